This design comes from an exercise in tuning for small area on the open sky130 flow, not from production work.
RTL that was checked went through simulation tests only; none was proved equivalent to the original.
Order is by start time. A run may have started before the one above it ended, and the first run may already hold edits.
Some runs may be left out. An edit can pass the tests and still lose a function that they never use.
Function not checked in run 1: the RTL went through the layout flow alone.

`design/flow/design.v`:
```
`timescale 1ns / 1ps
module pe( CLK, Row_ID, Data_I_In, Data_I_Out, Data_W_In, Data_W_Out, EN_W_In, EN_W_Out, EN_ID_In, EN_ID_Out, Psum_In, Psum_Out,
Addr_P_In,
Valid_P_In,
Addr_P_Out,
Valid_P_Out );
input CLK;
input [6-1:0] Row_ID;
input signed [8-1:0] Data_I_In, Data_W_In;
output reg signed [8-1:0] Data_I_Out, Data_W_Out;
input EN_W_In;
output reg EN_W_Out;
input [6-1:0] EN_ID_In;
output reg [6-1:0] EN_ID_Out;
input signed [24-1:0] Psum_In;
output reg signed [24-1:0] Psum_Out;
input [14-1:0]   Addr_P_In;
input [1-1:0]  Valid_P_In;
output reg [14-1:0] Addr_P_Out;
output reg [1-1:0] Valid_P_Out;
reg signed [8-1:0] Data_W_Buf;
always @(posedge CLK) begin
    Data_I_Out <= Data_I_In;
    Data_W_Out <= Data_W_In;
    EN_W_Out <= EN_W_In;
    EN_ID_Out <= EN_ID_In;
    Addr_P_Out <= Addr_P_In;
    Valid_P_Out <= Valid_P_In;
    if (EN_W_In & (EN_ID_In == Row_ID)) begin
        Data_W_Buf <= Data_W_In;
    end
    else if (!EN_W_In & (EN_ID_In == Row_ID)) begin
        Data_W_Buf <= 0;
    end
    Psum_Out <= Data_I_In * Data_W_Buf + Psum_In;
end
endmodule
`timescale 1ns / 1ps
module systolic ( CLK, i_Data_I_In, i_Data_W_In, i_EN_W_In, i_EN_ID_In, i_Psum_In, o_Psum_Out,
i_Addr_P_In, i_Valid_P_In, o_Addr_P_Out, o_Valid_P_Out
 );
input CLK;
input [8*8-1:0] i_Data_I_In;
input [8*8-1:0] i_Data_W_In;
input [8-1:0] i_EN_W_In;
input [6-1:0] i_EN_ID_In;
input [8*24-1:0] i_Psum_In;
output [8*24-1:0] o_Psum_Out;
input  [8*14-1:0] i_Addr_P_In;
input  [8*1-1:0] i_Valid_P_In;
output [8*14-1:0] o_Addr_P_Out;
output [8*1-1:0] o_Valid_P_Out;
wire [8*8*8-1:0] Data_I_In;
wire [8*8*8-1:0] Data_I_Out;
wire [8*8*8-1:0] Data_W_In;
wire [8*8*8-1:0] Data_W_Out;
wire [8*8-1:0] EN_W_In;
wire [8*8-1:0] EN_W_Out;
wire [8*8*6-1:0] EN_ID_In;
wire [8*8*6-1:0] EN_ID_Out;
wire [8*8*24-1:0] Psum_In;
wire [8*8*24-1:0] Psum_Out;
wire [8*8*14-1:0] Addr_P_In;
wire [8*8*1-1:0] Valid_P_In;
wire [8*8*14-1:0] Addr_P_Out;
wire [8*8*1-1:0] Valid_P_Out;
genvar i, j;
generate
    for(i=0;i<8;i=i+1) begin:loop_pe_col
        assign o_Addr_P_Out[14*i+:14] = Addr_P_Out[14*i+14*8*(8-1)+:14];
        assign o_Valid_P_Out[1*i+:1] = Valid_P_Out[1*i+1*8*(8-1)+:1];
        assign o_Psum_Out[24*i+:24] = Psum_Out[24*i+24*8*(8-1)+:24];
        for(j=0;j<8;j=j+1) begin:loop_pe_row
            pe pe ( .CLK(CLK),
                    .Row_ID(j),
                    .Data_I_In(Data_I_In[8*i+8*8*j+:8]),
                    .Data_I_Out(Data_I_Out[8*i+8*8*j+:8]),
                    .Data_W_In(Data_W_In[8*i+8*8*j+:8]),
                    .Data_W_Out(Data_W_Out[8*i+8*8*j+:8]),
                    .EN_W_In(EN_W_In[i+8*j]),
                    .EN_W_Out(EN_W_Out[i+8*j]),
                    .EN_ID_In(EN_ID_In[6*i+6*8*j+:6]),
                    .EN_ID_Out(EN_ID_Out[6*i+6*8*j+:6]),
                    .Psum_In(Psum_In[24*i+24*8*j+:24]),
                    .Psum_Out(Psum_Out[24*i+24*8*j+:24]),
                    .Addr_P_In(Addr_P_In[14*i+14*8*j+:14]),
                    .Valid_P_In(Valid_P_In[1*i+1*8*j+:1]),
                    .Addr_P_Out(Addr_P_Out[14*i+14*8*j+:14]),
                    .Valid_P_Out(Valid_P_Out[1*i+1*8*j+:1])
            );
       if (j>0) begin
                assign Data_W_In[8*i+8*8*j+:8] = Data_W_Out[8*i+8*8*(j-1)+:8];
                assign EN_W_In[i+8*j] = EN_W_Out[i+8*(j-1)];
                assign EN_ID_In[6*i+6*8*j+:6] = EN_ID_Out[6*i+6*8*(j-1)+:6];
                assign Psum_In[24*i+24*8*j+:24] = Psum_Out[24*i+24*8*(j-1)+:24];
                assign Addr_P_In[14*i+14*8*j+:14] = Addr_P_Out[14*i+14*8*(j-1)+:14];
                assign Valid_P_In[1*i+1*8*j+:1] = Valid_P_Out[1*i+1*8*(j-1)+:1];
            end
            else begin
                assign Data_W_In[8*i+8*8*j+:8] = i_Data_W_In[8*i+:8];
                assign EN_W_In[i+8*j] = i_EN_W_In[i];
                assign EN_ID_In[6*i+6*8*j+:6] = i_EN_ID_In[6*0+:6];
                assign Psum_In[24*i+24*8*j+:24] = i_Psum_In[24*i+:24];
                assign Addr_P_In[14*i+14*8*j+:14] = i_Addr_P_In[14*i+:14];
                assign Valid_P_In[1*i+1*8*j+:1] = i_Valid_P_In[1*i+:1];
            end
            if (i>0) begin
                assign Data_I_In[8*i+8*8*j+:8] = Data_I_Out[8*(i-1)+8*8*j+:8];                
            end
            else begin
                assign Data_I_In[8*i+8*8*j+:8] = i_Data_I_In[8*j+:8];
            end
        end
    end
endgenerate
endmodule
```
`design/flow/run.sh`:
```
#!/bin/bash
# synth_recipe.tcl (not shown) runs the flow's synth.tcl, then flattens the netlist and writes it again
# the make line also repeats each setting of config.mk as NAME=value (left out here)
make -C /OpenROAD-flow-scripts/flow DESIGN_CONFIG=/design/flow/config.mk WORK_HOME=/design/flow/orfs CLKGATE_MAP_FILE= SYNTH_SCRIPT=/design/flow/synth_recipe.tcl finish
```
`design/flow/config.mk`:
```
export PLATFORM = sky130hd
export DESIGN_NAME = systolic
export DESIGN_NICKNAME = systolic
export VERILOG_FILES = /design/flow/design.v
export SDC_FILE = /design/flow/constraint.sdc
export NUM_CORES = 4
export LEC_CHECK = 0
export CAP_MARGIN = 20
export CORE_MARGIN = 2
export CORE_UTILIZATION = 45
export PLACE_DENSITY = 0.6
export SLEW_MARGIN = 20
```
`design/flow/constraint.sdc`:
```
create_clock -name core_clock -period 8.0 [get_ports {CLK}]
set_input_delay 1.6000 -clock core_clock [delete_from_list [all_inputs] [get_ports {CLK}]]
set_output_delay 1.6000 -clock core_clock [all_outputs]
set_load 0.01 [all_outputs]
```
==> results.toml, run 1 <==
[outcome]
status = "timing/DRC/antenna clean"

[timing]
rsz0062_at_grt = "false"
finalHoldViolCount = 0
skew_ps = 88.6
setup_viol = 0
fin_crit_ps = 7410
timing.hold.ws_ps = 285
tightest_slew_ps = 1070
min_period_over_period_pct = 92.6
fmaxAchievable_mhz = 135
relSlewSlack_pct = 28.4
slew_violations = 0

[floorplan]
die_h_microns = 837
rows = 305
die_x_microns = 837
core_area_sq_um = 690000
die_area_sq_um = 700000
start_util_pct = 45.2
num_io_pins = 767

[placement]
dp_cells = 41200
io_buffers = 766
dp_hpwl_microns = 604000
gp_routability_congestion = 0.871

[clocking]
cts.clk_slew.worst_paths_ps = 70
cts_buffers = 455
cts_tree = "done"
h-tree-depth = 5
clockBufferDepth = 4
cts_resized = 0
root_buffer = "clkbuf_16"
cts_setup_buffers = 0
hold_buffers = 0
clk_latency_ps = 1120
cts_sinks = 4002

[cells_and_area]
fillers = 62900
nets = 39900
final_common_cell = "inv_1"
seq_area_sq_um = 85200
fin_util_pct = 50.5
synthToLayoutAreaGrowth_pct = 11.8
instances_no_fill = 42100
layout_common_cells = "inv_1 (5,681), fa_1 (3,584), dfxtp_1 (3,490), ha_1 (3,443), and2_1 (2,825)"
multi_input_area_sq_um = 205000
drive_gt1_share_pct = 3.76

[critical_path]
startpoint_type = "flip-flop"
crit_buf_inv = 5
required_ps = 8910
critPathSlowestCell = "o41ai_1"
path_max_fanout = 9
max_stage_delay_ps = 580
crit_arrival_ps = 8320
critPathKind = "flip-flop to flip-flop"
crit_path_end_kind = "flip-flop"
cpLargestDelayFamily = "adder cells"

[grt]
grt_max_degree = 73
antenna_found_initial = 63
grt_pass1_wl_microns = 1150000
grt_pass1_vias = 210000
grt_overflow_total = 0
grt_usage_pct = 20.3

[synth]
synthFlopType = "dfxtp_1"
avgSynthCellArea_sq_um = 10.0
synth_cell_types = 100
syn_area_sq_um = 312000
syn_inst = 31100
yosysTopAreaCell = "fa_1"
ys_seq_area_share_pct = 27.3
yosysTopAreaCellShare_pct = 23.0
synth.area.top_cells = "fa_1 (23%), dfxtp_1 (22%), ha_1 (14%), inv_1 (6.8%), and2_1 (5.7%)"
synthArstFlopShare_pct = 0
synth_warnings = 65
ys_ff_latch = 4002
synth_edf_count = 512

[job]
cap_viol_max_count = 0

[detailed_routing]
drc_errors = 0
via_per_inst = 4.93
vias = 207000
dr.pass1.iters = 8
wl_microns = 719000
drtIter0Drc = 10600
wire_per_inst_microns = 17.1
ant_nets = 0

[hold_path]
min_path_type = "flip-flop to flip-flop"
[through the flow]
stage	area (sq um)	setup TNS (ps)	worst slack, ps
2_1_floorplan	312000	0	184
3_3_place_gp	332000	-920	-276
3_5_place_dp	332000	-1160	-236
4_1_cts	349000	0	598
5_1_grt	349000	0	56.5
6_report	349000	0	590
[cells in the mapped netlist, types with 21 or more instances]
cell type  number
a211o_1        36
a211oi_1      112
a21boi_0       34
a21o_1        683
a21oi_1      1409
a31oi_1        66
a41oi_1        26
and2_1       2825
and3_1        665
and4_1         28
clkbuf_1       77
dfxtp_1      3490
edfxtp_1      512
fa_1         3584
ha_1         3443
inv_1        5681
mux2_2         64
nand2_1      1305
nand2b_1      318
nand3_1       264
nand4_1        70
nor2_1       1086
nor2b_1       613
nor3_1        337
nor4_1         42
o2111ai_1      21
o211ai_1       52
o21a_1        259
o21ai_0       652
o21ai_1        30
o21ba_2        29
o21bai_1      289
o22ai_1        24
o31a_1         40
o31ai_1        51
o41ai_1        57
or2_2          57
or3_1          60
xnor2_1      1849
xor2_1        516
[final timing paths]
check | to | depth (start not counted) | start | slack [ps]
worst max-delay path | loop_pe_col[7].loop_pe_row[1].pe.Psum_Out[22]$_DFF_P_ | 27 | loop_pe_col[7].loop_pe_row[1].pe.Data_W_Buf[1]$_SDFFCE_PN0P_ | 590
worst min-delay path | loop_pe_col[5].loop_pe_row[2].pe.Addr_P_Out[11]$_DFF_P_ | 0 | loop_pe_col[5].loop_pe_row[1].pe.Addr_P_Out[11]$_DFF_P_ | 280
worst max register to register | loop_pe_col[7].loop_pe_row[1].pe.Psum_Out[22]$_DFF_P_ | 27 | loop_pe_col[7].loop_pe_row[1].pe.Data_W_Buf[1]$_SDFFCE_PN0P_ | 590
worst min register to register | loop_pe_col[5].loop_pe_row[2].pe.Addr_P_Out[11]$_DFF_P_ | 0 | loop_pe_col[5].loop_pe_row[1].pe.Addr_P_Out[11]$_DFF_P_ | 280
[logic make-up after synthesis]
logic type                 share of synthesized area [%]
xor gates and xnor gates                            6.80
adders and majority gates                           36.8
buffers and inverters                               6.96
muxes                                              0.234
DFF                                                 27.3
AOI/OAI and AO/OA                                   8.42
and+or+nand+nor                                     13.5
[metal layers]
layer | up-vias | share of wire (%) | track usage, % | routed length (microns)
met2 | 3459 | 42 | 30.7 | 302000
met1 | 101000 | 52 | 31.5 | 373000
met5 | - | 0.013 | 0 | 92
met4 | 16 | 1.8 | 3.51 | 12800
li1 | 102000 | - | - | -
met3 | 666 | 4.3 | 2.43 | 30700
[layout make-up]
| type | count | area share [%] |
|---|---|---|
| inverter | 5681 | 6.11 |
| clock buffer | 583 | 3.63 |
| tap | 9210 | 3.30 |
| antenna | 57 | 0.0409 |
| sequential | 4002 | 24.4 |
| multi-input combinational | 21300 | 58.8 |
| clock inverter | 275 | 1.05 |
| timing repair buffer | 947 | 2.59 |
[sequential cells by signal (all words and copies together) (netlist names)]
name,flops
loop_pe_col.loop_pe_row.pe.Data_I_Out,448
loop_pe_col.loop_pe_row.pe.Data_W_Out,448
loop_pe_col.loop_pe_row.pe.Psum_Out,1536
loop_pe_col.loop_pe_row.pe.Data_W_Buf,512
loop_pe_col.loop_pe_row.pe.EN_W_Out,56
loop_pe_col.loop_pe_row.pe.Addr_P_Out,896
loop_pe_col.loop_pe_row.pe.EN_ID_Out,42
loop_pe_col.loop_pe_row.pe.Valid_P_Out,64
Power of run 1 is not shown: default switching activity piles up to over one toggle a cycle in this logic, so the estimate is an artifact.
==> run 2: changes to the inputs <==
==> design/flow/design.v (replaced) <==
`timescale 1ns / 1ps
module mac_first_c0 (a, w, sn, dci, q, dco);
  input [7:0] a, w;
  input [23:0] sn;
  input [1:0] dci;
  output [23:0] q;
  output [1:0] dco;
  wire n1, n2, n3, n4, n5, n6, n7, n8, n9, n10, n11, n12, n13, n14, n15, n16, n17, n18, n19, n20, n21, n22, n23, n24, n25, n26, n27, n28, n29, n30, n31, n32, n33, n34, n35, n36, n37, n38, n39, n40, n41, n42, n43, n44, n45, n46, n47, n48, n49, n50, n51, n52, n53, n54, n55, n56, n57, n58, n59, n60, n61, n62, n63, n64, n65, n66, n67, n68, n69, n70, n71, n72, n73, n74, n75, n76, n77, n78, n79, n80, n81, n82, n83, n84, n85, n86, n87, n88, n89, n90, n91, n92, n93, n94, n95, n96, n97, n98, n99, n100, n101, n102, n103, n104, n105, n106, n107, n108, n109, n110, n111, n112, n113, n114, n115, n116, n117, n118, n119, n120, n121, n122, n123, n124;
  wire [3:0] one, two, neg;
  assign one[0] = w[0] ^ 1'b0;
  assign two[0] = (w[1] & ~w[0] & ~1'b0) | (~w[1] & w[0] & 1'b0);
  assign neg[0] = w[1] & ~(w[0] & 1'b0);
  wire [7:0] x0 = a ^ {8{neg[0]}};
  assign n1 = ~((one[0] & x0[0]) | (two[0] & neg[0]));
  assign n2 = ~((one[0] & x0[1]) | (two[0] & x0[0]));
  assign n3 = ~((one[0] & x0[2]) | (two[0] & x0[1]));
  assign n4 = ~((one[0] & x0[3]) | (two[0] & x0[2]));
  assign n5 = ~((one[0] & x0[4]) | (two[0] & x0[3]));
  assign n6 = ~((one[0] & x0[5]) | (two[0] & x0[4]));
  assign n7 = ~((one[0] & x0[6]) | (two[0] & x0[5]));
  assign n8 = ~((one[0] & x0[7]) | (two[0] & x0[6]));
  assign n9 = (one[0] | two[0]) & x0[7];
  assign n10 = ~neg[0];
  assign one[1] = w[2] ^ w[1];
  assign two[1] = (w[3] & ~w[2] & ~w[1]) | (~w[3] & w[2] & w[1]);
  assign neg[1] = w[3] & ~(w[2] & w[1]);
  wire [7:0] x1 = a ^ {8{neg[1]}};
  assign n11 = ~((one[1] & x1[0]) | (two[1] & neg[1]));
  assign n12 = ~((one[1] & x1[1]) | (two[1] & x1[0]));
  assign n13 = ~((one[1] & x1[2]) | (two[1] & x1[1]));
  assign n14 = ~((one[1] & x1[3]) | (two[1] & x1[2]));
  assign n15 = ~((one[1] & x1[4]) | (two[1] & x1[3]));
  assign n16 = ~((one[1] & x1[5]) | (two[1] & x1[4]));
  assign n17 = ~((one[1] & x1[6]) | (two[1] & x1[5]));
  assign n18 = ~((one[1] & x1[7]) | (two[1] & x1[6]));
  assign n19 = (one[1] | two[1]) & x1[7];
  assign n20 = ~neg[1];
  assign one[2] = w[4] ^ w[3];
  assign two[2] = (w[5] & ~w[4] & ~w[3]) | (~w[5] & w[4] & w[3]);
  assign neg[2] = w[5] & ~(w[4] & w[3]);
  wire [7:0] x2 = a ^ {8{neg[2]}};
  assign n21 = ~((one[2] & x2[0]) | (two[2] & neg[2]));
  assign n22 = ~((one[2] & x2[1]) | (two[2] & x2[0]));
  assign n23 = ~((one[2] & x2[2]) | (two[2] & x2[1]));
  assign n24 = ~((one[2] & x2[3]) | (two[2] & x2[2]));
  assign n25 = ~((one[2] & x2[4]) | (two[2] & x2[3]));
  assign n26 = ~((one[2] & x2[5]) | (two[2] & x2[4]));
  assign n27 = ~((one[2] & x2[6]) | (two[2] & x2[5]));
  assign n28 = ~((one[2] & x2[7]) | (two[2] & x2[6]));
  assign n29 = (one[2] | two[2]) & x2[7];
  assign n30 = ~neg[2];
  assign one[3] = w[6] ^ w[5];
  assign two[3] = (w[7] & ~w[6] & ~w[5]) | (~w[7] & w[6] & w[5]);
  assign neg[3] = w[7] & ~(w[6] & w[5]);
  wire [7:0] x3 = a ^ {8{neg[3]}};
  assign n31 = ~((one[3] & x3[0]) | (two[3] & neg[3]));
  assign n32 = ~((one[3] & x3[1]) | (two[3] & x3[0]));
  assign n33 = ~((one[3] & x3[2]) | (two[3] & x3[1]));
  assign n34 = ~((one[3] & x3[3]) | (two[3] & x3[2]));
  assign n35 = ~((one[3] & x3[4]) | (two[3] & x3[3]));
  assign n36 = ~((one[3] & x3[5]) | (two[3] & x3[4]));
  assign n37 = ~((one[3] & x3[6]) | (two[3] & x3[5]));
  assign n38 = ~((one[3] & x3[7]) | (two[3] & x3[6]));
  assign n39 = (one[3] | two[3]) & x3[7];
  assign n40 = ~neg[3];
  add_fa un41 (.a(n10), .b(sn[0]), .c(n1), .s(q[0]), .co(n42));
  add_fa un43 (.a(sn[1]), .b(n2), .c(n42), .s(q[1]), .co(n44));
  add_fa un45 (.a(n20), .b(sn[2]), .c(n3), .s(n45), .co(n46));
  add_fa un47 (.a(n11), .b(n45), .c(n44), .s(q[2]), .co(n48));
  add_fa un49 (.a(sn[3]), .b(n4), .c(n12), .s(n49), .co(n50));
  add_fa un51 (.a(n46), .b(n49), .c(n48), .s(q[3]), .co(n52));
  add_fa un53 (.a(n30), .b(sn[4]), .c(n5), .s(n53), .co(n54));
  add_fa un55 (.a(n13), .b(n21), .c(n50), .s(n55), .co(n56));
  add_fa un57 (.a(n53), .b(n55), .c(n52), .s(q[4]), .co(dco[0]));
  add_fa un59 (.a(sn[5]), .b(n6), .c(n14), .s(n59), .co(n60));
  add_fa un61 (.a(n22), .b(n54), .c(n59), .s(n61), .co(n62));
  add_ha un63 (.a(n56), .b(n61), .s(q[5]), .co(n64));
  add_fa un65 (.a(n40), .b(sn[6]), .c(n7), .s(n65), .co(n66));
  add_fa un67 (.a(n15), .b(n23), .c(n31), .s(n67), .co(n68));
  add_fa un69 (.a(n60), .b(n65), .c(n67), .s(n69), .co(n70));
  add_fa un71 (.a(n62), .b(n69), .c(n64), .s(q[6]), .co(n72));
  add_fa un73 (.a(sn[7]), .b(n8), .c(n16), .s(n73), .co(n74));
  add_fa un75 (.a(n24), .b(n32), .c(n66), .s(n75), .co(n76));
  add_fa un77 (.a(n68), .b(n73), .c(n70), .s(n77), .co(n78));
  add_fa un79 (.a(n75), .b(n77), .c(n72), .s(q[7]), .co(n80));
  add_fa un81 (.a(sn[8]), .b(n9), .c(n17), .s(n81), .co(n82));
  add_fa un83 (.a(n25), .b(n33), .c(n74), .s(n83), .co(n84));
  add_fa un85 (.a(n81), .b(n76), .c(n83), .s(n85), .co(n86));
  add_fa un87 (.a(n78), .b(n85), .c(n80), .s(q[8]), .co(n88));
  add_fa un89 (.a(sn[9]), .b(n18), .c(n26), .s(n89), .co(n90));
  add_fa un91 (.a(n34), .b(n82), .c(n89), .s(n91), .co(n92));
  add_fa un93 (.a(n84), .b(n91), .c(n86), .s(n93), .co(n94));
  add_ha un95 (.a(n93), .b(n88), .s(q[9]), .co(dco[1]));
  add_fa un97 (.a(sn[10]), .b(n19), .c(n27), .s(n97), .co(n98));
  add_fa un99 (.a(n35), .b(n90), .c(n97), .s(n99), .co(n100));
  add_fa un101 (.a(n92), .b(n99), .c(n94), .s(q[10]), .co(n102));
  add_fa un103 (.a(sn[11]), .b(n28), .c(n36), .s(n103), .co(n104));
  add_fa un105 (.a(n98), .b(n103), .c(n100), .s(n105), .co(n106));
  add_ha un107 (.a(n105), .b(n102), .s(q[11]), .co(n108));
  add_fa un109 (.a(sn[12]), .b(n29), .c(n37), .s(n109), .co(n110));
  add_fa un111 (.a(n104), .b(n109), .c(n106), .s(n111), .co(n112));
  add_ha un113 (.a(n111), .b(n108), .s(q[12]), .co(n114));
  add_fa un115 (.a(sn[13]), .b(n38), .c(n110), .s(n115), .co(n116));
  add_fa un117 (.a(n115), .b(n112), .c(n114), .s(q[13]), .co(n118));
  add_fa un119 (.a(sn[14]), .b(n39), .c(n116), .s(n119), .co(n120));
  add_ha un121 (.a(n119), .b(n118), .s(q[14]), .co(n122));
  add_fa un123 (.a(sn[15]), .b(n120), .c(n122), .s(q[15]), .co(n124));
  wire [7:0] h = ~sn[23:16];
  assign q[23:16] = ~(h + {7'd0, ~n124});
endmodule
module mac_mid_c0 (a, w, sn, dci, q, dco);
  input [7:0] a, w;
  input [23:0] sn;
  input [1:0] dci;
  output [23:0] q;
  output [1:0] dco;
  wire n1, n2, n3, n4, n5, n6, n7, n8, n9, n10, n11, n12, n13, n14, n15, n16, n17, n18, n19, n20, n21, n22, n23, n24, n25, n26, n27, n28, n29, n30, n31, n32, n33, n34, n35, n36, n37, n38, n39, n40, n41, n42, n43, n44, n45, n46, n47, n48, n49, n50, n51, n52, n53, n54, n55, n56, n57, n58, n59, n60, n61, n62, n63, n64, n65, n66, n67, n68, n69, n70, n71, n72, n73, n74, n75, n76, n77, n78, n79, n80, n81, n82, n83, n84, n85, n86, n87, n88, n89, n90, n91, n92, n93, n94, n95, n96, n97, n98, n99, n100, n101, n102, n103, n104, n105, n106, n107, n108, n109, n110, n111, n112, n113, n114, n115, n116, n117, n118, n119, n120, n121, n122, n123, n124, n125, n126;
  wire [3:0] one, two, neg;
  assign one[0] = w[0] ^ 1'b0;
  assign two[0] = (w[1] & ~w[0] & ~1'b0) | (~w[1] & w[0] & 1'b0);
  assign neg[0] = w[1] & ~(w[0] & 1'b0);
  wire [7:0] x0 = a ^ {8{neg[0]}};
  assign n1 = ~((one[0] & x0[0]) | (two[0] & neg[0]));
  assign n2 = ~((one[0] & x0[1]) | (two[0] & x0[0]));
  assign n3 = ~((one[0] & x0[2]) | (two[0] & x0[1]));
  assign n4 = ~((one[0] & x0[3]) | (two[0] & x0[2]));
  assign n5 = ~((one[0] & x0[4]) | (two[0] & x0[3]));
  assign n6 = ~((one[0] & x0[5]) | (two[0] & x0[4]));
  assign n7 = ~((one[0] & x0[6]) | (two[0] & x0[5]));
  assign n8 = ~((one[0] & x0[7]) | (two[0] & x0[6]));
  assign n9 = (one[0] | two[0]) & x0[7];
  assign n10 = ~neg[0];
  assign one[1] = w[2] ^ w[1];
  assign two[1] = (w[3] & ~w[2] & ~w[1]) | (~w[3] & w[2] & w[1]);
  assign neg[1] = w[3] & ~(w[2] & w[1]);
  wire [7:0] x1 = a ^ {8{neg[1]}};
  assign n11 = ~((one[1] & x1[0]) | (two[1] & neg[1]));
  assign n12 = ~((one[1] & x1[1]) | (two[1] & x1[0]));
  assign n13 = ~((one[1] & x1[2]) | (two[1] & x1[1]));
  assign n14 = ~((one[1] & x1[3]) | (two[1] & x1[2]));
  assign n15 = ~((one[1] & x1[4]) | (two[1] & x1[3]));
  assign n16 = ~((one[1] & x1[5]) | (two[1] & x1[4]));
  assign n17 = ~((one[1] & x1[6]) | (two[1] & x1[5]));
  assign n18 = ~((one[1] & x1[7]) | (two[1] & x1[6]));
  assign n19 = (one[1] | two[1]) & x1[7];
  assign n20 = ~neg[1];
  assign one[2] = w[4] ^ w[3];
  assign two[2] = (w[5] & ~w[4] & ~w[3]) | (~w[5] & w[4] & w[3]);
  assign neg[2] = w[5] & ~(w[4] & w[3]);
  wire [7:0] x2 = a ^ {8{neg[2]}};
  assign n21 = ~((one[2] & x2[0]) | (two[2] & neg[2]));
  assign n22 = ~((one[2] & x2[1]) | (two[2] & x2[0]));
  assign n23 = ~((one[2] & x2[2]) | (two[2] & x2[1]));
  assign n24 = ~((one[2] & x2[3]) | (two[2] & x2[2]));
  assign n25 = ~((one[2] & x2[4]) | (two[2] & x2[3]));
  assign n26 = ~((one[2] & x2[5]) | (two[2] & x2[4]));
  assign n27 = ~((one[2] & x2[6]) | (two[2] & x2[5]));
  assign n28 = ~((one[2] & x2[7]) | (two[2] & x2[6]));
  assign n29 = (one[2] | two[2]) & x2[7];
  assign n30 = ~neg[2];
  assign one[3] = w[6] ^ w[5];
  assign two[3] = (w[7] & ~w[6] & ~w[5]) | (~w[7] & w[6] & w[5]);
  assign neg[3] = w[7] & ~(w[6] & w[5]);
  wire [7:0] x3 = a ^ {8{neg[3]}};
  assign n31 = ~((one[3] & x3[0]) | (two[3] & neg[3]));
  assign n32 = ~((one[3] & x3[1]) | (two[3] & x3[0]));
  assign n33 = ~((one[3] & x3[2]) | (two[3] & x3[1]));
  assign n34 = ~((one[3] & x3[3]) | (two[3] & x3[2]));
  assign n35 = ~((one[3] & x3[4]) | (two[3] & x3[3]));
  assign n36 = ~((one[3] & x3[5]) | (two[3] & x3[4]));
  assign n37 = ~((one[3] & x3[6]) | (two[3] & x3[5]));
  assign n38 = ~((one[3] & x3[7]) | (two[3] & x3[6]));
  assign n39 = (one[3] | two[3]) & x3[7];
  assign n40 = ~neg[3];
  add_fa un41 (.a(sn[0]), .b(n10), .c(n1), .s(q[0]), .co(n42));
  add_fa un43 (.a(sn[1]), .b(n2), .c(n42), .s(q[1]), .co(n44));
  add_fa un45 (.a(sn[2]), .b(n20), .c(n3), .s(n45), .co(n46));
  add_fa un47 (.a(n11), .b(n45), .c(n44), .s(q[2]), .co(n48));
  add_fa un49 (.a(sn[3]), .b(n4), .c(n12), .s(n49), .co(n50));
  add_fa un51 (.a(n46), .b(n49), .c(n48), .s(q[3]), .co(n52));
  add_fa un53 (.a(sn[4]), .b(n30), .c(n5), .s(n53), .co(n54));
  add_fa un55 (.a(n13), .b(n21), .c(n50), .s(n55), .co(n56));
  add_fa un57 (.a(n53), .b(n55), .c(n52), .s(q[4]), .co(dco[0]));
  add_fa un59 (.a(sn[5]), .b(dci[0]), .c(n6), .s(n59), .co(n60));
  add_fa un61 (.a(n14), .b(n22), .c(n54), .s(n61), .co(n62));
  add_fa un63 (.a(n59), .b(n56), .c(n61), .s(q[5]), .co(n64));
  add_fa un65 (.a(sn[6]), .b(n40), .c(n7), .s(n65), .co(n66));
  add_fa un67 (.a(n15), .b(n23), .c(n31), .s(n67), .co(n68));
  add_fa un69 (.a(n60), .b(n65), .c(n67), .s(n69), .co(n70));
  add_fa un71 (.a(n62), .b(n69), .c(n64), .s(q[6]), .co(n72));
  add_fa un73 (.a(sn[7]), .b(n8), .c(n16), .s(n73), .co(n74));
  add_fa un75 (.a(n24), .b(n32), .c(n66), .s(n75), .co(n76));
  add_fa un77 (.a(n68), .b(n73), .c(n70), .s(n77), .co(n78));
  add_fa un79 (.a(n75), .b(n77), .c(n72), .s(q[7]), .co(n80));
  add_fa un81 (.a(sn[8]), .b(n9), .c(n17), .s(n81), .co(n82));
  add_fa un83 (.a(n25), .b(n33), .c(n74), .s(n83), .co(n84));
  add_fa un85 (.a(n81), .b(n76), .c(n83), .s(n85), .co(n86));
  add_fa un87 (.a(n78), .b(n85), .c(n80), .s(q[8]), .co(n88));
  add_fa un89 (.a(sn[9]), .b(n18), .c(n26), .s(n89), .co(n90));
  add_fa un91 (.a(n34), .b(n82), .c(n89), .s(n91), .co(n92));
  add_fa un93 (.a(n84), .b(n91), .c(n86), .s(n93), .co(n94));
  add_ha un95 (.a(n93), .b(n88), .s(q[9]), .co(dco[1]));
  add_fa un97 (.a(sn[10]), .b(dci[1]), .c(n19), .s(n97), .co(n98));
  add_fa un99 (.a(n27), .b(n35), .c(n90), .s(n99), .co(n100));
  add_fa un101 (.a(n97), .b(n92), .c(n99), .s(n101), .co(n102));
  add_ha un103 (.a(n101), .b(n94), .s(q[10]), .co(n104));
  add_fa un105 (.a(sn[11]), .b(n28), .c(n36), .s(n105), .co(n106));
  add_fa un107 (.a(n98), .b(n105), .c(n100), .s(n107), .co(n108));
  add_fa un109 (.a(n102), .b(n107), .c(n104), .s(q[11]), .co(n110));
  add_fa un111 (.a(sn[12]), .b(n29), .c(n37), .s(n111), .co(n112));
  add_fa un113 (.a(n106), .b(n111), .c(n108), .s(n113), .co(n114));
  add_ha un115 (.a(n113), .b(n110), .s(q[12]), .co(n116));
  add_fa un117 (.a(sn[13]), .b(n38), .c(n112), .s(n117), .co(n118));
  add_fa un119 (.a(n117), .b(n114), .c(n116), .s(q[13]), .co(n120));
  add_fa un121 (.a(sn[14]), .b(n39), .c(n118), .s(n121), .co(n122));
  add_ha un123 (.a(n121), .b(n120), .s(q[14]), .co(n124));
  add_fa un125 (.a(sn[15]), .b(n122), .c(n124), .s(q[15]), .co(n126));
  wire [7:0] h = ~sn[23:16];
  assign q[23:16] = ~(h + {7'd0, ~n126});
endmodule
module mac_last_c0 (a, w, sn, dci, q, dco);
  input [7:0] a, w;
  input [23:0] sn;
  input [1:0] dci;
  output [23:0] q;
  output [1:0] dco;
  wire n1, n2, n3, n4, n5, n6, n7, n8, n9, n10, n11, n12, n13, n14, n15, n16, n17, n18, n19, n20, n21, n22, n23, n24, n25, n26, n27, n28, n29, n30, n31, n32, n33, n34, n35, n36, n37, n38, n39, n40, n41, n42, n43, n44, n45, n46, n47, n48, n49, n50, n51, n52, n53, n54, n55, n56, n57, n58, n59, n60, n61, n62, n63, n64, n65, n66, n67, n68, n69, n70, n71, n72, n73, n74, n75, n76, n77, n78, n79, n80, n81, n82, n83, n84, n85, n86, n87, n88, n89, n90, n91, n92, n93, n94, n95, n96, n97, n98, n99, n100, n101, n102, n103, n104, n105, n106, n107, n108, n109, n110, n111, n112, n113, n114, n115, n116, n117, n118, n119, n120, n121, n122, n123, n124, n125, n126, n127, n128, n129, n130, n131, n132, n133, n134, n135, n136, n137, n138, n139, n140, n141, n142;
  wire [3:0] one, two, neg;
  assign one[0] = w[0] ^ 1'b0;
  assign two[0] = (w[1] & ~w[0] & ~1'b0) | (~w[1] & w[0] & 1'b0);
  assign neg[0] = w[1] & ~(w[0] & 1'b0);
  wire [7:0] x0 = a ^ {8{neg[0]}};
  assign n1 = ~((one[0] & x0[0]) | (two[0] & neg[0]));
  assign n2 = ~((one[0] & x0[1]) | (two[0] & x0[0]));
  assign n3 = ~((one[0] & x0[2]) | (two[0] & x0[1]));
  assign n4 = ~((one[0] & x0[3]) | (two[0] & x0[2]));
  assign n5 = ~((one[0] & x0[4]) | (two[0] & x0[3]));
  assign n6 = ~((one[0] & x0[5]) | (two[0] & x0[4]));
  assign n7 = ~((one[0] & x0[6]) | (two[0] & x0[5]));
  assign n8 = ~((one[0] & x0[7]) | (two[0] & x0[6]));
  assign n9 = (one[0] | two[0]) & x0[7];
  assign n10 = ~neg[0];
  assign one[1] = w[2] ^ w[1];
  assign two[1] = (w[3] & ~w[2] & ~w[1]) | (~w[3] & w[2] & w[1]);
  assign neg[1] = w[3] & ~(w[2] & w[1]);
  wire [7:0] x1 = a ^ {8{neg[1]}};
  assign n11 = ~((one[1] & x1[0]) | (two[1] & neg[1]));
  assign n12 = ~((one[1] & x1[1]) | (two[1] & x1[0]));
  assign n13 = ~((one[1] & x1[2]) | (two[1] & x1[1]));
  assign n14 = ~((one[1] & x1[3]) | (two[1] & x1[2]));
  assign n15 = ~((one[1] & x1[4]) | (two[1] & x1[3]));
  assign n16 = ~((one[1] & x1[5]) | (two[1] & x1[4]));
  assign n17 = ~((one[1] & x1[6]) | (two[1] & x1[5]));
  assign n18 = ~((one[1] & x1[7]) | (two[1] & x1[6]));
  assign n19 = (one[1] | two[1]) & x1[7];
  assign n20 = ~neg[1];
  assign one[2] = w[4] ^ w[3];
  assign two[2] = (w[5] & ~w[4] & ~w[3]) | (~w[5] & w[4] & w[3]);
  assign neg[2] = w[5] & ~(w[4] & w[3]);
  wire [7:0] x2 = a ^ {8{neg[2]}};
  assign n21 = ~((one[2] & x2[0]) | (two[2] & neg[2]));
  assign n22 = ~((one[2] & x2[1]) | (two[2] & x2[0]));
  assign n23 = ~((one[2] & x2[2]) | (two[2] & x2[1]));
  assign n24 = ~((one[2] & x2[3]) | (two[2] & x2[2]));
  assign n25 = ~((one[2] & x2[4]) | (two[2] & x2[3]));
  assign n26 = ~((one[2] & x2[5]) | (two[2] & x2[4]));
  assign n27 = ~((one[2] & x2[6]) | (two[2] & x2[5]));
  assign n28 = ~((one[2] & x2[7]) | (two[2] & x2[6]));
  assign n29 = (one[2] | two[2]) & x2[7];
  assign n30 = ~neg[2];
  assign one[3] = w[6] ^ w[5];
  assign two[3] = (w[7] & ~w[6] & ~w[5]) | (~w[7] & w[6] & w[5]);
  assign neg[3] = w[7] & ~(w[6] & w[5]);
  wire [7:0] x3 = a ^ {8{neg[3]}};
  assign n31 = ~((one[3] & x3[0]) | (two[3] & neg[3]));
  assign n32 = ~((one[3] & x3[1]) | (two[3] & x3[0]));
  assign n33 = ~((one[3] & x3[2]) | (two[3] & x3[1]));
  assign n34 = ~((one[3] & x3[3]) | (two[3] & x3[2]));
  assign n35 = ~((one[3] & x3[4]) | (two[3] & x3[3]));
  assign n36 = ~((one[3] & x3[5]) | (two[3] & x3[4]));
  assign n37 = ~((one[3] & x3[6]) | (two[3] & x3[5]));
  assign n38 = ~((one[3] & x3[7]) | (two[3] & x3[6]));
  assign n39 = (one[3] | two[3]) & x3[7];
  assign n40 = ~neg[3];
  add_fa un41 (.a(sn[0]), .b(n10), .c(n1), .s(n41), .co(n42));
  add_fa un43 (.a(sn[1]), .b(n2), .c(n42), .s(n43), .co(n44));
  add_fa un45 (.a(sn[2]), .b(n20), .c(n3), .s(n45), .co(n46));
  add_fa un47 (.a(n11), .b(n45), .c(n44), .s(n47), .co(n48));
  add_fa un49 (.a(sn[3]), .b(n4), .c(n12), .s(n49), .co(n50));
  add_fa un51 (.a(n46), .b(n49), .c(n48), .s(n51), .co(n52));
  assign n53 = ~(n30 ^ sn[4]);
  assign n54 = n30 | sn[4];
  add_fa un55 (.a(n53), .b(n5), .c(n13), .s(n55), .co(n56));
  add_fa un57 (.a(n21), .b(n50), .c(n55), .s(n57), .co(n58));
  add_ha un59 (.a(dci[0]), .b(sn[5]), .s(n59), .co(n60));
  add_fa un61 (.a(n59), .b(n54), .c(n6), .s(n61), .co(n62));
  add_fa un63 (.a(n14), .b(n22), .c(n56), .s(n63), .co(n64));
  add_fa un65 (.a(n61), .b(n58), .c(n63), .s(n65), .co(n66));
  add_ha un67 (.a(n40), .b(sn[6]), .s(n67), .co(n68));
  add_fa un69 (.a(n60), .b(n67), .c(n7), .s(n69), .co(n70));
  add_fa un71 (.a(n15), .b(n23), .c(n31), .s(n71), .co(n72));
  add_fa un73 (.a(n62), .b(n69), .c(n71), .s(n73), .co(n74));
  add_fa un75 (.a(n64), .b(n73), .c(n66), .s(n75), .co(n76));
  add_ha un77 (.a(n68), .b(sn[7]), .s(n77), .co(n78));
  add_fa un79 (.a(n77), .b(n8), .c(n16), .s(n79), .co(n80));
  add_fa un81 (.a(n24), .b(n32), .c(n70), .s(n81), .co(n82));
  add_fa un83 (.a(n72), .b(n79), .c(n74), .s(n83), .co(n84));
  add_fa un85 (.a(n81), .b(n83), .c(n76), .s(n85), .co(n86));
  add_ha un87 (.a(sn[8]), .b(1'b1), .s(n87), .co(n88));
  add_fa un89 (.a(n87), .b(n78), .c(n9), .s(n89), .co(n90));
  add_fa un91 (.a(n17), .b(n25), .c(n33), .s(n91), .co(n92));
  add_fa un93 (.a(n80), .b(n89), .c(n91), .s(n93), .co(n94));
  add_fa un95 (.a(n82), .b(n93), .c(n84), .s(n95), .co(n96));
  add_fa un97 (.a(sn[9]), .b(n88), .c(n18), .s(n97), .co(n98));
  add_fa un99 (.a(n26), .b(n34), .c(n90), .s(n99), .co(n100));
  add_fa un101 (.a(n92), .b(n97), .c(n94), .s(n101), .co(n102));
  add_fa un103 (.a(n99), .b(n101), .c(n96), .s(n103), .co(n104));
  add_fa un105 (.a(sn[10]), .b(dci[1]), .c(n19), .s(n105), .co(n106));
  add_fa un107 (.a(n27), .b(n35), .c(n98), .s(n107), .co(n108));
  add_fa un109 (.a(n105), .b(n100), .c(n107), .s(n109), .co(n110));
  add_fa un111 (.a(n102), .b(n109), .c(n104), .s(n111), .co(n112));
  add_ha un113 (.a(sn[11]), .b(1'b1), .s(n113), .co(n114));
  add_fa un115 (.a(n113), .b(n28), .c(n36), .s(n115), .co(n116));
  add_fa un117 (.a(n106), .b(n115), .c(n108), .s(n117), .co(n118));
  add_fa un119 (.a(n110), .b(n117), .c(n112), .s(n119), .co(n120));
  add_ha un121 (.a(n114), .b(sn[12]), .s(n121), .co(n122));
  add_fa un123 (.a(n121), .b(n29), .c(n37), .s(n123), .co(n124));
  add_fa un125 (.a(n116), .b(n123), .c(n118), .s(n125), .co(n126));
  add_ha un127 (.a(sn[13]), .b(1'b1), .s(n127), .co(n128));
  add_fa un129 (.a(n127), .b(n122), .c(n38), .s(n129), .co(n130));
  add_fa un131 (.a(n124), .b(n129), .c(n126), .s(n131), .co(n132));
  add_ha un133 (.a(sn[14]), .b(1'b1), .s(n133), .co(n134));
  add_fa un135 (.a(n128), .b(n133), .c(n39), .s(n135), .co(n136));
  add_fa un137 (.a(n130), .b(n135), .c(n132), .s(n137), .co(n138));
  add_ha un139 (.a(n134), .b(sn[15]), .s(n139), .co(n140));
  add_fa un141 (.a(n139), .b(n136), .c(n138), .s(n141), .co(n142));
  wire [7:0] h = ~sn[23:16];
  wire [23:0] base = {h + {7'd0, ~n140} + {7'd0, ~n142} + 8'd250, ~{n141, n137, n131, n125, n119, n111, n103, n95, n85, n75, n65, n57, n51, n47, n43, n41}};
  assign q = base + ({23'd0, ~n52} << 4) + ({23'd0, ~n86} << 8) + ({23'd0, ~n120} << 12);
  assign dco = 2'd0;
endmodule
module mac_first_cx (a, w, sn, dci, q, dco);
  input [7:0] a, w;
  input [23:0] sn;
  input [0:0] dci;
  output [23:0] q;
  output [0:0] dco;
  wire n1, n2, n3, n4, n5, n6, n7, n8, n9, n10, n11, n12, n13, n14, n15, n16, n17, n18, n19, n20, n21, n22, n23, n24, n25, n26, n27, n28, n29, n30, n31, n32, n33, n34, n35, n36, n37, n38, n39, n40, n41, n42, n43, n44, n45, n46, n47, n48, n49, n50, n51, n52, n53, n54, n55, n56, n57, n58, n59, n60, n61, n62, n63, n64, n65, n66, n67, n68, n69, n70, n71, n72, n73, n74, n75, n76, n77, n78, n79, n80, n81, n82, n83, n84, n85, n86, n87, n88, n89, n90, n91, n92, n93, n94, n95, n96, n97, n98, n99, n100, n101, n102, n103, n104, n105, n106, n107, n108, n109, n110, n111, n112, n113, n114, n115, n116, n117, n118, n119, n120, n121, n122, n123, n124, n125, n126;
  wire [3:0] one, two, neg;
  assign one[0] = w[0] ^ 1'b0;
  assign two[0] = (w[1] & ~w[0] & ~1'b0) | (~w[1] & w[0] & 1'b0);
  assign neg[0] = w[1] & ~(w[0] & 1'b0);
  wire [7:0] x0 = a ^ {8{neg[0]}};
  assign n1 = ~((one[0] & x0[0]) | (two[0] & neg[0]));
  assign n2 = ~((one[0] & x0[1]) | (two[0] & x0[0]));
  assign n3 = ~((one[0] & x0[2]) | (two[0] & x0[1]));
  assign n4 = ~((one[0] & x0[3]) | (two[0] & x0[2]));
  assign n5 = ~((one[0] & x0[4]) | (two[0] & x0[3]));
  assign n6 = ~((one[0] & x0[5]) | (two[0] & x0[4]));
  assign n7 = ~((one[0] & x0[6]) | (two[0] & x0[5]));
  assign n8 = ~((one[0] & x0[7]) | (two[0] & x0[6]));
  assign n9 = (one[0] | two[0]) & x0[7];
  assign n10 = ~neg[0];
  assign one[1] = w[2] ^ w[1];
  assign two[1] = (w[3] & ~w[2] & ~w[1]) | (~w[3] & w[2] & w[1]);
  assign neg[1] = w[3] & ~(w[2] & w[1]);
  wire [7:0] x1 = a ^ {8{neg[1]}};
  assign n11 = ~((one[1] & x1[0]) | (two[1] & neg[1]));
  assign n12 = ~((one[1] & x1[1]) | (two[1] & x1[0]));
  assign n13 = ~((one[1] & x1[2]) | (two[1] & x1[1]));
  assign n14 = ~((one[1] & x1[3]) | (two[1] & x1[2]));
  assign n15 = ~((one[1] & x1[4]) | (two[1] & x1[3]));
  assign n16 = ~((one[1] & x1[5]) | (two[1] & x1[4]));
  assign n17 = ~((one[1] & x1[6]) | (two[1] & x1[5]));
  assign n18 = ~((one[1] & x1[7]) | (two[1] & x1[6]));
  assign n19 = (one[1] | two[1]) & x1[7];
  assign n20 = ~neg[1];
  assign one[2] = w[4] ^ w[3];
  assign two[2] = (w[5] & ~w[4] & ~w[3]) | (~w[5] & w[4] & w[3]);
  assign neg[2] = w[5] & ~(w[4] & w[3]);
  wire [7:0] x2 = a ^ {8{neg[2]}};
  assign n21 = ~((one[2] & x2[0]) | (two[2] & neg[2]));
  assign n22 = ~((one[2] & x2[1]) | (two[2] & x2[0]));
  assign n23 = ~((one[2] & x2[2]) | (two[2] & x2[1]));
  assign n24 = ~((one[2] & x2[3]) | (two[2] & x2[2]));
  assign n25 = ~((one[2] & x2[4]) | (two[2] & x2[3]));
  assign n26 = ~((one[2] & x2[5]) | (two[2] & x2[4]));
  assign n27 = ~((one[2] & x2[6]) | (two[2] & x2[5]));
  assign n28 = ~((one[2] & x2[7]) | (two[2] & x2[6]));
  assign n29 = (one[2] | two[2]) & x2[7];
  assign n30 = ~neg[2];
  assign one[3] = w[6] ^ w[5];
  assign two[3] = (w[7] & ~w[6] & ~w[5]) | (~w[7] & w[6] & w[5]);
  assign neg[3] = w[7] & ~(w[6] & w[5]);
  wire [7:0] x3 = a ^ {8{neg[3]}};
  assign n31 = ~((one[3] & x3[0]) | (two[3] & neg[3]));
  assign n32 = ~((one[3] & x3[1]) | (two[3] & x3[0]));
  assign n33 = ~((one[3] & x3[2]) | (two[3] & x3[1]));
  assign n34 = ~((one[3] & x3[3]) | (two[3] & x3[2]));
  assign n35 = ~((one[3] & x3[4]) | (two[3] & x3[3]));
  assign n36 = ~((one[3] & x3[5]) | (two[3] & x3[4]));
  assign n37 = ~((one[3] & x3[6]) | (two[3] & x3[5]));
  assign n38 = ~((one[3] & x3[7]) | (two[3] & x3[6]));
  assign n39 = (one[3] | two[3]) & x3[7];
  assign n40 = ~neg[3];
  add_fa un41 (.a(n10), .b(n1), .c(sn[0]), .s(q[0]), .co(n42));
  add_fa un43 (.a(n2), .b(sn[1]), .c(n42), .s(q[1]), .co(n44));
  add_fa un45 (.a(n20), .b(n3), .c(n11), .s(n45), .co(n46));
  add_fa un47 (.a(sn[2]), .b(n45), .c(n44), .s(q[2]), .co(n48));
  add_fa un49 (.a(n4), .b(n12), .c(sn[3]), .s(n49), .co(n50));
  add_fa un51 (.a(n46), .b(n49), .c(n48), .s(q[3]), .co(n52));
  add_fa un53 (.a(n30), .b(n5), .c(n13), .s(n53), .co(n54));
  add_fa un55 (.a(n21), .b(sn[4]), .c(n53), .s(n55), .co(n56));
  add_fa un57 (.a(n50), .b(n55), .c(n52), .s(q[4]), .co(n58));
  add_fa un59 (.a(n6), .b(n14), .c(n22), .s(n59), .co(n60));
  add_fa un61 (.a(sn[5]), .b(n54), .c(n59), .s(n61), .co(n62));
  add_fa un63 (.a(n56), .b(n61), .c(n58), .s(q[5]), .co(n64));
  add_fa un65 (.a(n40), .b(n7), .c(n15), .s(n65), .co(n66));
  add_fa un67 (.a(n23), .b(n31), .c(sn[6]), .s(n67), .co(n68));
  add_fa un69 (.a(n60), .b(n65), .c(n67), .s(n69), .co(n70));
  add_fa un71 (.a(n62), .b(n69), .c(n64), .s(q[6]), .co(n72));
  add_fa un73 (.a(n8), .b(n16), .c(n24), .s(n73), .co(n74));
  add_fa un75 (.a(n32), .b(sn[7]), .c(n66), .s(n75), .co(n76));
  add_fa un77 (.a(n73), .b(n68), .c(n75), .s(n77), .co(n78));
  add_fa un79 (.a(n70), .b(n77), .c(n72), .s(q[7]), .co(dco[0]));
  add_fa un81 (.a(n9), .b(n17), .c(n25), .s(n81), .co(n82));
  add_fa un83 (.a(n33), .b(sn[8]), .c(n74), .s(n83), .co(n84));
  add_fa un85 (.a(n81), .b(n76), .c(n83), .s(n85), .co(n86));
  add_ha un87 (.a(n78), .b(n85), .s(q[8]), .co(n88));
  add_fa un89 (.a(n18), .b(n26), .c(n34), .s(n89), .co(n90));
  add_fa un91 (.a(sn[9]), .b(n82), .c(n89), .s(n91), .co(n92));
  add_fa un93 (.a(n84), .b(n91), .c(n86), .s(n93), .co(n94));
  add_ha un95 (.a(n88), .b(n93), .s(q[9]), .co(n96));
  add_fa un97 (.a(n19), .b(n27), .c(n35), .s(n97), .co(n98));
  add_fa un99 (.a(sn[10]), .b(n90), .c(n97), .s(n99), .co(n100));
  add_fa un101 (.a(n92), .b(n99), .c(n94), .s(n101), .co(n102));
  add_ha un103 (.a(n96), .b(n101), .s(q[10]), .co(n104));
  add_fa un105 (.a(n28), .b(n36), .c(sn[11]), .s(n105), .co(n106));
  add_fa un107 (.a(n98), .b(n105), .c(n100), .s(n107), .co(n108));
  add_fa un109 (.a(n107), .b(n102), .c(n104), .s(q[11]), .co(n110));
  add_fa un111 (.a(n29), .b(n37), .c(sn[12]), .s(n111), .co(n112));
  add_fa un113 (.a(n106), .b(n111), .c(n108), .s(n113), .co(n114));
  add_ha un115 (.a(n113), .b(n110), .s(q[12]), .co(n116));
  add_fa un117 (.a(n38), .b(sn[13]), .c(n112), .s(n117), .co(n118));
  add_fa un119 (.a(n117), .b(n114), .c(n116), .s(q[13]), .co(n120));
  add_fa un121 (.a(n39), .b(sn[14]), .c(n118), .s(n121), .co(n122));
  add_ha un123 (.a(n121), .b(n120), .s(q[14]), .co(n124));
  add_fa un125 (.a(sn[15]), .b(n122), .c(n124), .s(q[15]), .co(n126));
  wire [7:0] h = ~sn[23:16];
  assign q[23:16] = ~(h + {7'd0, ~n126});
endmodule
module mac_mid_cx (a, w, sn, dci, q, dco);
  input [7:0] a, w;
  input [23:0] sn;
  input [0:0] dci;
  output [23:0] q;
  output [0:0] dco;
  wire n1, n2, n3, n4, n5, n6, n7, n8, n9, n10, n11, n12, n13, n14, n15, n16, n17, n18, n19, n20, n21, n22, n23, n24, n25, n26, n27, n28, n29, n30, n31, n32, n33, n34, n35, n36, n37, n38, n39, n40, n41, n42, n43, n44, n45, n46, n47, n48, n49, n50, n51, n52, n53, n54, n55, n56, n57, n58, n59, n60, n61, n62, n63, n64, n65, n66, n67, n68, n69, n70, n71, n72, n73, n74, n75, n76, n77, n78, n79, n80, n81, n82, n83, n84, n85, n86, n87, n88, n89, n90, n91, n92, n93, n94, n95, n96, n97, n98, n99, n100, n101, n102, n103, n104, n105, n106, n107, n108, n109, n110, n111, n112, n113, n114, n115, n116, n117, n118, n119, n120, n121, n122, n123, n124, n125, n126;
  wire [3:0] one, two, neg;
  assign one[0] = w[0] ^ 1'b0;
  assign two[0] = (w[1] & ~w[0] & ~1'b0) | (~w[1] & w[0] & 1'b0);
  assign neg[0] = w[1] & ~(w[0] & 1'b0);
  wire [7:0] x0 = a ^ {8{neg[0]}};
  assign n1 = ~((one[0] & x0[0]) | (two[0] & neg[0]));
  assign n2 = ~((one[0] & x0[1]) | (two[0] & x0[0]));
  assign n3 = ~((one[0] & x0[2]) | (two[0] & x0[1]));
  assign n4 = ~((one[0] & x0[3]) | (two[0] & x0[2]));
  assign n5 = ~((one[0] & x0[4]) | (two[0] & x0[3]));
  assign n6 = ~((one[0] & x0[5]) | (two[0] & x0[4]));
  assign n7 = ~((one[0] & x0[6]) | (two[0] & x0[5]));
  assign n8 = ~((one[0] & x0[7]) | (two[0] & x0[6]));
  assign n9 = (one[0] | two[0]) & x0[7];
  assign n10 = ~neg[0];
  assign one[1] = w[2] ^ w[1];
  assign two[1] = (w[3] & ~w[2] & ~w[1]) | (~w[3] & w[2] & w[1]);
  assign neg[1] = w[3] & ~(w[2] & w[1]);
  wire [7:0] x1 = a ^ {8{neg[1]}};
  assign n11 = ~((one[1] & x1[0]) | (two[1] & neg[1]));
  assign n12 = ~((one[1] & x1[1]) | (two[1] & x1[0]));
  assign n13 = ~((one[1] & x1[2]) | (two[1] & x1[1]));
  assign n14 = ~((one[1] & x1[3]) | (two[1] & x1[2]));
  assign n15 = ~((one[1] & x1[4]) | (two[1] & x1[3]));
  assign n16 = ~((one[1] & x1[5]) | (two[1] & x1[4]));
  assign n17 = ~((one[1] & x1[6]) | (two[1] & x1[5]));
  assign n18 = ~((one[1] & x1[7]) | (two[1] & x1[6]));
  assign n19 = (one[1] | two[1]) & x1[7];
  assign n20 = ~neg[1];
  assign one[2] = w[4] ^ w[3];
  assign two[2] = (w[5] & ~w[4] & ~w[3]) | (~w[5] & w[4] & w[3]);
  assign neg[2] = w[5] & ~(w[4] & w[3]);
  wire [7:0] x2 = a ^ {8{neg[2]}};
  assign n21 = ~((one[2] & x2[0]) | (two[2] & neg[2]));
  assign n22 = ~((one[2] & x2[1]) | (two[2] & x2[0]));
  assign n23 = ~((one[2] & x2[2]) | (two[2] & x2[1]));
  assign n24 = ~((one[2] & x2[3]) | (two[2] & x2[2]));
  assign n25 = ~((one[2] & x2[4]) | (two[2] & x2[3]));
  assign n26 = ~((one[2] & x2[5]) | (two[2] & x2[4]));
  assign n27 = ~((one[2] & x2[6]) | (two[2] & x2[5]));
  assign n28 = ~((one[2] & x2[7]) | (two[2] & x2[6]));
  assign n29 = (one[2] | two[2]) & x2[7];
  assign n30 = ~neg[2];
  assign one[3] = w[6] ^ w[5];
  assign two[3] = (w[7] & ~w[6] & ~w[5]) | (~w[7] & w[6] & w[5]);
  assign neg[3] = w[7] & ~(w[6] & w[5]);
  wire [7:0] x3 = a ^ {8{neg[3]}};
  assign n31 = ~((one[3] & x3[0]) | (two[3] & neg[3]));
  assign n32 = ~((one[3] & x3[1]) | (two[3] & x3[0]));
  assign n33 = ~((one[3] & x3[2]) | (two[3] & x3[1]));
  assign n34 = ~((one[3] & x3[3]) | (two[3] & x3[2]));
  assign n35 = ~((one[3] & x3[4]) | (two[3] & x3[3]));
  assign n36 = ~((one[3] & x3[5]) | (two[3] & x3[4]));
  assign n37 = ~((one[3] & x3[6]) | (two[3] & x3[5]));
  assign n38 = ~((one[3] & x3[7]) | (two[3] & x3[6]));
  assign n39 = (one[3] | two[3]) & x3[7];
  assign n40 = ~neg[3];
  add_fa un41 (.a(sn[0]), .b(n10), .c(n1), .s(q[0]), .co(n42));
  add_fa un43 (.a(sn[1]), .b(n2), .c(n42), .s(q[1]), .co(n44));
  add_fa un45 (.a(sn[2]), .b(n20), .c(n3), .s(n45), .co(n46));
  add_fa un47 (.a(n11), .b(n45), .c(n44), .s(q[2]), .co(n48));
  add_fa un49 (.a(sn[3]), .b(n4), .c(n12), .s(n49), .co(n50));
  add_fa un51 (.a(n46), .b(n49), .c(n48), .s(q[3]), .co(n52));
  add_fa un53 (.a(sn[4]), .b(n30), .c(n5), .s(n53), .co(n54));
  add_fa un55 (.a(n13), .b(n21), .c(n50), .s(n55), .co(n56));
  add_fa un57 (.a(n53), .b(n55), .c(n52), .s(q[4]), .co(n58));
  add_fa un59 (.a(sn[5]), .b(n6), .c(n14), .s(n59), .co(n60));
  add_fa un61 (.a(n22), .b(n54), .c(n59), .s(n61), .co(n62));
  add_fa un63 (.a(n56), .b(n61), .c(n58), .s(q[5]), .co(n64));
  add_fa un65 (.a(sn[6]), .b(n40), .c(n7), .s(n65), .co(n66));
  add_fa un67 (.a(n15), .b(n23), .c(n31), .s(n67), .co(n68));
  add_fa un69 (.a(n60), .b(n65), .c(n67), .s(n69), .co(n70));
  add_fa un71 (.a(n62), .b(n69), .c(n64), .s(q[6]), .co(n72));
  add_fa un73 (.a(sn[7]), .b(n8), .c(n16), .s(n73), .co(n74));
  add_fa un75 (.a(n24), .b(n32), .c(n66), .s(n75), .co(n76));
  add_fa un77 (.a(n68), .b(n73), .c(n70), .s(n77), .co(n78));
  add_fa un79 (.a(n75), .b(n77), .c(n72), .s(q[7]), .co(dco[0]));
  add_fa un81 (.a(sn[8]), .b(dci[0]), .c(n9), .s(n81), .co(n82));
  add_fa un83 (.a(n17), .b(n25), .c(n33), .s(n83), .co(n84));
  add_fa un85 (.a(n74), .b(n81), .c(n83), .s(n85), .co(n86));
  add_fa un87 (.a(n76), .b(n85), .c(n78), .s(q[8]), .co(n88));
  add_fa un89 (.a(sn[9]), .b(n18), .c(n26), .s(n89), .co(n90));
  add_fa un91 (.a(n34), .b(n82), .c(n84), .s(n91), .co(n92));
  add_fa un93 (.a(n89), .b(n86), .c(n91), .s(n93), .co(n94));
  add_ha un95 (.a(n93), .b(n88), .s(q[9]), .co(n96));
  add_fa un97 (.a(sn[10]), .b(n19), .c(n27), .s(n97), .co(n98));
  add_fa un99 (.a(n35), .b(n90), .c(n97), .s(n99), .co(n100));
  add_fa un101 (.a(n92), .b(n99), .c(n94), .s(n101), .co(n102));
  add_ha un103 (.a(n101), .b(n96), .s(q[10]), .co(n104));
  add_fa un105 (.a(sn[11]), .b(n28), .c(n36), .s(n105), .co(n106));
  add_fa un107 (.a(n98), .b(n105), .c(n100), .s(n107), .co(n108));
  add_fa un109 (.a(n107), .b(n102), .c(n104), .s(q[11]), .co(n110));
  add_fa un111 (.a(sn[12]), .b(n29), .c(n37), .s(n111), .co(n112));
  add_fa un113 (.a(n106), .b(n111), .c(n108), .s(n113), .co(n114));
  add_ha un115 (.a(n113), .b(n110), .s(q[12]), .co(n116));
  add_fa un117 (.a(sn[13]), .b(n38), .c(n112), .s(n117), .co(n118));
  add_fa un119 (.a(n117), .b(n114), .c(n116), .s(q[13]), .co(n120));
  add_fa un121 (.a(sn[14]), .b(n39), .c(n118), .s(n121), .co(n122));
  add_ha un123 (.a(n121), .b(n120), .s(q[14]), .co(n124));
  add_fa un125 (.a(sn[15]), .b(n122), .c(n124), .s(q[15]), .co(n126));
  wire [7:0] h = ~sn[23:16];
  assign q[23:16] = ~(h + {7'd0, ~n126});
endmodule
module mac_last_cx (a, w, sn, dci, q, dco);
  input [7:0] a, w;
  input [23:0] sn;
  input [0:0] dci;
  output [23:0] q;
  output [0:0] dco;
  wire n1, n2, n3, n4, n5, n6, n7, n8, n9, n10, n11, n12, n13, n14, n15, n16, n17, n18, n19, n20, n21, n22, n23, n24, n25, n26, n27, n28, n29, n30, n31, n32, n33, n34, n35, n36, n37, n38, n39, n40, n41, n42, n43, n44, n45, n46, n47, n48, n49, n50, n51, n52, n53, n54, n55, n56, n57, n58, n59, n60, n61, n62, n63, n64, n65, n66, n67, n68, n69, n70, n71, n72, n73, n74, n75, n76, n77, n78, n79, n80, n81, n82, n83, n84, n85, n86, n87, n88, n89, n90, n91, n92, n93, n94, n95, n96, n97, n98, n99, n100, n101, n102, n103, n104, n105, n106, n107, n108, n109, n110, n111, n112, n113, n114, n115, n116, n117, n118, n119, n120, n121, n122, n123, n124, n125, n126, n127, n128, n129, n130, n131, n132, n133, n134, n135, n136, n137, n138;
  wire [3:0] one, two, neg;
  assign one[0] = w[0] ^ 1'b0;
  assign two[0] = (w[1] & ~w[0] & ~1'b0) | (~w[1] & w[0] & 1'b0);
  assign neg[0] = w[1] & ~(w[0] & 1'b0);
  wire [7:0] x0 = a ^ {8{neg[0]}};
  assign n1 = ~((one[0] & x0[0]) | (two[0] & neg[0]));
  assign n2 = ~((one[0] & x0[1]) | (two[0] & x0[0]));
  assign n3 = ~((one[0] & x0[2]) | (two[0] & x0[1]));
  assign n4 = ~((one[0] & x0[3]) | (two[0] & x0[2]));
  assign n5 = ~((one[0] & x0[4]) | (two[0] & x0[3]));
  assign n6 = ~((one[0] & x0[5]) | (two[0] & x0[4]));
  assign n7 = ~((one[0] & x0[6]) | (two[0] & x0[5]));
  assign n8 = ~((one[0] & x0[7]) | (two[0] & x0[6]));
  assign n9 = (one[0] | two[0]) & x0[7];
  assign n10 = ~neg[0];
  assign one[1] = w[2] ^ w[1];
  assign two[1] = (w[3] & ~w[2] & ~w[1]) | (~w[3] & w[2] & w[1]);
  assign neg[1] = w[3] & ~(w[2] & w[1]);
  wire [7:0] x1 = a ^ {8{neg[1]}};
  assign n11 = ~((one[1] & x1[0]) | (two[1] & neg[1]));
  assign n12 = ~((one[1] & x1[1]) | (two[1] & x1[0]));
  assign n13 = ~((one[1] & x1[2]) | (two[1] & x1[1]));
  assign n14 = ~((one[1] & x1[3]) | (two[1] & x1[2]));
  assign n15 = ~((one[1] & x1[4]) | (two[1] & x1[3]));
  assign n16 = ~((one[1] & x1[5]) | (two[1] & x1[4]));
  assign n17 = ~((one[1] & x1[6]) | (two[1] & x1[5]));
  assign n18 = ~((one[1] & x1[7]) | (two[1] & x1[6]));
  assign n19 = (one[1] | two[1]) & x1[7];
  assign n20 = ~neg[1];
  assign one[2] = w[4] ^ w[3];
  assign two[2] = (w[5] & ~w[4] & ~w[3]) | (~w[5] & w[4] & w[3]);
  assign neg[2] = w[5] & ~(w[4] & w[3]);
  wire [7:0] x2 = a ^ {8{neg[2]}};
  assign n21 = ~((one[2] & x2[0]) | (two[2] & neg[2]));
  assign n22 = ~((one[2] & x2[1]) | (two[2] & x2[0]));
  assign n23 = ~((one[2] & x2[2]) | (two[2] & x2[1]));
  assign n24 = ~((one[2] & x2[3]) | (two[2] & x2[2]));
  assign n25 = ~((one[2] & x2[4]) | (two[2] & x2[3]));
  assign n26 = ~((one[2] & x2[5]) | (two[2] & x2[4]));
  assign n27 = ~((one[2] & x2[6]) | (two[2] & x2[5]));
  assign n28 = ~((one[2] & x2[7]) | (two[2] & x2[6]));
  assign n29 = (one[2] | two[2]) & x2[7];
  assign n30 = ~neg[2];
  assign one[3] = w[6] ^ w[5];
  assign two[3] = (w[7] & ~w[6] & ~w[5]) | (~w[7] & w[6] & w[5]);
  assign neg[3] = w[7] & ~(w[6] & w[5]);
  wire [7:0] x3 = a ^ {8{neg[3]}};
  assign n31 = ~((one[3] & x3[0]) | (two[3] & neg[3]));
  assign n32 = ~((one[3] & x3[1]) | (two[3] & x3[0]));
  assign n33 = ~((one[3] & x3[2]) | (two[3] & x3[1]));
  assign n34 = ~((one[3] & x3[3]) | (two[3] & x3[2]));
  assign n35 = ~((one[3] & x3[4]) | (two[3] & x3[3]));
  assign n36 = ~((one[3] & x3[5]) | (two[3] & x3[4]));
  assign n37 = ~((one[3] & x3[6]) | (two[3] & x3[5]));
  assign n38 = ~((one[3] & x3[7]) | (two[3] & x3[6]));
  assign n39 = (one[3] | two[3]) & x3[7];
  assign n40 = ~neg[3];
  add_fa un41 (.a(sn[0]), .b(n10), .c(n1), .s(n41), .co(n42));
  add_fa un43 (.a(sn[1]), .b(n2), .c(n42), .s(n43), .co(n44));
  add_fa un45 (.a(sn[2]), .b(n20), .c(n3), .s(n45), .co(n46));
  add_fa un47 (.a(n11), .b(n45), .c(n44), .s(n47), .co(n48));
  add_fa un49 (.a(sn[3]), .b(n4), .c(n12), .s(n49), .co(n50));
  add_fa un51 (.a(n46), .b(n49), .c(n48), .s(n51), .co(n52));
  add_fa un53 (.a(sn[4]), .b(n30), .c(n5), .s(n53), .co(n54));
  add_fa un55 (.a(n13), .b(n21), .c(n50), .s(n55), .co(n56));
  add_fa un57 (.a(n53), .b(n55), .c(n52), .s(n57), .co(n58));
  assign n59 = ~(n6 ^ sn[5]);
  assign n60 = n6 | sn[5];
  add_fa un61 (.a(n14), .b(n22), .c(n54), .s(n61), .co(n62));
  add_fa un63 (.a(n59), .b(n56), .c(n61), .s(n63), .co(n64));
  add_fa un65 (.a(sn[6]), .b(n40), .c(n7), .s(n65), .co(n66));
  add_fa un67 (.a(n15), .b(n23), .c(n31), .s(n67), .co(n68));
  add_fa un69 (.a(n60), .b(n65), .c(n67), .s(n69), .co(n70));
  add_fa un71 (.a(n62), .b(n69), .c(n64), .s(n71), .co(n72));
  add_fa un73 (.a(sn[7]), .b(n8), .c(n16), .s(n73), .co(n74));
  add_fa un75 (.a(n24), .b(n32), .c(n66), .s(n75), .co(n76));
  add_fa un77 (.a(n68), .b(n73), .c(n70), .s(n77), .co(n78));
  add_fa un79 (.a(n75), .b(n77), .c(n72), .s(n79), .co(n80));
  add_ha un81 (.a(dci[0]), .b(sn[8]), .s(n81), .co(n82));
  add_fa un83 (.a(n81), .b(n9), .c(n17), .s(n83), .co(n84));
  add_fa un85 (.a(n25), .b(n33), .c(n74), .s(n85), .co(n86));
  add_fa un87 (.a(n83), .b(n76), .c(n85), .s(n87), .co(n88));
  add_fa un89 (.a(n78), .b(n87), .c(n80), .s(n89), .co(n90));
  add_fa un91 (.a(sn[9]), .b(n82), .c(n18), .s(n91), .co(n92));
  add_fa un93 (.a(n26), .b(n34), .c(n84), .s(n93), .co(n94));
  add_fa un95 (.a(n91), .b(n86), .c(n93), .s(n95), .co(n96));
  add_fa un97 (.a(n88), .b(n95), .c(n90), .s(n97), .co(n98));
  add_ha un99 (.a(sn[10]), .b(1'b1), .s(n99), .co(n100));
  add_fa un101 (.a(n99), .b(n19), .c(n27), .s(n101), .co(n102));
  add_fa un103 (.a(n35), .b(n92), .c(n101), .s(n103), .co(n104));
  add_fa un105 (.a(n94), .b(n103), .c(n96), .s(n105), .co(n106));
  add_ha un107 (.a(sn[11]), .b(1'b1), .s(n107), .co(n108));
  add_fa un109 (.a(n100), .b(n107), .c(n28), .s(n109), .co(n110));
  add_fa un111 (.a(n36), .b(n102), .c(n109), .s(n111), .co(n112));
  add_fa un113 (.a(n104), .b(n111), .c(n106), .s(n113), .co(n114));
  add_ha un115 (.a(sn[12]), .b(1'b1), .s(n115), .co(n116));
  add_fa un117 (.a(n108), .b(n115), .c(n29), .s(n117), .co(n118));
  add_fa un119 (.a(n37), .b(n110), .c(n117), .s(n119), .co(n120));
  add_fa un121 (.a(n112), .b(n119), .c(n114), .s(n121), .co(n122));
  add_ha un123 (.a(n116), .b(sn[13]), .s(n123), .co(n124));
  add_fa un125 (.a(n123), .b(n38), .c(n118), .s(n125), .co(n126));
  add_fa un127 (.a(n120), .b(n125), .c(n122), .s(n127), .co(n128));
  add_ha un129 (.a(sn[14]), .b(1'b1), .s(n129), .co(n130));
  add_fa un131 (.a(n129), .b(n124), .c(n39), .s(n131), .co(n132));
  add_fa un133 (.a(n131), .b(n126), .c(n128), .s(n133), .co(n134));
  add_ha un135 (.a(n130), .b(sn[15]), .s(n135), .co(n136));
  add_fa un137 (.a(n135), .b(n132), .c(n134), .s(n137), .co(n138));
  wire [7:0] h = ~sn[23:16];
  wire [23:0] base = {h + {7'd0, ~n136} + {7'd0, ~n138} + 8'd250, ~{n137, n133, n127, n121, n113, n105, n97, n89, n79, n71, n63, n57, n51, n47, n43, n41}};
  assign q = base + ({23'd0, ~n58} << 5) + ({23'd0, ~n98} << 10);
  assign dco = 1'd0;
endmodule
module add_fa (a, b, c, s, co);
  input a, b, c;
  output s, co;
  assign s = a ^ b ^ c;
  assign co = (a & b) | (a & c) | (b & c);
endmodule
module add_ha (a, b, s, co);
  input a, b;
  output s, co;
  assign s = a ^ b;
  assign co = a & b;
endmodule
`timescale 1ns / 1ps
module systolic ( CLK, i_Data_I_In, i_Data_W_In, i_EN_W_In, i_EN_ID_In, i_Psum_In, o_Psum_Out,
i_Addr_P_In, i_Valid_P_In, o_Addr_P_Out, o_Valid_P_Out
 );
input CLK;
input [8*8-1:0] i_Data_I_In;
input [8*8-1:0] i_Data_W_In;
input [8-1:0] i_EN_W_In;
input [6-1:0] i_EN_ID_In;
input [8*24-1:0] i_Psum_In;
output [8*24-1:0] o_Psum_Out;
input  [8*14-1:0] i_Addr_P_In;
input  [8*1-1:0] i_Valid_P_In;
output [8*14-1:0] o_Addr_P_Out;
output [8*1-1:0] o_Valid_P_Out;
genvar r, c;
wire [3:0] ld_e0 = (i_EN_ID_In[5:3] == 3'd0) ? {1'b0, i_EN_ID_In[2:0]} + 4'd1 : 4'd0;
reg  [2:0] ld_e1, ld_e2, ld_e3, ld_e4;
reg  [1:0] ld_e5, ld_e6;
reg        ld_e7;
always @(posedge CLK) begin
    ld_e1 <= (i_EN_ID_In[5:3] == 3'd0) ? i_EN_ID_In[2:0] : 3'd0;
    ld_e2 <= (ld_e1 == 3'd0) ? 3'd0 : ld_e1 - 3'd1;
    ld_e3 <= (ld_e2 == 3'd0) ? 3'd0 : ld_e2 - 3'd1;
    ld_e4 <= (ld_e3 == 3'd0) ? 3'd0 : ld_e3 - 3'd1;
    ld_e5 <= (ld_e4 == 3'd0) ? 2'd0 : ld_e4[1:0] - 2'd1;
    ld_e6 <= (ld_e5 == 2'd0) ? 2'd0 : ld_e5 - 2'd1;
    ld_e7 <= (ld_e6 == 2'd2);
end
wire [7:0] load;
assign load[0] = (ld_e0 == 4'd1);
assign load[1] = (ld_e1 == 3'd1);
assign load[2] = (ld_e2 == 3'd1);
assign load[3] = (ld_e3 == 3'd1);
assign load[4] = (ld_e4 == 3'd1);
assign load[5] = (ld_e5 == 2'd1);
assign load[6] = (ld_e6 == 2'd1);
assign load[7] = ld_e7;
wire [8*8-1:0] wd [0:7];
assign wd[0] = i_Data_W_In & {{8{i_EN_W_In[7]}}, {8{i_EN_W_In[6]}}, {8{i_EN_W_In[5]}}, {8{i_EN_W_In[4]}},
                              {8{i_EN_W_In[3]}}, {8{i_EN_W_In[2]}}, {8{i_EN_W_In[1]}}, {8{i_EN_W_In[0]}}};
generate
    for (r = 1; r < 8; r = r + 1) begin : g_wd
        reg [8*8-1:0] q;
        always @(posedge CLK) q <= wd[r-1];
        assign wd[r] = q;
    end
endgenerate
wire [7:0] act [0:7][0:7];
generate
    for (r = 0; r < 8; r = r + 1) begin : g_act
        assign act[r][0] = i_Data_I_In[8*r +: 8];
        for (c = 1; c < 8; c = c + 1) begin : g_col
            reg [7:0] q;
            always @(posedge CLK) q <= act[r][c-1];
            assign act[r][c] = q;
        end
    end
endgenerate
wire [23:0] psn [0:7][0:7];
generate
    for (c = 0; c < 8; c = c + 1) begin : g_c
        localparam ND = (c == 0) ? 2 : 1;
        wire [ND-1:0] dc [0:7];
        for (r = 0; r < 8; r = r + 1) begin : g_r
            reg [7:0] wq;
            always @(posedge CLK) if (load[r]) wq <= wd[r][8*c +: 8];
            wire [23:0] sn;
            wire [ND-1:0] dci;
            if (r == 0) begin
                assign sn = ~i_Psum_In[24*c +: 24];
                assign dci = {ND{1'b0}};
            end else begin
                assign sn = psn[r-1][c];
                assign dci = dc[r-1];
            end
            wire [23:0] q;
            wire [ND-1:0] dco;
            if (r == 0 && c == 0)      mac_first_c0 u_mac (.a(act[r][c]), .w(wq), .sn(sn), .dci(dci), .q(q), .dco(dco));
            else if (r == 0)           mac_first_cx u_mac (.a(act[r][c]), .w(wq), .sn(sn), .dci(dci), .q(q), .dco(dco));
            else if (r == 7 && c == 0) mac_last_c0  u_mac (.a(act[r][c]), .w(wq), .sn(sn), .dci(dci), .q(q), .dco(dco));
            else if (r == 7)           mac_last_cx  u_mac (.a(act[r][c]), .w(wq), .sn(sn), .dci(dci), .q(q), .dco(dco));
            else if (c == 0)           mac_mid_c0   u_mac (.a(act[r][c]), .w(wq), .sn(sn), .dci(dci), .q(q), .dco(dco));
            else                       mac_mid_cx   u_mac (.a(act[r][c]), .w(wq), .sn(sn), .dci(dci), .q(q), .dco(dco));
            reg [23:0] pq;
            always @(posedge CLK) pq <= q;
            assign psn[r][c] = pq;
            if (r < 7) begin : g_dc
                reg [ND-1:0] dq;
                always @(posedge CLK) dq <= dco;
                assign dc[r] = dq;
            end
        end
        assign o_Psum_Out[24*c +: 24] = psn[7][c];
    end
endgenerate
wire [8*(14+1)-1:0] tag [0:8];
assign tag[0] = {i_Valid_P_In, i_Addr_P_In};
generate
    for (r = 1; r < 9; r = r + 1) begin : g_tag
        reg [8*(14+1)-1:0] q;
        always @(posedge CLK) q <= tag[r-1];
        assign tag[r] = q;
    end
endgenerate
assign {o_Valid_P_Out, o_Addr_P_Out} = tag[8];
endmodule
--- a/design/flow/config.mk
+++ b/design/flow/config.mk
@@ -8,5 +8,9 @@
 export CAP_MARGIN = 20
 export CORE_MARGIN = 2
 export CORE_UTILIZATION = 45
+export CTS_BUF_LIST = sky130_fd_sc_hd__clkbuf_8
+export GPL_TIMING_DRIVEN = 0
 export PLACE_DENSITY = 0.6
 export SLEW_MARGIN = 20
+export SYNTH_HIERARCHICAL = 1
+export SYNTH_MINIMUM_KEEP_SIZE = 0
==> run 2 against run 1 <==
Fmax shrank 2.5%. Non-clock buffer count grew 985. Final cell count shrank 42%. Design area shrank 33%.
==> results.toml, run 2 <==
[detailed_routing]
via_per_inst = 4.94
vias = 120000
wl_microns = 466000
wire_per_inst_microns = 19.1
drc_errors = 0
drtIter0Drc = 7127
ant_nets = 0
dr.pass1.iters = 6

[grt]
grt_overflow_total = 0
grt_max_degree = 38
grt_pass1_wl_microns = 721000
grt_usage_pct = 20.3
antenna_found_initial = 78
grt_pass1_vias = 125000

[timing]
relSlewSlack_pct = 33.4
min_period_over_period_pct = 95.0
finalHoldViolCount = 0
skew_ps = 73.4
layout_setup_ws_ps = 401
tns_ps = 0
tightest_slew_ps = 996
timing.hold.ws_ps = 295
slew_violations = 0
fin_crit_ps = 7600
fmaxAchievable_mhz = 132
setup_viol = 0
rsz0062_at_grt = "false"

[floorplan]
num_io_pins = 767
rows = 246
die_h_microns = 676
die_x_microns = 676
die_area_sq_um = 457000
start_util_pct = 45.2
core_area_sq_um = 449000

[critical_path]
path_max_fanout = 10
startpoint_type = "flip-flop"
critPathKind = "flip-flop to flip-flop"
required_ps = 9110
crit_path_end_kind = "flip-flop"
crit_arrival_ps = 8710

[clocking]
h-tree-depth = 6
cts_resized = 0
cts.clk_slew.worst_paths_ps = 60
cts_sinks = 3984
clockBufferDepth = 4
hold_buffers = 0
root_buffer = "clkbuf_8"
cts_tree = "done"
clk_latency_ps = 1270
cts_buffers = 662
cts_setup_buffers = 0

[cells_and_area]
largest_reg_flops = 1536
final_common_cell = "dfxtp_1"
reg_top3 = "g_c.g_r.pq: 1536 flops, g_tag.q: 960 flops, g_c.g_r.wq: 512 flops"
multi_input_area_sq_um = 111000
nets = 21400
fin_util_pct = 52.0
synthToLayoutAreaGrowth_pct = 14.9
layout_common_cells = "dfxtp_1 (3,471), fa_1 (2,511), xnor2_1 (1,873), a22oi_1 (1,183), inv_1 (1,017)"
top_register = "g_c.g_r.pq"
seq_area_sq_um = 84900
drive_gt1_share_pct = 7.87
fillers = 39400

[synth]
syn_area_sq_um = 203000
syn_inst = 16300
synth_warnings = 7
avgSynthCellArea_sq_um = 12.4

[job]
cap_viol_max_count = 0

[placement]
gp_routability_congestion = 0.918
dp_hpwl_microns = 382000
dp_slack_ps = 150
io_buffers = 766

[hold_path]
min_path_type = "flip-flop to flip-flop"

[outcome]
status = "timing/DRC/antenna clean"
## run 2: final cells by class
cell class / count / share of cell area, %
Clock buffer: 798 / 4.70
Sequential cell: 3984 / 36.3
Buffer: 1140 / 1.99
Clock inverter: 422 / 1.51
Timing Repair Buffer: 792 / 3.50
Antenna cell: 31 / 0.0332
Inverter: 845 / 1.36
Multi-Input combinational cell: 10400 / 47.4
Tap cell: 5952 / 3.19
## run 2: path summary, 6_finish.rpt
kind	end	slack (ps)	cells after the start	from
min	g_tag[4].q[93]$_DFF_P_	300	0	g_tag[3].q[93]$_DFF_P_
max	g_c[5].g_r[7].pq[20]$_DFF_P_	400	21	g_c[5].g_r[7].wq[1]$_DFFE_PP_
min reg2reg	g_tag[4].q[93]$_DFF_P_	300	0	g_tag[3].q[93]$_DFF_P_
max reg2reg	g_c[5].g_r[7].pq[20]$_DFF_P_	400	21	g_c[5].g_r[7].wq[1]$_DFFE_PP_
## run 2: per-stage QoR
| step | instance area (sq um) | std cells |
|---|---|---|
| 2_1_floorplan | 203000 | 16400 |
| 3_3_place_gp | 218000 | 23100 |
| 3_5_place_dp | 219000 | 23100 |
| 4_1_cts | 234000 | 24300 |
| 5_1_grt | 234000 | 24400 |
| 6_report | 234000 | 24400 |
## run 2: critical path, stage by stage (launching register included)
cell	delay (ps)
edfxtp_1	350
clkbuf_1	460
nor3b_1	120
a21oi_1	540
nand2b_1	180
a21boi_0	230
fa_1	250
fa_1	430
fa_1	390
fa_1	390
fa_1	380
fa_1	380
fa_1	390
fa_1	390
fa_1	400
fa_1	550
ha_1	370
or3_1	340
or3_4	380
o32ai_2	240
o21ba_1	180
xnor2_1	120
## run 2: routing by layer
metal,track usage [%],part of all wire (%),vias up
met3,3.72,6.0,730
met2,31.1,43,2993
met1,29.6,48,59100
met4,5.59,2.8,66
li1,-,-,57500
met5,0,0.087,-
Power of run 2 is left out for the same reason.
==> run 3: changes to the inputs <==
--- a/design/flow/config.mk
+++ b/design/flow/config.mk
@@ -8,7 +8,6 @@
 export CAP_MARGIN = 20
 export CORE_MARGIN = 2
 export CORE_UTILIZATION = 45
-export CTS_BUF_LIST = sky130_fd_sc_hd__clkbuf_8
 export GPL_TIMING_DRIVEN = 0
 export PLACE_DENSITY = 0.6
 export SLEW_MARGIN = 20
==> run 3 against run 2 <==
Clock skew down 21 ps. Still clean on timing, DRC and antenna. First-iteration DRC count is 2.2% higher. Fmax shrank 0.35%. Design area about the same. Highest routed layer unchanged. Final cell count shrank 1.8%.
==> results.toml, run 3 <==
[outcome]
status = "timing/DRC/antenna clean"

[clocking]
clockBufferDepth = 4
h-tree-depth = 5
cts_tree = "done"
cts_setup_buffers = 0
root_buffer = "clkbuf_16"
cts_sinks = 3984
cts_buffers = 419
hold_buffers = 0
clk_latency_ps = 1000
cts.clk_slew.worst_paths_ps = 60

[cells_and_area]
final_common_cell = "dfxtp_1"
drive_gt1_share_pct = 6.09
final_area_sq_um = 234000
synthToLayoutAreaGrowth_pct = 14.9
layout_common_cells = "dfxtp_1 (3,471), fa_1 (2,511), xnor2_1 (1,873), a22oi_1 (1,183), inv_1 (845)"
reg_top3 = "g_c.g_r.pq: 1536 flops, g_tag.q: 960 flops, g_c.g_r.wq: 512 flops"
nets = 21200
top_register = "g_c.g_r.pq"
largest_reg_flops = 1536

[critical_path]
startpoint_type = "flip-flop"
crit_path_end_kind = "flip-flop"
critPathSlowestCell = "fa_1"
crit_top_cell = "fa_1"
crit_start = "g_c[5].g_r[7].wq[1]$_DFFE_PP_"
path_max_fanout = 10
required_ps = 8840
max_stage_delay_ps = 550
crit_arrival_ps = 8470
critPathKind = "flip-flop to flip-flop"
rr_startpoint = "g_c[5].g_r[7].wq[1]$_DFFE_PP_"
cp_cell_sequence = "clkbuf_1 > nor3b_1 > a21oi_1 > nand2b_1 > a21boi_0 > fa_1 > fa_1 > fa_1 > fa_1 > fa_1 > fa_1 > fa_1 > fa_1 > fa_1 > fa_1 > ha_1 > or3_1 > or3_4 > o32ai_2 > o21ba_1 > xnor2_1"

[detailed_routing]
wire_per_inst_microns = 19.3
via_per_inst = 4.98
wl_microns = 463000
ant_nets = 0
vias = 119000
drc_errors = 0
dr.pass1.iters = 5
drtIter0Drc = 7282

[floorplan]
die_area_sq_um = 457000
num_io_pins = 767
die_x_microns = 676
core_area_sq_um = 449000
die_h_microns = 676
start_util_pct = 45.2
rows = 246

[timing]
slew_violations = 0
relSlewSlack_pct = 30.3
setup_viol = 0
fin_crit_ps = 7630
rsz0062_at_grt = "false"
min_period_over_period_pct = 95.3
finalHoldViolCount = 0
skew_ps = 52.1
fmaxAchievable_mhz = 131
tightest_slew_ps = 1040

[synth]
synth_warnings = 7
syn_area_sq_um = 203000
avgSynthCellArea_sq_um = 12.4
syn_inst = 16300

[grt]
use_met3_pct = 3.35
gr-usage-met1_pct = 29.7
grt_pass1_vias = 123000
grt_max_degree = 38
grt_overflow_total = 0
grt_usage_pct = 20.2
top_usage_layer = "met2"
antenna_found_initial = 78
grt_pass1_wl_microns = 716000
grtUsageMet2_pct = 31.0

[job]
cap_viol_max_count = 0

[placement]
postPlaceCellArea_sq_um = 219000
io_buffers = 766
dp_hpwl_microns = 382000
gp_routability_congestion = 0.918

[hold_path]
min_path_type = "flip-flop to flip-flop"
hold_start = "g_tag[7].q[36]$_DFF_P_"
run 3: changes by cell type in the layout (fill, tap and decap cells not counted), sizes merged:
cell	previous run	this run
diode	31	29
clkbuf	1346	1122
clkinvlp	28	33
clkinv	136	95
bufinv	46	37
inv	1057	887
run 3: worst paths after layout:
kind,to,slack (ps),cells after the start
worst max-delay path,g_c[5].g_r[7].pq[20]$_DFF_P_,370,21
worst min-delay path,g_tag[8].q[36]$_DFF_P_,300,0
worst max register to register,g_c[5].g_r[7].pq[20]$_DFF_P_,370,21
worst min register to register,g_tag[8].q[36]$_DFF_P_,300,0
run 3: repair_timing:
| item | in CTS | in global routing |
|---|---|---|
| gates resized for setup | 0 | 3 |
| endpoints found under the setup margin | 0 | 4 |
| endpoints found under the hold margin | 0 | 0 |
run 3: per-stage QoR:
stage	instances	hold slack [ps]	worst slack (ps)	utilization, %	setup TNS, ps
after floorplan	16400	310	1040	-	0
after global placement	23100	310	-2180	48.6	-137730
after detailed placement	23100	312	150	48.7	0
after CTS	23900	296	388	52.0	0
after global routing	23900	310	2.03	52.0	0
final	23900	297	375	52.0	0
run 3: layer usage:
metal,wire length (microns),vias to the layer above
li1,-,56900
met1,222000,58700
met2,201000,2813
met3,26700,669
met4,12400,66
met5,409,-
run 3: area by class of cell:
type                    instances  area, sq um
diodes                         29         72.6
plain buffers                1140         4660
clock buffers                 574        11900
clock inverters               207         2580
fillers                     39200       216000
inverters                     845         3170
multi-input cells           10400       111000
flip-flops and latches       3984        84900
well taps                    5952         7450
repair buffers                792         8180
run 3: critical path, delay by kind of cell (launching register included):
family | cells | cell delay, ps
flops | 1 | 350
fa+ha+maj | 11 | 4320
xor+xnor | 1 | 130
simple gates | 4 | 1030
buf+inv | 1 | 470
compound gates | 4 | 1180
Power of run 3 is left out for the same reason.

[afterwards: timing with drivers on the ports]
The flow's constraints put no driver on any port. The routed layouts listed below were extracted and timed again, unchanged, in two steps. Step 1: set_driving_cell puts a clkbuf_16 on CLK and a buf_2 on each other input, an assumption about the parent block. Step 2 adds t to the input delays and takes it off the output delays; t is the mean of the earliest and latest rising clock arrival at the registers after step 1. Input paths then give back, and output paths get back, about the clock's delay inside the block. Slacks: ideal / step 1 / step 2; pairs: ideal / step 1.
| run | shift t [ns] | setup WS [ns] | clock arrival spread, ns |
|---|---|---|---|
| run 1 | 1.196 | 0.590 / 0.590 / -0.305 | 0.129 / 0.129 |
| run 2 | 1.363 | 0.401 / 0.401 / 0.193 | 0.080 / 0.080 |
| run 3 | 1.105 | 0.375 / 0.375 / 0.171 | 0.064 / 0.065 |
Met with ideal ports but missed after step 2: setup timing in run 1. For run 1, which loses most, drivers alone change the setup slack by 0.000 ns; drivers and shift together by -0.895 ns.
